What follows belongs to an exercise in optimizing a design on an open flow for small area; a production flow would make more cautious choices. Where RTL was checked, it was by simulation tests only, not by an equivalence proof against the original. Runs are listed by start time; runs that overlapped did not see each other's results, and the first one shown may already differ from the original design. Not every run is shown, and edits may drop behaviour that the tests do not exercise. The RTL of runs 3 and 4 was laid out without a check of its function.

===== flow/config.mk =====
export PLATFORM = sky130hd
export DESIGN_NAME = orionkeyboard
export DESIGN_NICKNAME = orionkeyboard
export VERILOG_FILES = /design/flow/design.v
export SDC_FILE = /design/flow/constraint.sdc
export NUM_CORES = 4
export LEC_CHECK = 0
export CAP_MARGIN = 20
export CORE_MARGIN = 2
export CORE_UTILIZATION = 40
export SLEW_MARGIN = 20

===== flow/constraint.sdc =====
create_clock -name core_clock -period 10.0 [get_ports {clk}]
set_input_delay 2.0000 -clock core_clock [delete_from_list [all_inputs] [get_ports {clk}]]
set_output_delay 2.0000 -clock core_clock [all_outputs]
set_load 0.01 [all_outputs]

===== flow/design.v =====
module ps2_keyboard (
input clk,
input reset,
output ps2_clk_en_o_,
output ps2_data_en_o_,
input  ps2_clk_i,
input  ps2_data_i,
output reg rx_extended,
output reg rx_released,
output rx_shift_key_on,
output reg [7:0] rx_scan_code,
output reg [7:0] rx_ascii,
output reg rx_data_ready,
input rx_read,
input [7:0] tx_data,
input tx_write,
output tx_write_ack_o,
output reg tx_error_no_keyboard_ack,
input  translate
  );
parameter TIMER_60USEC_VALUE_PP = 2950;   
parameter TIMER_60USEC_BITS_PP  = 12;    
parameter TIMER_5USEC_VALUE_PP = 185;    
parameter TIMER_5USEC_BITS_PP  = 8;      
parameter TRAP_SHIFT_KEYS_PP = 0;        
parameter m1_rx_clk_h = 1;
parameter m1_rx_clk_l = 0;
parameter m1_rx_falling_edge_marker = 13;
parameter m1_rx_rising_edge_marker = 14;
parameter m1_tx_force_clk_l = 3;
parameter m1_tx_first_wait_clk_h = 10;
parameter m1_tx_first_wait_clk_l = 11;
parameter m1_tx_reset_timer = 12;
parameter m1_tx_wait_clk_h = 2;
parameter m1_tx_clk_h = 4;
parameter m1_tx_clk_l = 5;
parameter m1_tx_wait_keyboard_ack = 6;
parameter m1_tx_done_recovery = 7;
parameter m1_tx_error_no_keyboard_ack = 8;
parameter m1_tx_rising_edge_marker = 9;
parameter m2_rx_data_ready = 1;
parameter m2_rx_data_ready_ack = 0;
wire timer_60usec_done;
wire timer_5usec_done;
wire extended;
wire released;
wire shift_key_on;
wire rx_output_event;     
wire rx_output_strobe;    
wire tx_parity_bit;
wire rx_shifting_done;
wire tx_shifting_done;
wire [11:0] shift_key_plus_code;
reg [11-1:0] q;
reg [3:0] m1_state;
reg [3:0] m1_next_state;
reg m2_state;
reg m2_next_state;
reg [3:0] bit_count;
reg enable_timer_60usec;
reg enable_timer_5usec;
reg [TIMER_60USEC_BITS_PP-1:0] timer_60usec_count;
reg [TIMER_5USEC_BITS_PP-1:0] timer_5usec_count;
reg [7:0] ascii;       
reg left_shift_key;
reg right_shift_key;
reg hold_extended;     
reg hold_released;     
reg ps2_clk_s;         
reg ps2_data_s;        
reg ps2_clk_hi_z;      
reg ps2_data_hi_z;     
assign ps2_clk_en_o_  = ps2_clk_hi_z  ;
assign ps2_data_en_o_ = ps2_data_hi_z ;
always @(posedge clk)
begin
  if (reset)
  begin
    ps2_clk_s <= 0;
    ps2_data_s <= 0;
  end
  else
  begin
    ps2_clk_s <= ps2_clk_i;
    ps2_data_s <= ps2_data_i;
  end
end
always @(posedge clk)
begin : m1_state_register
  if (reset) m1_state <= m1_rx_clk_h;
  else m1_state <= m1_next_state;
end
always @(m1_state
         or q
         or tx_shifting_done
         or tx_write
         or ps2_clk_s
         or ps2_data_s
         or timer_60usec_done
         or timer_5usec_done
         )
begin : m1_state_logic
  ps2_clk_hi_z <= 1;
  ps2_data_hi_z <= 1;
  tx_error_no_keyboard_ack <= 0;
  enable_timer_60usec <= 0;
  enable_timer_5usec <= 0;
  case (m1_state)
    m1_rx_clk_h :
      begin
        enable_timer_60usec <= 1;
        if (tx_write) m1_next_state <= m1_tx_reset_timer;
        else if (~ps2_clk_s) m1_next_state <= m1_rx_falling_edge_marker;
        else m1_next_state <= m1_rx_clk_h;
      end
    m1_rx_falling_edge_marker :
      begin
        enable_timer_60usec <= 0;
        m1_next_state <= m1_rx_clk_l;
      end
    m1_rx_rising_edge_marker :
      begin
        enable_timer_60usec <= 0;
        m1_next_state <= m1_rx_clk_h;
      end
    m1_rx_clk_l :
      begin
        enable_timer_60usec <= 1;
        if (tx_write) m1_next_state <= m1_tx_reset_timer;
        else if (ps2_clk_s) m1_next_state <= m1_rx_rising_edge_marker;
        else m1_next_state <= m1_rx_clk_l;
      end
    m1_tx_reset_timer:
      begin
        enable_timer_60usec <= 0;
        m1_next_state <= m1_tx_force_clk_l;
      end
    m1_tx_force_clk_l :
      begin
        enable_timer_60usec <= 1;
        ps2_clk_hi_z <= 0;   
        if (timer_60usec_done) m1_next_state <= m1_tx_first_wait_clk_h;
        else m1_next_state <= m1_tx_force_clk_l;
      end
    m1_tx_first_wait_clk_h :
      begin
        enable_timer_5usec <= 1;
        ps2_data_hi_z <= 0;         
        if (~ps2_clk_s && timer_5usec_done)
          m1_next_state <= m1_tx_clk_l;
        else
          m1_next_state <= m1_tx_first_wait_clk_h;
      end
    m1_tx_first_wait_clk_l :
      begin
        ps2_data_hi_z <= 0;
        if (~ps2_clk_s) m1_next_state <= m1_tx_clk_l;
        else m1_next_state <= m1_tx_first_wait_clk_l;
      end
    m1_tx_wait_clk_h :
      begin
        enable_timer_5usec <= 1;
        ps2_data_hi_z <= q[0];
        if (ps2_clk_s && timer_5usec_done)
          m1_next_state <= m1_tx_rising_edge_marker;
        else
          m1_next_state <= m1_tx_wait_clk_h;
      end
    m1_tx_rising_edge_marker :
      begin
        ps2_data_hi_z <= q[0];
        m1_next_state <= m1_tx_clk_h;
      end
    m1_tx_clk_h :
      begin
        ps2_data_hi_z <= q[0];
        if (tx_shifting_done) m1_next_state <= m1_tx_wait_keyboard_ack;
        else if (~ps2_clk_s) m1_next_state <= m1_tx_clk_l;
        else m1_next_state <= m1_tx_clk_h;
      end
    m1_tx_clk_l :
      begin
        ps2_data_hi_z <= q[0];
        if (ps2_clk_s) m1_next_state <= m1_tx_wait_clk_h;
        else m1_next_state <= m1_tx_clk_l;
      end
    m1_tx_wait_keyboard_ack :
      begin
        if (~ps2_clk_s && ps2_data_s)
          m1_next_state <= m1_tx_error_no_keyboard_ack;
        else if (~ps2_clk_s && ~ps2_data_s)
          m1_next_state <= m1_tx_done_recovery;
        else m1_next_state <= m1_tx_wait_keyboard_ack;
      end
    m1_tx_done_recovery :
      begin
        if (ps2_clk_s && ps2_data_s) m1_next_state <= m1_rx_clk_h;
        else m1_next_state <= m1_tx_done_recovery;
      end
    m1_tx_error_no_keyboard_ack :
      begin
        tx_error_no_keyboard_ack <= 1;
        if (ps2_clk_s && ps2_data_s) m1_next_state <= m1_rx_clk_h;
        else m1_next_state <= m1_tx_error_no_keyboard_ack;
      end
    default : m1_next_state <= m1_rx_clk_h;
  endcase
end
always @(posedge clk)
begin : m2_state_register
  if (reset) m2_state <= m2_rx_data_ready_ack;
  else m2_state <= m2_next_state;
end
always @(m2_state or rx_output_strobe or rx_read)
begin : m2_state_logic
  rx_data_ready <= 1'b0;
  case (m2_state)
    m2_rx_data_ready_ack:
          begin
            rx_data_ready <= 1'b0;
            if (rx_output_strobe) m2_next_state <= m2_rx_data_ready;
            else m2_next_state <= m2_rx_data_ready_ack;
          end
    m2_rx_data_ready:
          begin
            rx_data_ready <= 1'b1;
            if (rx_read) m2_next_state <= m2_rx_data_ready_ack;
            else m2_next_state <= m2_rx_data_ready;
          end
    default : m2_next_state <= m2_rx_data_ready_ack;
  endcase
end
always @(posedge clk)
begin
  if (   reset
      || rx_shifting_done
      || (m1_state == m1_tx_wait_keyboard_ack)         
      ) bit_count <= 0;   
  else if (timer_60usec_done
           && (m1_state == m1_rx_clk_h)
           && (ps2_clk_s)
      ) bit_count <= 0;   
  else if ( (m1_state == m1_rx_falling_edge_marker)    
           ||(m1_state == m1_tx_rising_edge_marker)    
           )
    bit_count <= bit_count + 1;
end
assign rx_shifting_done = (bit_count == 11);
assign tx_shifting_done = (bit_count == 11-1);
assign tx_write_ack_o = (  (tx_write && (m1_state == m1_rx_clk_h))
                         ||(tx_write && (m1_state == m1_rx_clk_l))
                         );
assign tx_parity_bit = ~^tx_data;
always @(posedge clk)
begin
  if (reset) q <= 0;
  else if (tx_write_ack_o) q <= {1'b1,tx_parity_bit,tx_data,1'b0};
  else if ( (m1_state == m1_rx_falling_edge_marker)
           ||(m1_state == m1_tx_rising_edge_marker) )
    q <= {ps2_data_s,q[11-1:1]};
end
always @(posedge clk)
begin
  if (reset || ~enable_timer_60usec) timer_60usec_count <= 0;
  else if (~timer_60usec_done) timer_60usec_count <= timer_60usec_count + 1;
end
assign timer_60usec_done = (timer_60usec_count == (TIMER_60USEC_VALUE_PP - 1));
always @(posedge clk)
begin
  if (reset || ~enable_timer_5usec) timer_5usec_count <= 0;
  else if (~timer_5usec_done) timer_5usec_count <= timer_5usec_count + 1;
end
assign timer_5usec_done = (timer_5usec_count == TIMER_5USEC_VALUE_PP - 1);
assign extended = 1'b0 ;
assign released = (q[8:1] == 16'hF0) && rx_shifting_done && translate ;
always @(posedge clk)
begin
  if (reset || rx_output_event)
  begin
    hold_extended <= 0;
    hold_released <= 0;
  end
  else
  begin
    if (rx_shifting_done && extended) hold_extended <= 1;
    if (rx_shifting_done && released) hold_released <= 1;
  end
end
always @(posedge clk)
begin
  if (reset) left_shift_key <= 0;
  else if ((q[8:1] == 16'h12) && rx_shifting_done && ~hold_released)
    left_shift_key <= 1;
  else if ((q[8:1] == 16'h12) && rx_shifting_done && hold_released)
    left_shift_key <= 0;
end
always @(posedge clk)
begin
  if (reset) right_shift_key <= 0;
  else if ((q[8:1] == 16'h59) && rx_shifting_done && ~hold_released)
    right_shift_key <= 1;
  else if ((q[8:1] == 16'h59) && rx_shifting_done && hold_released)
    right_shift_key <= 0;
end
assign rx_shift_key_on = left_shift_key || right_shift_key;
always @(posedge clk)
begin
  if (reset)
  begin
    rx_extended <= 0;
    rx_released <= 0;
    rx_scan_code <= 0;
    rx_ascii <= 0;
  end
  else if (rx_output_strobe)
  begin
    rx_extended <= hold_extended;
    rx_released <= hold_released;
    rx_scan_code <= q[8:1];
    rx_ascii <= ascii;
  end
end
assign rx_output_event  = (rx_shifting_done
                          && ~extended 
                          && ~released
                          );
assign rx_output_strobe = (rx_shifting_done
                          && ~extended 
                          && ~released
                          && ( (TRAP_SHIFT_KEYS_PP == 0) 
                               || ( (q[8:1] != 16'h59)
                                    &&(q[8:1] != 16'h12)
                                  )
                             )
                          );
assign shift_key_plus_code = {3'b0,rx_shift_key_on,q[8:1]};
always @(shift_key_plus_code)
begin
  casez (shift_key_plus_code)
    12'h?66 : ascii <= 8'h08;   
    12'h?0d : ascii <= 8'h09;   
    12'h?5a : ascii <= 8'h0d;   
    12'h?76 : ascii <= 8'h1b;   
    12'h?29 : ascii <= 8'h20;   
    12'h116 : ascii <= 8'h21;   
    12'h152 : ascii <= 8'h22;   
    12'h126 : ascii <= 8'h23;   
    12'h125 : ascii <= 8'h24;   
    12'h12e : ascii <= 8'h25;   
    12'h13d : ascii <= 8'h26;   
    12'h052 : ascii <= 8'h27;   
    12'h146 : ascii <= 8'h28;   
    12'h145 : ascii <= 8'h29;   
    12'h13e : ascii <= 8'h2a;   
    12'h155 : ascii <= 8'h2b;   
    12'h041 : ascii <= 8'h2c;   
    12'h04e : ascii <= 8'h2d;   
    12'h049 : ascii <= 8'h2e;   
    12'h04a : ascii <= 8'h2f;   
    12'h045 : ascii <= 8'h30;   
    12'h016 : ascii <= 8'h31;   
    12'h01e : ascii <= 8'h32;   
    12'h026 : ascii <= 8'h33;   
    12'h025 : ascii <= 8'h34;   
    12'h02e : ascii <= 8'h35;   
    12'h036 : ascii <= 8'h36;   
    12'h03d : ascii <= 8'h37;   
    12'h03e : ascii <= 8'h38;   
    12'h046 : ascii <= 8'h39;   
    12'h14c : ascii <= 8'h3a;   
    12'h04c : ascii <= 8'h3b;   
    12'h141 : ascii <= 8'h3c;   
    12'h055 : ascii <= 8'h3d;   
    12'h149 : ascii <= 8'h3e;   
    12'h14a : ascii <= 8'h3f;   
    12'h11e : ascii <= 8'h40;   
    12'h11c : ascii <= 8'h41;   
    12'h132 : ascii <= 8'h42;   
    12'h121 : ascii <= 8'h43;   
    12'h123 : ascii <= 8'h44;   
    12'h124 : ascii <= 8'h45;   
    12'h12b : ascii <= 8'h46;   
    12'h134 : ascii <= 8'h47;   
    12'h133 : ascii <= 8'h48;   
    12'h143 : ascii <= 8'h49;   
    12'h13b : ascii <= 8'h4a;   
    12'h142 : ascii <= 8'h4b;   
    12'h14b : ascii <= 8'h4c;   
    12'h13a : ascii <= 8'h4d;   
    12'h131 : ascii <= 8'h4e;   
    12'h144 : ascii <= 8'h4f;   
    12'h14d : ascii <= 8'h50;   
    12'h115 : ascii <= 8'h51;   
    12'h12d : ascii <= 8'h52;   
    12'h11b : ascii <= 8'h53;   
    12'h12c : ascii <= 8'h54;   
    12'h13c : ascii <= 8'h55;   
    12'h12a : ascii <= 8'h56;   
    12'h11d : ascii <= 8'h57;   
    12'h122 : ascii <= 8'h58;   
    12'h135 : ascii <= 8'h59;   
    12'h11a : ascii <= 8'h5a;   
    12'h054 : ascii <= 8'h5b;   
    12'h05d : ascii <= 8'h5c;   
    12'h05b : ascii <= 8'h5d;   
    12'h136 : ascii <= 8'h5e;   
    12'h14e : ascii <= 8'h5f;   
    12'h00e : ascii <= 8'h60;   
    12'h01c : ascii <= 8'h61;   
    12'h032 : ascii <= 8'h62;   
    12'h021 : ascii <= 8'h63;   
    12'h023 : ascii <= 8'h64;   
    12'h024 : ascii <= 8'h65;   
    12'h02b : ascii <= 8'h66;   
    12'h034 : ascii <= 8'h67;   
    12'h033 : ascii <= 8'h68;   
    12'h043 : ascii <= 8'h69;   
    12'h03b : ascii <= 8'h6a;   
    12'h042 : ascii <= 8'h6b;   
    12'h04b : ascii <= 8'h6c;   
    12'h03a : ascii <= 8'h6d;   
    12'h031 : ascii <= 8'h6e;   
    12'h044 : ascii <= 8'h6f;   
    12'h04d : ascii <= 8'h70;   
    12'h015 : ascii <= 8'h71;   
    12'h02d : ascii <= 8'h72;   
    12'h01b : ascii <= 8'h73;   
    12'h02c : ascii <= 8'h74;   
    12'h03c : ascii <= 8'h75;   
    12'h02a : ascii <= 8'h76;   
    12'h01d : ascii <= 8'h77;   
    12'h022 : ascii <= 8'h78;   
    12'h035 : ascii <= 8'h79;   
    12'h01a : ascii <= 8'h7a;   
    12'h154 : ascii <= 8'h7b;   
    12'h15d : ascii <= 8'h7c;   
    12'h15b : ascii <= 8'h7d;   
    12'h10e : ascii <= 8'h7e;   
    12'h?71 : ascii <= 8'h7f;   
    default : ascii <= 8'h2e;   
  endcase
end
endmodule
`default_nettype none
module orionkeyboard
(
input				clk,
input				reset,
output              res_k,
output              turb_10,
output              turb_5,
output              turb_2,
output              rom_s,
output              cpm_s,
input				ps2_clk,
input				ps2_data,
input		[7:0]	rk_kb_scan,
output		[7:0]	rk_kb_out,
output      [1:0]   pref,
output				key_rus_lat,
output				key_us,
output				key_ss,
input				ind_rus_lat,
output		[7:0]	rk_kbo,
output              key_int
);
assign			key_rus_lat	=	caps;
assign			key_us		=	ctrl;
assign			key_ss		=	shift;
assign          res_k       =   res_key;
assign          turb_10     =   turbo10;
assign          turb_5      =   turbo5;
assign          turb_2      =   turbo2;
assign          rom_s       =   rom;
assign          cpm_s       =   cpm;
assign	rk_kbo	=	rk_kb;
assign  key_int =   keyb_int;
assign  pref    =   prefix;
reg		[7:0]	rk_kb;
reg				shift;
reg				ctrl;
reg				caps;
reg             res_key;
reg             turbo10;
reg             turbo5;
reg             turbo2;
reg             rom;
reg             cpm;
reg				ex_code;
reg		[3:0]	state;
reg				press_release;
reg				strobe;
reg             keyb_int;
reg     [1:0]   prefix;
reg				ps2rden;
wire	[7:0]	ps2q;
wire			ps2dsr;
reg		[7:0]	keymatrix[0:7];
always @(posedge clk) begin
	if (reset) begin
		shift			<= 1;
		ctrl			<= 1;
		caps			<= 1;
		state			<= 0;
		res_key         <= 0;
		cpm             <= 0;
		turbo10         <= 0;
		turbo5          <= 0;
		turbo2          <= 0;
		rom             <= 0;
		ex_code         <= 0;
		keyb_int        <= 0;
		prefix          <= 2'b00;
		rk_kb           <= 8'h00;
		press_release   <= 0;
		strobe          <= 0;
		ps2rden         <= 0;
	end 
	else begin
		case (state)
		0: begin
			if (ps2dsr) begin
					ps2rden <= 1;
					state <= 1;
					end
			end
		1:	begin
				state <= 2;
				ps2rden <= 0;
			end
		2:	begin
				ps2rden <= 0;
				if (ps2q == 8'hF0) begin
					state <= 6;
				end
				else if (ps2q == 8'hE0) begin
						ex_code	<= 1;
						state <= 0;
					end
							else	begin
									state <= 4;
									end
			end		
		4:	begin
			if ((ps2q == 8'h12) && ex_code) begin
				ex_code <= 0;
				state <= 0;
			end
				else
					rk_kb <= ps2q;
					prefix<=ex_code? 1 : 0;
					keyb_int<=1'b1;					
					case(ps2q)
						8'h12, 8'h59:	shift		<= 1'b0;		
						8'h14:			ctrl		<= 1'b0;		
						8'h58:			caps		<= 1'b0;		 
						8'h7e:          res_key     <= 1'b1;         
						8'h07:          turbo10     <= 1'b1;         
						8'h78:          turbo5      <= 1'b1;         
						8'h09:          turbo2      <= 1'b1;         
						8'h01:          rom         <= 1'b1;         
						8'h0a:          cpm         <= 1'b1;         
						default: begin
									press_release	<= 1'b1; 
									strobe	<=	1'b1;
						end
					endcase
			state <= 5;
			end
		5:	begin
			strobe	<=	1'b0;
			keyb_int<=  0;
			state	<=	0;
			ex_code <=  0;
			end
		6:	begin
				if (ps2dsr) begin
					ps2rden <= 1;
					state <= 7;
				end
			end
		7:	begin
				ps2rden <= 0;
				state <= 8;
			end
		8:	begin
			if (ps2q == 8'hE0) begin
				ex_code <= 1'b1;
				state <=  6;
				end
			else	begin	
					state <= 9;
					end
			end
		9:	begin
				if ((ps2q == 8'h12) && ex_code) begin
					ex_code <= 0;
					state <= 6;
				end
			else
			    rk_kb <= ps2q;
			    prefix<=2;
				case(ps2q)
					8'h12, 8'h59:	shift			<= 1'b1;  
					8'h14:			ctrl			<= 1'b1;
					8'h58:			caps		 	<= 1'b1;
					8'h7e:          res_key         <= 1'b0;         
					8'h07:          turbo10         <= 1'b0;         
					8'h78:          turbo5          <= 1'b0;         
					8'h09:          turbo2          <= 1'b0;         
					8'h01:          rom             <= 1'b0;         
					8'h0a:          cpm             <= 1'b0;         
					default: 
						begin
						press_release	<= 1'b0;
						strobe	<=	1'b1;
						keyb_int<=  1'b1;
						end
				endcase
				state <= 10;
			end
		10:	begin
			ex_code <=  0;
			strobe	<=	1'b0;
			keyb_int<=  0;
			state	<=	0;
			end
		endcase
	end
end
assign	rk_kb_out = ~(8'h00 |   ((rk_kb_scan[0]==1'b0)? keymatrix[0]: 8'h0) |
								((rk_kb_scan[1]==1'b0)? keymatrix[7]: 8'h0) |
								((rk_kb_scan[2]==1'b0)? keymatrix[6]: 8'h0) |
								((rk_kb_scan[3]==1'b0)? keymatrix[5]: 8'h0) |
								((rk_kb_scan[4]==1'b0)? keymatrix[4]: 8'h0) |
								((rk_kb_scan[5]==1'b0)? keymatrix[3]: 8'h0) |
								((rk_kb_scan[6]==1'b0)? keymatrix[2]: 8'h0) |
								((rk_kb_scan[7]==1'b0)? keymatrix[1]: 8'h0) );
always	@(posedge	clk)
begin
	if (reset) begin
		keymatrix[0]	<= 8'h0;
		keymatrix[1]	<= 8'h0;
		keymatrix[2]	<= 8'h0;
		keymatrix[3]	<= 8'h0;
		keymatrix[4]	<= 8'h0;
		keymatrix[5]	<= 8'h0;
		keymatrix[6]	<= 8'h0;
		keymatrix[7]	<= 8'h0;
	end
	else	begin
				if (strobe) begin
					case ({ex_code, rk_kb[7:0]})
					9'h16c:	keymatrix[0][0]	<= press_release;  
					9'h171:	keymatrix[0][1]	<= press_release;  
					9'h076:	keymatrix[0][2]	<= press_release;  
					9'h005:	keymatrix[0][3]	<= press_release;  
					9'h006:	keymatrix[0][4]	<= press_release;  
					9'h004:	keymatrix[0][5]	<= press_release;  
					9'h00c:	keymatrix[0][6]	<= press_release;  
					9'h003:	keymatrix[0][7]	<= press_release;  
					9'h022:	keymatrix[1][0]	<= press_release;  
					9'h035:	keymatrix[1][1]	<= press_release;  
					9'h01a:	keymatrix[1][2]	<= press_release;  
					9'h054:	keymatrix[1][3]	<= press_release;  
					9'h05d:	keymatrix[1][4]	<= press_release;  
					9'h05b:	keymatrix[1][5]	<= press_release;  
					9'h00e:	keymatrix[1][6]	<= press_release;  
					9'h029:	keymatrix[1][7]	<= press_release;  
					9'h04d:	keymatrix[2][0]	<= press_release;  
					9'h015:	keymatrix[2][1]	<= press_release;  
					9'h02d:	keymatrix[2][2]	<= press_release;  
					9'h01b:	keymatrix[2][3]	<= press_release;  
					9'h02c:	keymatrix[2][4]	<= press_release;  
					9'h03c:	keymatrix[2][5]	<= press_release;  
					9'h02a:	keymatrix[2][6]	<= press_release;  
					9'h01d:	keymatrix[2][7]	<= press_release;  
					9'h033:	keymatrix[3][0]	<= press_release;  
					9'h043:	keymatrix[3][1]	<= press_release;  
					9'h03b:	keymatrix[3][2]	<= press_release;  
					9'h042:	keymatrix[3][3]	<= press_release;  
					9'h04b:	keymatrix[3][4]	<= press_release;  
					9'h03a:	keymatrix[3][5]	<= press_release;  
					9'h031:	keymatrix[3][6]	<= press_release;  
					9'h044:	keymatrix[3][7]	<= press_release;  
					9'h052:	keymatrix[4][0]	<= press_release;  
					9'h01c:	keymatrix[4][1]	<= press_release;  
					9'h032:	keymatrix[4][2]	<= press_release;  
					9'h021:	keymatrix[4][3]	<= press_release;  
					9'h023:	keymatrix[4][4]	<= press_release;  
					9'h024:	keymatrix[4][5]	<= press_release;  
					9'h02b:	keymatrix[4][6]	<= press_release;  
					9'h034:	keymatrix[4][7]	<= press_release;  
					9'h04c:	keymatrix[5][2]	<= press_release;  
					9'h07c:	keymatrix[5][2]	<= press_release;  
					9'h04e:	keymatrix[5][3]	<= press_release;  
					9'h079:	keymatrix[5][3]	<= press_release;  
					9'h041:	keymatrix[5][4]	<= press_release;  
					9'h055:	keymatrix[5][5]	<= press_release;  
					9'h07b:	keymatrix[5][5]	<= press_release;  
					9'h049:	keymatrix[5][6]	<= press_release;  
					9'h071:	keymatrix[5][6]	<= press_release;  
					9'h04a:	keymatrix[5][7]	<= press_release;  
					9'h14a:	keymatrix[5][7]	<= press_release;  
					9'h045:	keymatrix[6][0]	<= press_release;  
		            9'h070:	keymatrix[6][0]	<= press_release;  
			        9'h016:	keymatrix[6][1]	<= press_release;  
			        9'h069:	keymatrix[6][1]	<= press_release;  
			        9'h01e:	keymatrix[6][2]	<= press_release;  
			        9'h072:	keymatrix[6][2]	<= press_release;  
			        9'h026:	keymatrix[6][3]	<= press_release;  
			        9'h07a:	keymatrix[6][3]	<= press_release;  
			        9'h025:	keymatrix[6][4]	<= press_release;  
			        9'h06b:	keymatrix[6][4]	<= press_release;  
			        9'h02e:	keymatrix[6][5]	<= press_release;  
			        9'h073:	keymatrix[6][5]	<= press_release;  
			        9'h036:	keymatrix[6][6]	<= press_release;  
			        9'h074:	keymatrix[6][6]	<= press_release;  
			        9'h03d:	keymatrix[6][7]	<= press_release;  
			        9'h06c:	keymatrix[6][7]	<= press_release;  
			        9'h03e:	keymatrix[5][0]	<= press_release;  
			        9'h075:	keymatrix[5][0]	<= press_release;  
			        9'h046:	keymatrix[5][1]	<= press_release;  
			        9'h07d:	keymatrix[5][1]	<= press_release;  
					9'h00d:	keymatrix[7][0]	<= press_release;  
					9'h170:	keymatrix[7][1]	<= press_release;  
		            9'h05a:	keymatrix[7][2]	<= press_release;  
		            9'h15a:	keymatrix[7][2]	<= press_release;  
					9'h066:	keymatrix[7][3]	<= press_release;  
					9'h16b:	keymatrix[7][4]	<= press_release;  
					9'h175:	keymatrix[7][5]	<= press_release;  
					9'h174:	keymatrix[7][6]	<= press_release;  
					9'h172:	keymatrix[7][7]	<= press_release;  
					endcase
				end
		end
end
ps2_keyboard ps2_keyboard_ins(
	.clk(clk),
	.reset(reset),
	.ps2_clk_en_o_(),
	.ps2_data_en_o_(),
	.ps2_clk_i(ps2_clk),
	.ps2_data_i(ps2_data),
	.rx_extended(),
	.rx_released(),
	.rx_shift_key_on(),
	.rx_scan_code(ps2q),
	.rx_ascii(),
	.rx_data_ready(ps2dsr),
	.rx_read(ps2rden),
	.tx_data(8'h00),
	.tx_write(1'b0),
	.tx_write_ack_o(),
	.tx_error_no_keyboard_ack(),
	.translate(1'b0)
  );
endmodule

===== flow/run.sh =====
#!/bin/bash
# synth_recipe.tcl (not shown) runs the flow's synth.tcl, then flattens the netlist and writes it again
# the make line also repeats each setting of config.mk as NAME=value (left out here)
make -C /OpenROAD-flow-scripts/flow DESIGN_CONFIG=/design/flow/config.mk WORK_HOME=/design/flow/orfs CLKGATE_MAP_FILE= SYNTH_SCRIPT=/design/flow/synth_recipe.tcl finish

==> results.json, run 1 <==
{
  "drive_gt1_share_pct": 6.06,
  "critPathRequiredTime_ps": 8000,
  "antenna_left": 0,
  "grt_setup_unrepaired": "false",
  "die_h_um": 139,
  "netlist.area_leader.share_pct": 39.0,
  "clock_path_buffers": 2,
  "clk_latency_ps": 420,
  "dp_hpwl_mm": 12.7,
  "arrival_ps": 4210,
  "regArea_um2": 2820,
  "root_buffer": "clkbuf_16",
  "wl_mm": 18.9,
  "yosysTopAreaCell": "dfxtp_1",
  "grt_max_degree": 82,
  "ctsResizeCount": 0,
  "synth_common_cells": "141 x dfxtp_1, 110 x nor2_1, 104 x nand2_1",
  "syn_inst": 933,
  "clk_pin_slew_ps": 60,
  "hold_viol": 0,
  "dpl-instance-area_um2": 7700,
  "synth-edff-count": 0,
  "setup_viol_count_final": 0,
  "core_area_um2": 17800,
  "nFillCells": 1727,
  "start_kind": "input pin",
  "tritoncts": "built",
  "ys_top_cells_by_area": "dfxtp_1 39%, mux2i_1 6.6%, nor2_1 5.7%, nand2_1 5.4%, a21oi_1 4.7%",
  "slew_viol_final": 0,
  "post-cts-setup-buffers": 0,
  "drt_iter0_drc": 639,
  "post-route-period-util_pct": 62.1,
  "firstDrtPassIters": 5,
  "outcome": "no timing/DRC/antenna violations",
  "ctsHoldBuffers": 0,
  "multi_input_area_um2": 3870,
  "gr-usage-all-layers_pct": 19.6,
  "initial_core_util_pct": 40.6,
  "place.gp.congestion": 0.911,
  "finalClockSkew_ps": 7.15,
  "max_cap_violations": 0,
  "routed_via_density": 5.56,
  "grt_pass1_wl_mm": 30.8,
  "antenna_found_initial": 0,
  "wl_per_cell_um": 16.2,
  "cts.sinks": 141,
  "post-route-min-period_ps": 6210,
  "endpoint_kind": "primary output",
  "fmax_ghz": 0.161,
  "chipWidth_um": 139,
  "worst-setup-path-type": "input pin to primary output",
  "tightest_slew_ps": 1010,
  "yosysWarnings": 3,
  "via_count": 6494,
  "ys_seq_area_share_pct": 39.0,
  "synth_top_flop_cell": "dfxtp_1",
  "ys_types": 65,
  "globalRoute.totalOverflow": 0,
  "antennaDiodeCount": 0,
  "cts_made_buffers": 17,
  "cts_max_level": 4,
  "rows": 49,
  "final_core_util_pct": 46.7,
  "synth_most_common_cell": "dfxtp_1",
  "ios": 41,
  "tns_ps": 0,
  "dieArea_um2": 19200,
  "portBuffers": 39,
  "cp_max_fo": 8,
  "syn-cell-area_um2": 7240,
  "finalNetCount": 946,
  "route.detailed.drc": 0,
  "maxSlewHeadroom_pct": 31.7,
  "syn_nets": 952,
  "grt_pass1_vias": 5715,
  "ys_ff_latch": 141,
  "async_flop_share_pct": 0,
  "worstHoldPathType": "flip-flop to flip-flop",
  "area_growth_pct": 15.0,
  "synth.avg_cell_area_um2": 7.76,
  "final_design_area_no_fill_um2": 8330
}
[stage by stage]
| stage | worst slack (ps) | hold slack [ps] | instances |
|---|---|---|---|
| after floorplan | 5210 | 432 | 933 |
| after global placement | 3880 | 438 | 1137 |
| after detailed placement | 3860 | 441 | 1137 |
| after CTS | 3830 | 450 | 1169 |
| after global routing | 3700 | 459 | 1169 |
| final | 3790 | 445 | 1169 |
[worst paths after layout]
| check | slack (ps) | depth (start not counted) | from | end |
|---|---|---|---|---|
| max | 3790 | 4 | rk_kb_scan[5] | rk_kb_out[2] |
| min | 450 | 2 | keyb_int | keyb_int |
| max reg2reg | 7420 | 5 | strobe | keymatrix[6][7] |
| min reg2reg | 450 | 2 | keyb_int | keyb_int |
[layout make-up]
cell class / instances / area share, %
multi-input cells: 643 / 46.5
flip-flops and latches: 141 / 33.9
clock buffers: 21 / 5.41
repair buffers: 44 / 5.11
inverters: 80 / 3.61
well taps: 229 / 3.44
clock inverters: 11 / 2.00
[critical path, cell delays in order]
cell and delay [ps]:
clkdlybuf4s50_1 720, o22ai_1 180, nor4_1 630, clkdlybuf4s50_1 670
[registers in the layout (all words and copies together), names as in the netlist, 2 cells and up]
signal                               flops
ps2_keyboard_ins.timer_60usec_count     12
ps2_keyboard_ins.bit_count               4
keymatrix                               64
ps2_keyboard_ins.m1_state                4
rk_kb                                    8
ps2_keyboard_ins.rx_scan_code            8
ps2_keyboard_ins.q                      10
prefix                                   2
state                                    4
ps2_keyboard_ins.timer_5usec_count       8
[layout by cell type, fill, tap and decap left out, types with 4 or more instances in the layout]
master	Yosys	layout
nand3_1	47	47
nor4b_1	6	5
nor2_1	110	110
nor3_1	25	24
a31oi_1	8	8
nand2b_1	11	11
nand2_1	104	104
nand4_1	8	8
clkdlybuf4s50_1	0	38
dfxtp_1	141	140
a22oi_1	4	4
nor4_1	18	17
or3_1	7	7
mux2i_1	48	48
nor4b_2	3	4
xor2_1	13	13
bufinv_16	0	4
xnor2_1	8	8
a211oi_1	12	12
a221o_1	4	4
o21ai_0	14	14
o22ai_1	39	39
buf_4	0	6
ha_1	6	6
clkbuf_16	0	17
or4b_1	4	4
nor2b_1	12	12
nand4bb_1	6	6
a21oi_1	68	68
inv_1	80	80
nand3b_1	5	5
[per-layer routing]
layer / up-vias / GRT usage, % / wire [um]
met5: - / 0 / 0
met2: 184 / 28.6 / 8290
met4: 0 / 7.25 / 373
met3: 30 / 5.11 / 1130
met1: 3053 / 28.0 / 9100
li1: 3227 / - / -
[cells by family (layout without fill, tap and decap cells)]
group,count (synthesis),in the layout,share of synthesized area [%]
buf+inv,149,156,7.90
fa+ha+maj,6,6,1.04
mux,50,50,6.95
xor+xnor,21,21,2.54
flops,141,141,39.0
simple gates,394,394,27.9
compound gates,172,172,14.7
Power of run 1 is not shown: the default activity estimate is doubtful for this run.
==> inputs of run 2 (changes only) <==
==> flow/design.v (replaced) <==
module ps2_keyboard (
  input            clk,
  input            reset,
  input            ps2_clk_i,
  input            ps2_data_i,
  output           rx_done,
  output reg [7:0] rx_data
);
reg        ps2_clk_s;
reg  [1:0] m;
reg  [3:0] bit_count;
reg [11:0] timer;
wire in_clk_h   = ~m[1] & ~m[0];
wire fall       =  m[1] &  m[0];
wire rise       =  m[1] & ~m[0];
wire timer_done = (timer == 12'h020);
assign rx_done = (bit_count == 4'd11);
always @(posedge clk) begin
  if (reset) begin
    ps2_clk_s <= 1'b0;
    m         <= 2'b00;
  end else begin
    ps2_clk_s <= ps2_clk_i;
    m[0]      <= m[1] ? m[0] : ~ps2_clk_s;
    m[1]      <= ~m[1] & (m[0] == ps2_clk_s);
  end
end
always @(posedge clk) begin
  if (reset || rx_done || (timer_done && in_clk_h && ps2_clk_s))
    bit_count <= 4'd0;
  else if (fall)
    bit_count <= bit_count + 4'd1;
end
always @(posedge clk) begin
  if (reset || rise)
    timer <= 12'd0;
  else
    timer <= {timer[10:0], ~(timer[11] ^ timer[10])};
end
always @(posedge clk) begin
  if (in_clk_h && ~ps2_clk_s && (bit_count != 4'd0) && (bit_count <= 4'd8))
    rx_data <= {ps2_data_i, rx_data[7:1]};
end
endmodule
`default_nettype none
module orionkeyboard
(
input				clk,
input				reset,
output              res_k,
output              turb_10,
output              turb_5,
output              turb_2,
output              rom_s,
output              cpm_s,
input				ps2_clk,
input				ps2_data,
input		[7:0]	rk_kb_scan,
output		[7:0]	rk_kb_out,
output      [1:0]   pref,
output				key_rus_lat,
output				key_us,
output				key_ss,
input				ind_rus_lat,
output		[7:0]	rk_kbo,
output              key_int
);
wire       rx_done;
wire [7:0] code;
ps2_keyboard ps2_keyboard_ins (
  .clk        (clk),
  .reset      (reset),
  .ps2_clk_i  (ps2_clk),
  .ps2_data_i (ps2_data),
  .rx_done    (rx_done),
  .rx_data    (code)
);
reg [7:0] rk_kb;
reg       shift, ctrl, caps;
reg       res_key, turbo10, turbo5, turbo2, rom, cpm;
reg       ex_code;
reg       brk;           
reg [1:0] prefix;
reg [2:0] ph;            
reg [7:0] keymatrix [0:7];
assign key_rus_lat = caps;
assign key_us      = ctrl;
assign key_ss      = shift;
assign res_k       = res_key;
assign turb_10     = turbo10;
assign turb_5      = turbo5;
assign turb_2      = turbo2;
assign rom_s       = rom;
assign cpm_s       = cpm;
assign rk_kbo      = rk_kb;
assign pref        = prefix;
wire ph4 =  ph[2] &  ph[1] & ~ph[0];
wire ph5 =  ph[2] & ~ph[1];
wire is_f0  = (code == 8'hF0);
wire is_e0  = (code == 8'hE0);
wire is_12  = (code == 8'h12);
reg  is_mod;
always @* begin
  case (code)
    8'h12, 8'h59, 8'h14, 8'h58, 8'h7e, 8'h07, 8'h78, 8'h09, 8'h01, 8'h0a: is_mod = 1'b1;
    default: is_mod = 1'b0;
  endcase
end
wire apply = ~is_e0 & (brk | ~is_f0);
wire strobe = ph5 & apply & ~is_mod;
assign key_int = ph5 & apply & (~brk | ~is_mod);
always @(posedge clk) begin
  if (reset)
    ph <= 3'b000;
  else
    ph <= {ph[1], ph[0], ~ph[2] & (ph[0] | rx_done)};
end
always @(posedge clk) begin
  if (reset) begin
    shift   <= 1'b1;
    ctrl    <= 1'b1;
    caps    <= 1'b1;
    res_key <= 1'b0;
    cpm     <= 1'b0;
    turbo10 <= 1'b0;
    turbo5  <= 1'b0;
    turbo2  <= 1'b0;
    rom     <= 1'b0;
    rk_kb   <= 8'h00;
    prefix  <= 2'b00;
  end else if (ph4 && apply) begin
    if (!(is_12 && ex_code))
      rk_kb <= code;
    prefix <= brk ? 2'd2 : {1'b0, ex_code};
    case (code)
      8'h12, 8'h59: shift   <= brk;
      8'h14:        ctrl    <= brk;
      8'h58:        caps    <= brk;
      8'h7e:        res_key <= ~brk;
      8'h07:        turbo10 <= ~brk;
      8'h78:        turbo5  <= ~brk;
      8'h09:        turbo2  <= ~brk;
      8'h01:        rom     <= ~brk;
      8'h0a:        cpm     <= ~brk;
      default: ;
    endcase
  end
end
always @(posedge clk) begin
  if (reset) begin
    ex_code <= 1'b0;
    brk     <= 1'b0;
  end else if (ph5) begin
    ex_code <= is_e0 | (ex_code & ~brk & is_f0);
    brk     <= (~brk & is_f0) | (brk & is_e0);
  end
end
assign	rk_kb_out = ~(8'h00 |   ((rk_kb_scan[0]==1'b0)? keymatrix[0]: 8'h0) |
								((rk_kb_scan[1]==1'b0)? keymatrix[7]: 8'h0) |
								((rk_kb_scan[2]==1'b0)? keymatrix[6]: 8'h0) |
								((rk_kb_scan[3]==1'b0)? keymatrix[5]: 8'h0) |
								((rk_kb_scan[4]==1'b0)? keymatrix[4]: 8'h0) |
								((rk_kb_scan[5]==1'b0)? keymatrix[3]: 8'h0) |
								((rk_kb_scan[6]==1'b0)? keymatrix[2]: 8'h0) |
								((rk_kb_scan[7]==1'b0)? keymatrix[1]: 8'h0) );
wire press_release = ~brk;
always	@(posedge	clk)
begin
	if (reset) begin
		keymatrix[0]	<= 8'h0;
		keymatrix[1]	<= 8'h0;
		keymatrix[2]	<= 8'h0;
		keymatrix[3]	<= 8'h0;
		keymatrix[4]	<= 8'h0;
		keymatrix[5]	<= 8'h0;
		keymatrix[6]	<= 8'h0;
		keymatrix[7]	<= 8'h0;
	end
	else	begin
				if (strobe) begin
					case ({ex_code, code[7:0]})
					9'h16c:	keymatrix[0][0]	<= press_release;  
					9'h171:	keymatrix[0][1]	<= press_release;  
					9'h076:	keymatrix[0][2]	<= press_release;  
					9'h005:	keymatrix[0][3]	<= press_release;  
					9'h006:	keymatrix[0][4]	<= press_release;  
					9'h004:	keymatrix[0][5]	<= press_release;  
					9'h00c:	keymatrix[0][6]	<= press_release;  
					9'h003:	keymatrix[0][7]	<= press_release;  
					9'h022:	keymatrix[1][0]	<= press_release;  
					9'h035:	keymatrix[1][1]	<= press_release;  
					9'h01a:	keymatrix[1][2]	<= press_release;  
					9'h054:	keymatrix[1][3]	<= press_release;  
					9'h05d:	keymatrix[1][4]	<= press_release;  
					9'h05b:	keymatrix[1][5]	<= press_release;  
					9'h00e:	keymatrix[1][6]	<= press_release;  
					9'h029:	keymatrix[1][7]	<= press_release;  
					9'h04d:	keymatrix[2][0]	<= press_release;  
					9'h015:	keymatrix[2][1]	<= press_release;  
					9'h02d:	keymatrix[2][2]	<= press_release;  
					9'h01b:	keymatrix[2][3]	<= press_release;  
					9'h02c:	keymatrix[2][4]	<= press_release;  
					9'h03c:	keymatrix[2][5]	<= press_release;  
					9'h02a:	keymatrix[2][6]	<= press_release;  
					9'h01d:	keymatrix[2][7]	<= press_release;  
					9'h033:	keymatrix[3][0]	<= press_release;  
					9'h043:	keymatrix[3][1]	<= press_release;  
					9'h03b:	keymatrix[3][2]	<= press_release;  
					9'h042:	keymatrix[3][3]	<= press_release;  
					9'h04b:	keymatrix[3][4]	<= press_release;  
					9'h03a:	keymatrix[3][5]	<= press_release;  
					9'h031:	keymatrix[3][6]	<= press_release;  
					9'h044:	keymatrix[3][7]	<= press_release;  
					9'h052:	keymatrix[4][0]	<= press_release;  
					9'h01c:	keymatrix[4][1]	<= press_release;  
					9'h032:	keymatrix[4][2]	<= press_release;  
					9'h021:	keymatrix[4][3]	<= press_release;  
					9'h023:	keymatrix[4][4]	<= press_release;  
					9'h024:	keymatrix[4][5]	<= press_release;  
					9'h02b:	keymatrix[4][6]	<= press_release;  
					9'h034:	keymatrix[4][7]	<= press_release;  
					9'h04c:	keymatrix[5][2]	<= press_release;  
					9'h07c:	keymatrix[5][2]	<= press_release;  
					9'h04e:	keymatrix[5][3]	<= press_release;  
					9'h079:	keymatrix[5][3]	<= press_release;  
					9'h041:	keymatrix[5][4]	<= press_release;  
					9'h055:	keymatrix[5][5]	<= press_release;  
					9'h07b:	keymatrix[5][5]	<= press_release;  
					9'h049:	keymatrix[5][6]	<= press_release;  
					9'h071:	keymatrix[5][6]	<= press_release;  
					9'h04a:	keymatrix[5][7]	<= press_release;  
					9'h14a:	keymatrix[5][7]	<= press_release;  
					9'h045:	keymatrix[6][0]	<= press_release;  
					9'h070:	keymatrix[6][0]	<= press_release;  
					9'h016:	keymatrix[6][1]	<= press_release;  
					9'h069:	keymatrix[6][1]	<= press_release;  
					9'h01e:	keymatrix[6][2]	<= press_release;  
					9'h072:	keymatrix[6][2]	<= press_release;  
					9'h026:	keymatrix[6][3]	<= press_release;  
					9'h07a:	keymatrix[6][3]	<= press_release;  
					9'h025:	keymatrix[6][4]	<= press_release;  
					9'h06b:	keymatrix[6][4]	<= press_release;  
					9'h02e:	keymatrix[6][5]	<= press_release;  
					9'h073:	keymatrix[6][5]	<= press_release;  
					9'h036:	keymatrix[6][6]	<= press_release;  
					9'h074:	keymatrix[6][6]	<= press_release;  
					9'h03d:	keymatrix[6][7]	<= press_release;  
					9'h06c:	keymatrix[6][7]	<= press_release;  
					9'h03e:	keymatrix[5][0]	<= press_release;  
					9'h075:	keymatrix[5][0]	<= press_release;  
					9'h046:	keymatrix[5][1]	<= press_release;  
					9'h07d:	keymatrix[5][1]	<= press_release;  
					9'h00d:	keymatrix[7][0]	<= press_release;  
					9'h170:	keymatrix[7][1]	<= press_release;  
					9'h05a:	keymatrix[7][2]	<= press_release;  
					9'h15a:	keymatrix[7][2]	<= press_release;  
					9'h066:	keymatrix[7][3]	<= press_release;  
					9'h16b:	keymatrix[7][4]	<= press_release;  
					9'h175:	keymatrix[7][5]	<= press_release;  
					9'h174:	keymatrix[7][6]	<= press_release;  
					9'h172:	keymatrix[7][7]	<= press_release;  
					default: ;
					endcase
				end
		end
end
endmodule
==> run 2 against run 1 <==
Net effect:
- still clean on timing, DRC and antenna
- synthesized cell count fell by 27%
- via count fell by 26%
- register-to-register slack worse by 420 ps
- count of clock-buffer cells in the layout increased by 4
- fmax up 3.2%
- utilization rose by 0.86 points
- largest cell class unchanged
- final cell count fell by 24%
- die area decreased by 18%
- critical path depth unchanged
- worst hold slack improved by 5.9 ps
- synthesized area shrank 19%
- design area decreased by 18%
==> results.json, run 2 <==
{
  "outcome": "no timing/DRC/antenna violations",
  "ios": 41,
  "post-route-period-util_pct": 60.2,
  "grt_max_degree": 94,
  "multi_input_area_um2": 3000,
  "final_common_cell": "dfxtp_1",
  "path_cells": "clkdlybuf4s50_1 > o22ai_1 > nor4_1 > clkdlybuf4s50_1",
  "antennaDiodeCount": 0,
  "yosysWarnings": 3,
  "die_h_um": 125,
  "cts.sinks": 115,
  "ys_ff_latch": 115,
  "root_buffer": "clkbuf_16",
  "chipWidth_um": 125,
  "area_growth_pct": 16.7,
  "ys_top_cells_by_area": "dfxtp_1 36%, mux2i_1 11%, nand2b_1 7.7%, o22ai_1 4.6%, inv_1 4.5%",
  "synth_compound_area_share_pct": 9.22,
  "synth_adder_area_share_pct": 0.639,
  "fmax_ghz": 0.166,
  "yosysTopAreaCell": "dfxtp_1",
  "clk_pin_slew_ps": 50,
  "syn-cell-area_um2": 5880,
  "grt_pass1_vias": 4681,
  "finalNetCount": 712,
  "globalRoute.totalOverflow": 0,
  "core_area_um2": 14400,
  "slowest_delay_ps": 720,
  "synth_top_family_by_area": "simple AND/OR/NAND/NOR gates",
  "ys_seq_area_share_pct": 40.5,
  "initial_core_util_pct": 40.7,
  "slowest_stage": "clkdlybuf4s50_1",
  "post-route-min-period_ps": 6020,
  "dp_hpwl_mm": 10.4,
  "synth_most_common_cell": "dfxtp_1",
  "synth-edff-count": 8,
  "async_flop_share_pct": 0,
  "synthMuxAreaShare_pct": 11.1,
  "clock_path_buffers": 2,
  "syn_inst": 679,
  "drt_iter0_drc": 396,
  "route.detailed.drc": 0,
  "dpl-instance-area_um2": 6310,
  "gr-usage-all-layers_pct": 20.4,
  "via_count": 4785,
  "post-cts-setup-buffers": 0,
  "critPathRequiredTime_ps": 8000,
  "cts_max_level": 4,
  "tns_ps": 0,
  "final_cell_mix": "107 x dfxtp_1, 72 x nand2b_1, 70 x inv_1",
  "largest_reg_flops": 64,
  "regMostFlops": "keymatrix",
  "syn_nets": 695,
  "synth_simple_gate_area_share_pct": 29.0,
  "wl_mm": 15.5,
  "netlist.area_leader.share_pct": 36.5,
  "tritoncts": "built",
  "antenna_left": 0,
  "synth.avg_cell_area_um2": 8.65,
  "maxSlewHeadroom_pct": 33.1,
  "portBuffers": 39,
  "slew_viol_final": 0,
  "arrival_ps": 4020,
  "place.gp.congestion": 0.841,
  "routed_via_density": 5.36,
  "drive_gt1_share_pct": 8.33,
  "dieArea_um2": 15700,
  "worst-setup-path-type": "input pin to primary output",
  "critical_path.most_common_cell": "clkdlybuf4s50_1",
  "rows": 44,
  "finalClockSkew_ps": 8.09,
  "setup_viol_count_final": 0,
  "wl_per_cell_um": 17.4,
  "synth_common_cells": "107 x dfxtp_1, 72 x nand2b_1, 70 x inv_1",
  "max_cap_violations": 0,
  "final_design_area_no_fill_um2": 6860,
  "ctsResizeCount": 0,
  "grt_pass1_wl_mm": 24.9,
  "clk_latency_ps": 430,
  "nFillCells": 1432,
  "reg_top3": "keymatrix x64, ps2_keyboard_ins.timer x12",
  "ctsHoldBuffers": 0,
  "endpoint_kind": "primary output",
  "synth_top_flop_cell": "dfxtp_1",
  "hold_viol": 0,
  "cts_made_buffers": 17,
  "tightest_slew_ps": 996,
  "firstDrtPassIters": 5,
  "regArea_um2": 2380,
  "cp_max_fo": 8,
  "synthXorXnorAreaFrac_pct": 0.894,
  "start_kind": "input pin",
  "antenna_found_initial": 0,
  "worstHoldPathType": "flip-flop to flip-flop",
  "ys_types": 60,
  "grt_setup_unrepaired": "false"
}
-- run 2: changes by cell type after synthesis, sizes merged, moves of 11 or more --
cell	previous run	this run
buf	6	20
xor2	13	2
nand2b	11	72
nand3	47	33
dfxtp	141	107
nor3	27	9
nor2	110	29
clkbuf	63	29
nand2	104	67
a21oi	68	21
mux2i	48	65
-- run 2: cells by family (layout without fill, tap and decap cells) --
| group | count (synthesis) | count (layout) |
|---|---|---|
| AND/OR/NAND/NOR | 285 | 285 |
| XOR/XNOR | 6 | 6 |
| AO/OA/AOI/OAI | 86 | 86 |
| adder cells (fa/ha/maj) | 3 | 3 |
| multiplexers | 65 | 65 |
| flip-flops | 115 | 115 |
| buffers and inverters | 119 | 148 |
-- run 2: path summary, 6_finish.rpt --
check | start | end | slack (ps) | depth (start not counted)
hold / removal | ps2_keyboard_ins.timer[5] | ps2_keyboard_ins.timer[6] | 450 | 1
setup / recovery | rk_kb_scan[3] | rk_kb_out[1] | 3980 | 4
setup reg to reg | ps2_keyboard_ins.rx_data[1] | keymatrix[5][2] | 7000 | 5
hold reg to reg | ps2_keyboard_ins.timer[5] | ps2_keyboard_ins.timer[6] | 450 | 1
-- run 2: area by class of cell --
| type | count | share of cell area, % |
|---|---|---|
| inverter | 70 | 3.83 |
| tap | 184 | 3.36 |
| multi-input combinational | 445 | 43.8 |
| clock inverter | 6 | 0.803 |
| sequential | 115 | 34.8 |
| timing repair buffer | 47 | 6.55 |
| clock buffer | 25 | 6.94 |
-- run 2: critical path, delay by kind of cell --
| family | cells | cell delay, ps |
|---|---|---|
| AO/OA/AOI/OAI | 1 | 170 |
| buffers and inverters | 2 | 1360 |
| AND/OR/NAND/NOR | 1 | 480 |
-- run 2: routing by layer --
layer | wire, um | vias to the layer above | GRT usage [%]
met5 | 0 | - | 0
met4 | 409 | 0 | 9.93
met3 | 794 | 28 | 4.49
met2 | 7100 | 144 | 31.7
met1 | 7210 | 2278 | 27.1
li1 | - | 2335 | -
-- run 2: stage by stage --
step           hold slack [ps]  utilization, %  instances  setup slack [ps]
5_1_grt                    474            47.5        892              3890
4_1_cts                    453            47.4        891              4000
2_1_floorplan              421               -        679              5210
3_5_place_dp               441            43.8        860              4030
3_3_place_gp               437            43.7        860              3940
6_report                   451            47.5        892              3980
Power of run 2 is not shown: the default activity estimate is doubtful for this run.
==> inputs of run 3 (changes only) <==
==> flow/design.v (replaced) <==
module ps2_keyboard (
  input            clk,
  input            reset,
  input            ps2_clk_i,
  input            ps2_data_i,
  output           rx_done,
  output reg [7:0] rx_data
);
reg        ps2_clk_s;
reg  [1:0] m;
reg  [3:0] bit_count;
reg [11:0] timer;
wire in_clk_h   = ~m[1] & ~m[0];
wire fall       =  m[1] &  m[0];
wire rise       =  m[1] & ~m[0];
wire timer_done = (timer == 12'h020);
assign rx_done = (bit_count == 4'd11);
always @(posedge clk) begin
  if (reset) begin
    ps2_clk_s <= 1'b0;
    m         <= 2'b00;
  end else begin
    ps2_clk_s <= ps2_clk_i;
    m[0]      <= m[1] ? m[0] : ~ps2_clk_s;
    m[1]      <= ~m[1] & (m[0] == ps2_clk_s);
  end
end
always @(posedge clk) begin
  if (reset || rx_done || (timer_done && in_clk_h && ps2_clk_s))
    bit_count <= 4'd0;
  else if (fall)
    bit_count <= bit_count + 4'd1;
end
always @(posedge clk) begin
  if (reset || rise)
    timer <= 12'd0;
  else
    timer <= {timer[10:0], ~(timer[11] ^ timer[10])};
end
always @(posedge clk) begin
  if (in_clk_h && ~ps2_clk_s && (bit_count != 4'd0) && (bit_count <= 4'd8))
    rx_data <= {ps2_data_i, rx_data[7:1]};
end
endmodule
`default_nettype none
module orionkeyboard
(
input				clk,
input				reset,
output              res_k,
output              turb_10,
output              turb_5,
output              turb_2,
output              rom_s,
output              cpm_s,
input				ps2_clk,
input				ps2_data,
input		[7:0]	rk_kb_scan,
output		[7:0]	rk_kb_out,
output      [1:0]   pref,
output				key_rus_lat,
output				key_us,
output				key_ss,
input				ind_rus_lat,
output		[7:0]	rk_kbo,
output              key_int
);
wire       rx_done;
wire [7:0] code;
ps2_keyboard ps2_keyboard_ins (
  .clk        (clk),
  .reset      (reset),
  .ps2_clk_i  (ps2_clk),
  .ps2_data_i (ps2_data),
  .rx_done    (rx_done),
  .rx_data    (code)
);
reg [7:0] rk_kb;
reg       shift, ctrl, caps;
reg       res_key, turbo10, turbo5, turbo2, rom, cpm;
reg       ex_code;
reg       brk;           
reg [1:0] prefix;
reg [2:0] ph;            
reg [63:0] km;
assign key_rus_lat = caps;
assign key_us      = ctrl;
assign key_ss      = shift;
assign res_k       = res_key;
assign turb_10     = turbo10;
assign turb_5      = turbo5;
assign turb_2      = turbo2;
assign rom_s       = rom;
assign cpm_s       = cpm;
assign rk_kbo      = rk_kb;
assign pref        = prefix;
wire ph4 =  ph[2] &  ph[1] & ~ph[0];
wire ph5 =  ph[2] & ~ph[1];
wire is_f0  = (code == 8'hF0);
wire is_e0  = (code == 8'hE0);
wire is_12  = (code == 8'h12);
reg  is_mod;
always @* begin
  case (code)
    8'h12, 8'h59, 8'h14, 8'h58, 8'h7e, 8'h07, 8'h78, 8'h09, 8'h01, 8'h0a: is_mod = 1'b1;
    default: is_mod = 1'b0;
  endcase
end
wire apply = ~is_e0 & (brk | ~is_f0);
wire strobe = ph5 & apply & ~is_mod;
assign key_int = ph5 & apply & (~brk | ~is_mod);
always @(posedge clk) begin
  if (reset)
    ph <= 3'b000;
  else
    ph <= {ph[1], ph[0], ~ph[2] & (ph[0] | rx_done)};
end
always @(posedge clk) begin
  if (reset) begin
    shift   <= 1'b1;
    ctrl    <= 1'b1;
    caps    <= 1'b1;
    res_key <= 1'b0;
    cpm     <= 1'b0;
    turbo10 <= 1'b0;
    turbo5  <= 1'b0;
    turbo2  <= 1'b0;
    rom     <= 1'b0;
    rk_kb   <= 8'h00;
    prefix  <= 2'b00;
  end else if (ph4 && apply) begin
    if (!(is_12 && ex_code))
      rk_kb <= code;
    prefix <= brk ? 2'd2 : {1'b0, ex_code};
    case (code)
      8'h12, 8'h59: shift   <= brk;
      8'h14:        ctrl    <= brk;
      8'h58:        caps    <= brk;
      8'h7e:        res_key <= ~brk;
      8'h07:        turbo10 <= ~brk;
      8'h78:        turbo5  <= ~brk;
      8'h09:        turbo2  <= ~brk;
      8'h01:        rom     <= ~brk;
      8'h0a:        cpm     <= ~brk;
      default: ;
    endcase
  end
end
always @(posedge clk) begin
  if (reset) begin
    ex_code <= 1'b0;
    brk     <= 1'b0;
  end else if (ph5) begin
    ex_code <= is_e0 | (ex_code & ~brk & is_f0);
    brk     <= (~brk & is_f0) | (brk & is_e0);
  end
end
assign	rk_kb_out = ~(8'h00 |   ((rk_kb_scan[0]==1'b0)? km[8*0 +: 8]: 8'h0) |
								((rk_kb_scan[1]==1'b0)? km[8*7 +: 8]: 8'h0) |
								((rk_kb_scan[2]==1'b0)? km[8*6 +: 8]: 8'h0) |
								((rk_kb_scan[3]==1'b0)? km[8*5 +: 8]: 8'h0) |
								((rk_kb_scan[4]==1'b0)? km[8*4 +: 8]: 8'h0) |
								((rk_kb_scan[5]==1'b0)? km[8*3 +: 8]: 8'h0) |
								((rk_kb_scan[6]==1'b0)? km[8*2 +: 8]: 8'h0) |
								((rk_kb_scan[7]==1'b0)? km[8*1 +: 8]: 8'h0) );
wire km_d = ~brk & ~reset;
reg [63:0] km_sel;
always @* begin
  km_sel = 64'd0;
  case ({ex_code, code})
    9'h16c: km_sel[0] = 1'b1;
    9'h171: km_sel[1] = 1'b1;
    9'h076: km_sel[2] = 1'b1;
    9'h005: km_sel[3] = 1'b1;
    9'h006: km_sel[4] = 1'b1;
    9'h004: km_sel[5] = 1'b1;
    9'h00c: km_sel[6] = 1'b1;
    9'h003: km_sel[7] = 1'b1;
    9'h022: km_sel[8] = 1'b1;
    9'h035: km_sel[9] = 1'b1;
    9'h01a: km_sel[10] = 1'b1;
    9'h054: km_sel[11] = 1'b1;
    9'h05d: km_sel[12] = 1'b1;
    9'h05b: km_sel[13] = 1'b1;
    9'h00e: km_sel[14] = 1'b1;
    9'h029: km_sel[15] = 1'b1;
    9'h04d: km_sel[16] = 1'b1;
    9'h015: km_sel[17] = 1'b1;
    9'h02d: km_sel[18] = 1'b1;
    9'h01b: km_sel[19] = 1'b1;
    9'h02c: km_sel[20] = 1'b1;
    9'h03c: km_sel[21] = 1'b1;
    9'h02a: km_sel[22] = 1'b1;
    9'h01d: km_sel[23] = 1'b1;
    9'h033: km_sel[24] = 1'b1;
    9'h043: km_sel[25] = 1'b1;
    9'h03b: km_sel[26] = 1'b1;
    9'h042: km_sel[27] = 1'b1;
    9'h04b: km_sel[28] = 1'b1;
    9'h03a: km_sel[29] = 1'b1;
    9'h031: km_sel[30] = 1'b1;
    9'h044: km_sel[31] = 1'b1;
    9'h052: km_sel[32] = 1'b1;
    9'h01c: km_sel[33] = 1'b1;
    9'h032: km_sel[34] = 1'b1;
    9'h021: km_sel[35] = 1'b1;
    9'h023: km_sel[36] = 1'b1;
    9'h024: km_sel[37] = 1'b1;
    9'h02b: km_sel[38] = 1'b1;
    9'h034: km_sel[39] = 1'b1;
    9'h04c: km_sel[42] = 1'b1;
    9'h07c: km_sel[42] = 1'b1;
    9'h04e: km_sel[43] = 1'b1;
    9'h079: km_sel[43] = 1'b1;
    9'h041: km_sel[44] = 1'b1;
    9'h055: km_sel[45] = 1'b1;
    9'h07b: km_sel[45] = 1'b1;
    9'h049: km_sel[46] = 1'b1;
    9'h071: km_sel[46] = 1'b1;
    9'h04a: km_sel[47] = 1'b1;
    9'h14a: km_sel[47] = 1'b1;
    9'h045: km_sel[48] = 1'b1;
    9'h070: km_sel[48] = 1'b1;
    9'h016: km_sel[49] = 1'b1;
    9'h069: km_sel[49] = 1'b1;
    9'h01e: km_sel[50] = 1'b1;
    9'h072: km_sel[50] = 1'b1;
    9'h026: km_sel[51] = 1'b1;
    9'h07a: km_sel[51] = 1'b1;
    9'h025: km_sel[52] = 1'b1;
    9'h06b: km_sel[52] = 1'b1;
    9'h02e: km_sel[53] = 1'b1;
    9'h073: km_sel[53] = 1'b1;
    9'h036: km_sel[54] = 1'b1;
    9'h074: km_sel[54] = 1'b1;
    9'h03d: km_sel[55] = 1'b1;
    9'h06c: km_sel[55] = 1'b1;
    9'h03e: km_sel[40] = 1'b1;
    9'h075: km_sel[40] = 1'b1;
    9'h046: km_sel[41] = 1'b1;
    9'h07d: km_sel[41] = 1'b1;
    9'h00d: km_sel[56] = 1'b1;
    9'h170: km_sel[57] = 1'b1;
    9'h05a: km_sel[58] = 1'b1;
    9'h15a: km_sel[58] = 1'b1;
    9'h066: km_sel[59] = 1'b1;
    9'h16b: km_sel[60] = 1'b1;
    9'h175: km_sel[61] = 1'b1;
    9'h174: km_sel[62] = 1'b1;
    9'h172: km_sel[63] = 1'b1;
    default: ;
  endcase
end
genvar gi;
generate for (gi = 0; gi < 64; gi = gi + 1) begin : g_km
  always @(posedge clk)
    if (reset || (strobe && km_sel[gi]))
      km[gi] <= km_d;
end endgenerate
endmodule
--- a/flow/config.mk
+++ b/flow/config.mk
@@ -10,2 +10,5 @@
 export CORE_UTILIZATION = 40
+export CTS_BUF_LIST = sky130_fd_sc_hd__clkbuf_4
+export CTS_CLUSTER_DIAMETER = 100
+export CTS_CLUSTER_SIZE = 30
 export SLEW_MARGIN = 20
==> run 3 against run 2 <==
Net effect:
- still clean on timing, DRC and antenna
- via count shrank 12%
- register-to-register slack better by 60 ps
- clock skew increased by 12 ps
- synthesized cell count is 22% lower
- fmax grew 0.34%
- sequential share of layout area is 12 points higher
- flip-flop and latch count is the same
- utilization fell by 0.75 points
- global-route usage is 0.33 points lower
- setup slack better by 20 ps
- count of clock-buffer cells in the layout is 5 lower
- largest cell class is now sequential cells
- highest routed layer unchanged
==> results.json, run 3 <==
{
  "slew_viol_final": 0,
  "route.detailed.drc": 0,
  "place.gp.congestion": 0.770,
  "nFillCells": 1293,
  "antenna_found_initial": 1,
  "dp_hpwl_mm": 8.66,
  "start_kind": "input pin",
  "initial_core_util_pct": 41.2,
  "synth-edff-count": 72,
  "regArea_um2": 3020,
  "slowest_stage": "clkdlybuf4s50_1",
  "gr-usage-all-layers_pct": 20.1,
  "die_h_um": 124,
  "cts_max_level": 4,
  "met1_usage_pct": 28.1,
  "netlist.area_leader.share_pct": 37.7,
  "regMostFlops": "km",
  "chipWidth_um": 124,
  "syn_inst": 533,
  "hold_path_end": "ps2_keyboard_ins.timer[6]",
  "drt_iter0_drc": 411,
  "setup_viol_count_final": 0,
  "ys_ff_latch": 115,
  "core_area_um2": 13900,
  "tightest_slew_ps": 1030,
  "tns_ps": 0,
  "globalRoute.totalOverflow": 0,
  "portBuffers": 39,
  "cp_num_buf_inv": 2,
  "ff2ff_setup_slack_ps": 7060,
  "firstDrtPassIters": 7,
  "synth_most_common_cell": "edfxtp_1",
  "synth_common_cells": "72 x edfxtp_1, 71 x inv_1, 43 x dfxtp_1",
  "outcome": "no timing/DRC/antenna violations",
  "clk_latency_ps": 540,
  "wl_mm": 14.4,
  "finalNetCount": 561,
  "grt.met2_usage_pct": 30.4,
  "ys_seq_area_share_pct": 52.7,
  "syn-cell-area_um2": 5740,
  "finalClockSkew_ps": 19.6,
  "min_from": "ps2_keyboard_ins.timer[5]",
  "path_cells": "clkdlybuf4s50_1 > o22ai_1 > nor4_1 > clkdlybuf4s50_1",
  "antenna_left": 0,
  "via_count": 4206,
  "cp_max_fo": 8,
  "multi_input_area_um2": 2190,
  "r2r_cells": 5,
  "arrival_ps": 4000,
  "synth_top_flop_cell": "edfxtp_1",
  "worst-setup-path-type": "input pin to primary output",
  "area_growth_pct": 13.6,
  "ctsResizeCount": 0,
  "critical_path.most_common_cell": "clkdlybuf4s50_1",
  "post-cts-setup-buffers": 0,
  "path_delay_family": "buffers and inverters",
  "hold_viol": 0,
  "post-route-min-period_ps": 6000,
  "endpoint_kind": "primary output",
  "async_flop_share_pct": 0,
  "clock_path_buffers": 2,
  "max_cap_violations": 0,
  "top_usage_layer": "met2",
  "slowest_delay_ps": 750,
  "wl_per_cell_um": 19.5,
  "tritoncts": "built",
  "rows": 43,
  "grt_pass1_vias": 4108,
  "post-route-period-util_pct": 60.0,
  "ctsHoldBuffers": 0,
  "cts.sinks": 115,
  "yosysTopAreaCell": "edfxtp_1",
  "ys_types": 60,
  "ys_top_cells_by_area": "edfxtp_1 38%, dfxtp_1 15%, a31o_1 5.8%, inv_1 4.6%, o22ai_1 3.5%",
  "drive_gt1_share_pct": 11.8,
  "r2r_end": "km[63]",
  "cts_made_buffers": 17,
  "synth.avg_cell_area_um2": 10.8,
  "routed_via_density": 5.69,
  "largest_reg_flops": 64,
  "grt_max_degree": 94,
  "grt_setup_unrepaired": "false",
  "met3_usage_pct": 4.85,
  "dieArea_um2": 15300,
  "root_buffer": "clkbuf_4",
  "hold_depth": 1,
  "clk_pin_slew_ps": 100,
  "critPathRequiredTime_ps": 8000,
  "maxSlewHeadroom_pct": 31.1,
  "reg_top3": "km x64, ps2_keyboard_ins.timer x12",
  "final_common_cell": "edfxtp_1",
  "worstHoldPathType": "flip-flop to flip-flop",
  "fmax_ghz": 0.167,
  "yosysWarnings": 2,
  "grt_pass1_wl_mm": 22.7,
  "final_cell_mix": "72 x edfxtp_1, 71 x inv_1, 43 x dfxtp_1",
  "critical_path.reg2reg.startpoint": "ps2_keyboard_ins.rx_data[4]",
  "syn_nets": 549,
  "ios": 41
}
[run 3: changes by cell type after synthesis, sizes merged, moves of 12 or more]
cell,delta
a21o,+12
a31o,+41
a41o,+12
dfxtp,-64
edfxtp,+64
mux2i,-56
nand2,-58
nand2b,-62
nand3,-14
nor2,-14
o22ai,-12
[run 3: worst register-to-register path: cells and delay by family (launching register included)]
family	cells	cell delay [ps]
buffers and inverters	1	330
AO/OA/AOI/OAI	2	730
flip-flops	1	630
AND/OR/NAND/NOR	2	1020
[run 3: logic make-up after synthesis]
kind of cell	count (synthesis)	synth area share [%]
AO/OA/AOI/OAI	144	19.7
AND/OR/NAND/NOR	129	14.8
buffers and inverters	128	9.90
flip-flops	115	52.7
multiplexers	9	1.57
XOR/XNOR	5	0.763
adder cells (fa/ha/maj)	3	0.654
[run 3: worst max path at each step]
stage | from | end | slack (ps) | cells after the start
final | rk_kb_scan[4] | rk_kb_out[1] | 4000 | 4
after global routing | rk_kb_scan[1] | rk_kb_out[3] | 3930 | 4
after floorplan | rk_kb_scan[6] | rk_kb_out[4] | 5210 | 3
after detailed placement | rk_kb_scan[4] | rk_kb_out[1] | 4000 | 4
after CTS | rk_kb_scan[3] | rk_kb_out[3] | 3990 | 4
after global placement | rk_kb_scan[4] | rk_kb_out[1] | 3980 | 4
[run 3: area by class of cell]
cell class / count / share of cell area, %
repair buffers: 50 / 7.24
clock inverters: 12 / 2.86
inverters: 71 / 4.09
well taps: 180 / 3.45
flip-flops and latches: 115 / 46.4
clock buffers: 20 / 2.30
multi-input cells: 290 / 33.6
diodes: 1 / 0.0384
[run 3: metal layers]
layer	routed length (um)	up-vias
li1	-	1994
met1	6880	2071
met2	6660	124
met3	674	17
met4	208	0
met5	0	-
[run 3: per-stage QoR]
| step | hold WS [ps] | worst slack (ps) | std cells | instance area (um2) | util, % |
|---|---|---|---|---|---|
| 2_1_floorplan | 421 | 5210 | 533 | 5740 | - |
| 3_3_place_gp | 434 | 3980 | 705 | 6170 | 44.3 |
| 3_5_place_dp | 435 | 4000 | 705 | 6170 | 44.3 |
| 4_1_cts | 460 | 3990 | 737 | 6500 | 46.7 |
| 5_1_grt | 487 | 3930 | 739 | 6520 | 46.8 |
| 6_report | 463 | 4000 | 739 | 6520 | 46.8 |
Power of run 3 is not shown: the default activity estimate is doubtful for this run.
==> inputs of run 4 (changes only) <==
--- a/flow/config.mk
+++ b/flow/config.mk
@@ -10,5 +10,5 @@
 export CORE_UTILIZATION = 40
-export CTS_BUF_LIST = sky130_fd_sc_hd__clkbuf_4
-export CTS_CLUSTER_DIAMETER = 100
-export CTS_CLUSTER_SIZE = 30
+export CTS_BUF_LIST = sky130_fd_sc_hd__clkbuf_2 sky130_fd_sc_hd__clkbuf_4
+export CTS_CLUSTER_DIAMETER = 200
+export CTS_CLUSTER_SIZE = 50
 export SLEW_MARGIN = 20
==> run 4 against run 3 <==
Net effect:
- flip-flop and latch count stayed put
- count of clock-buffer cells in the layout stayed put
- global-route usage stayed put
- synthesized area stayed put
- largest cell class unchanged
- highest routed layer unchanged
==> results.json, run 4 <==
{
  "synth.avg_cell_area_um2": 10.8,
  "grt_pass1_wl_mm": 22.7,
  "cts_made_buffers": 17,
  "finalNetCount": 561,
  "root_buffer": "clkbuf_4",
  "worst-setup-path-type": "input pin to primary output",
  "globalRoute.totalOverflow": 0,
  "critical_path.most_common_cell": "clkdlybuf4s50_1",
  "portBuffers": 39,
  "antenna_left": 0,
  "syn_nets": 549,
  "ys_seq_area_share_pct": 52.7,
  "yosysTopAreaCell": "edfxtp_1",
  "hold_viol": 0,
  "ys_types": 60,
  "synth_common_cells": "72 x edfxtp_1, 71 x inv_1, 43 x dfxtp_1",
  "firstDrtPassIters": 7,
  "final_common_cell": "edfxtp_1",
  "yosysWarnings": 2,
  "nFillCells": 1293,
  "tritoncts": "built",
  "slew_viol_final": 0,
  "ys_ff_latch": 115,
  "chipWidth_um": 124,
  "largest_reg_flops": 64,
  "setup_viol_count_final": 0,
  "routed_via_density": 5.69,
  "endpoint_kind": "primary output",
  "cts_max_level": 4,
  "drive_gt1_share_pct": 11.8,
  "via_count": 4206,
  "syn-cell-area_um2": 5740,
  "place.gp.congestion": 0.770,
  "tightest_slew_ps": 1030,
  "dieArea_um2": 15300,
  "post-route-period-util_pct": 60.0,
  "clock_path_buffers": 2,
  "slowest_stage": "clkdlybuf4s50_1",
  "drt_iter0_drc": 411,
  "gr-usage-all-layers_pct": 20.1,
  "post-route-min-period_ps": 6000,
  "finalClockSkew_ps": 19.6,
  "dp_hpwl_mm": 8.66,
  "netlist.area_leader.share_pct": 37.7,
  "regMostFlops": "km",
  "ys_top_cells_by_area": "edfxtp_1 38%, dfxtp_1 15%, a31o_1 5.8%, inv_1 4.6%, o22ai_1 3.5%",
  "maxSlewHeadroom_pct": 31.1,
  "tns_ps": 0,
  "worstHoldPathType": "flip-flop to flip-flop",
  "synth_top_flop_cell": "edfxtp_1",
  "reg_top3": "km x64, ps2_keyboard_ins.timer x12",
  "outcome": "no timing/DRC/antenna violations",
  "ctsResizeCount": 0,
  "clk_pin_slew_ps": 100,
  "path_delay_family": "buffers and inverters",
  "cts.sinks": 115,
  "wl_per_cell_um": 19.5,
  "ios": 41,
  "max_cap_violations": 0,
  "arrival_ps": 4000,
  "path_cells": "clkdlybuf4s50_1 > o22ai_1 > nor4_1 > clkdlybuf4s50_1",
  "area_growth_pct": 13.6,
  "post-cts-setup-buffers": 0,
  "final_cell_mix": "72 x edfxtp_1, 71 x inv_1, 43 x dfxtp_1",
  "grt_setup_unrepaired": "false",
  "wl_mm": 14.4,
  "route.detailed.drc": 0,
  "slowest_delay_ps": 750,
  "start_kind": "input pin",
  "clk_latency_ps": 540,
  "cp_num_buf_inv": 2,
  "cp_max_fo": 8,
  "die_h_um": 124,
  "syn_inst": 533,
  "ctsHoldBuffers": 0,
  "synth_most_common_cell": "edfxtp_1",
  "antenna_found_initial": 1,
  "async_flop_share_pct": 0,
  "rows": 43,
  "fmax_ghz": 0.167,
  "critPathRequiredTime_ps": 8000,
  "synth-edff-count": 72,
  "core_area_um2": 13900,
  "grt_max_degree": 94,
  "grt_pass1_vias": 4108,
  "initial_core_util_pct": 41.2
}
run 4: cell counts after synthesis:
Identical to the previous run, type by type.
run 4: path summary, 6_finish.rpt:
path	startpoint	to	slack, ps	cells after the start
worst max register to register	ps2_keyboard_ins.rx_data[4]	km[63]	7060	5
worst min-delay path	ps2_keyboard_ins.timer[5]	ps2_keyboard_ins.timer[6]	460	1
worst min register to register	ps2_keyboard_ins.timer[5]	ps2_keyboard_ins.timer[6]	460	1
worst max-delay path	rk_kb_scan[4]	rk_kb_out[1]	4000	4
run 4: final cells by class:
cell class / instances / area (um2) / area share (%)
repair buffers: 50 / 472 / 7.24
well taps: 180 / 225 / 3.45
inverters: 71 / 267 / 4.09
clock inverters: 12 / 186 / 2.86
multi-input cells: 290 / 2190 / 33.6
clock buffers: 20 / 150 / 2.30
flip-flops and latches: 115 / 3020 / 46.4
diodes: 1 / 2.50 / 0.0384
run 4: worst reg2reg max path, stage by stage (launching register included):
cell	delay, ps
edfxtp_1	630
nor4_4	970
a221o_1	350
nor3_4	50
buf_4	330
a41o_1	380
run 4: cell families after synthesis:
| logic type | after synthesis | synth area share (%) |
|---|---|---|
| multiplexers | 9 | 1.57 |
| flip-flops | 115 | 52.7 |
| adder cells (fa/ha/maj) | 3 | 0.654 |
| buffers and inverters | 128 | 9.90 |
| AO/OA/AOI/OAI | 144 | 19.7 |
| XOR/XNOR | 5 | 0.763 |
| AND/OR/NAND/NOR | 129 | 14.8 |
run 4: through the flow:
step                      util (%)  worst slack (ps)  hold slack [ps]  instance area, um2  cells
after global placement        44.3              3980              434                6170    705
after CTS                     46.7              3990              460                6500    737
after detailed placement      44.3              4000              435                6170    705
final                         46.8              4000              463                6520    739
after global routing          46.8              3930              487                6520    739
after floorplan                  -              5210              421                5740    533
run 4: metal layers:
layer / track usage [%] / vias to the layer above / routed length, um
met1: 28.1 / 2071 / 6880
met4: 7.24 / 0 / 208
li1: - / 1994 / -
met2: 30.4 / 124 / 6660
met3: 4.85 / 17 / 674
met5: 0 / - / 0
Power of run 4 is not shown: the default activity estimate is doubtful for this run.
==> inputs of run 5 (changes only) <==
==> flow/design.v (replaced) <==
module ps2_keyboard (
  input            clk,
  input            reset,
  input            ps2_clk_i,
  input            ps2_data_i,
  output           rx_done,
  output reg [7:0] rx_data
);
reg        ps2_clk_s;
reg  [1:0] m;
reg  [3:0] bit_count;
reg [11:0] timer_s;
wire [11:0] timer = timer_s ^ 12'hAAA;
wire in_clk_h   = ~m[1] & ~m[0];
wire fall       =  m[1] &  m[0];
wire rise       =  m[1] & ~m[0];
wire timer_done = (timer == 12'h020);
wire timer_clr  = reset | rise;
assign rx_done = (bit_count == 4'd11);
always @(posedge clk) begin
  if (reset) begin
    ps2_clk_s <= 1'b0;
    m         <= 2'b00;
  end else begin
    ps2_clk_s <= ps2_clk_i;
    m[0]      <= m[1] ? m[0] : ~ps2_clk_s;
    m[1]      <= ~m[1] & (m[0] == ps2_clk_s);
  end
end
always @(posedge clk) begin
  if (reset || rx_done || (timer_done && in_clk_h && ps2_clk_s))
    bit_count <= 4'd0;
  else if (fall)
    bit_count <= bit_count + 4'd1;
end
always @(posedge clk)
  timer_s <= ({12{~timer_clr}} & {timer[10:0], ~(timer[11] ^ timer[10])}) ^ 12'hAAA;
always @(posedge clk) begin
  if (in_clk_h && ~ps2_clk_s && (bit_count != 4'd0) && (bit_count <= 4'd8))
    rx_data <= {ps2_data_i, rx_data[7:1]};
end
endmodule
`default_nettype none
module orionkeyboard
(
input				clk,
input				reset,
output              res_k,
output              turb_10,
output              turb_5,
output              turb_2,
output              rom_s,
output              cpm_s,
input				ps2_clk,
input				ps2_data,
input		[7:0]	rk_kb_scan,
output		[7:0]	rk_kb_out,
output      [1:0]   pref,
output				key_rus_lat,
output				key_us,
output				key_ss,
input				ind_rus_lat,
output		[7:0]	rk_kbo,
output              key_int
);
wire       rx_done;
wire [7:0] code;
ps2_keyboard ps2_keyboard_ins (
  .clk        (clk),
  .reset      (reset),
  .ps2_clk_i  (ps2_clk),
  .ps2_data_i (ps2_data),
  .rx_done    (rx_done),
  .rx_data    (code)
);
reg [7:0]  rk_kb;
reg        shift, ctrl, caps;
reg        res_key, turbo10, turbo5, turbo2, rom, cpm;
reg        ex_code;
reg        brk;           
reg [1:0]  prefix;
reg [2:0]  ph;            
reg [63:0] kmn;           
assign key_rus_lat = caps;
assign key_us      = ctrl;
assign key_ss      = shift;
assign res_k       = res_key;
assign turb_10     = turbo10;
assign turb_5      = turbo5;
assign turb_2      = turbo2;
assign rom_s       = rom;
assign cpm_s       = cpm;
assign rk_kbo      = rk_kb;
assign pref        = prefix;
wire ph4 =  ph[2] &  ph[1] & ~ph[0];
wire ph5 =  ph[2] & ~ph[1];
wire is_f0  = (code == 8'hF0);
wire is_e0  = (code == 8'hE0);
wire is_12  = (code == 8'h12);
reg  is_mod;
always @* begin
  case (code)
    8'h12, 8'h59, 8'h14, 8'h58, 8'h7e, 8'h07, 8'h78, 8'h09, 8'h01, 8'h0a: is_mod = 1'b1;
    default: is_mod = 1'b0;
  endcase
end
wire apply = ~is_e0 & (brk | ~is_f0);
assign key_int = ph5 & apply & (~brk | ~is_mod);
always @(posedge clk) begin
  if (reset)
    ph <= 3'b000;
  else
    ph <= {ph[1], ph[0], ~ph[2] & (ph[0] | rx_done)};
end
always @(posedge clk) begin
  if (reset) begin
    shift   <= 1'b1;
    ctrl    <= 1'b1;
    caps    <= 1'b1;
    res_key <= 1'b0;
    cpm     <= 1'b0;
    turbo10 <= 1'b0;
    turbo5  <= 1'b0;
    turbo2  <= 1'b0;
    rom     <= 1'b0;
    rk_kb   <= 8'h00;
    prefix  <= 2'b00;
  end else if (ph4 && apply) begin
    if (!(is_12 && ex_code))
      rk_kb <= code;
    prefix <= brk ? 2'd2 : {1'b0, ex_code};
    case (code)
      8'h12, 8'h59: shift   <= brk;
      8'h14:        ctrl    <= brk;
      8'h58:        caps    <= brk;
      8'h7e:        res_key <= ~brk;
      8'h07:        turbo10 <= ~brk;
      8'h78:        turbo5  <= ~brk;
      8'h09:        turbo2  <= ~brk;
      8'h01:        rom     <= ~brk;
      8'h0a:        cpm     <= ~brk;
      default: ;
    endcase
  end
end
always @(posedge clk) begin
  if (reset) begin
    ex_code <= 1'b0;
    brk     <= 1'b0;
  end else if (ph5) begin
    ex_code <= is_e0 | (ex_code & ~brk & is_f0);
    brk     <= (~brk & is_f0) | (brk & is_e0);
  end
end
wire lo_0 = (code[3:0] == 4'h0) | reset;
wire lo_1 = (code[3:0] == 4'h1) | reset;
wire lo_2 = (code[3:0] == 4'h2) | reset;
wire lo_3 = (code[3:0] == 4'h3) | reset;
wire lo_4 = (code[3:0] == 4'h4) | reset;
wire lo_5 = (code[3:0] == 4'h5) | reset;
wire lo_6 = (code[3:0] == 4'h6) | reset;
wire lo_9 = (code[3:0] == 4'h9) | reset;
wire lo_a = (code[3:0] == 4'ha) | reset;
wire lo_b = (code[3:0] == 4'hb) | reset;
wire lo_c = (code[3:0] == 4'hc) | reset;
wire lo_d = (code[3:0] == 4'hd) | reset;
wire lo_e = (code[3:0] == 4'he) | reset;
wire hi_00 = (ph5 & ({ex_code, code[7:4]} == 5'h00)) | reset;
wire hi_01 = (ph5 & ({ex_code, code[7:4]} == 5'h01)) | reset;
wire hi_02 = (ph5 & ({ex_code, code[7:4]} == 5'h02)) | reset;
wire hi_03 = (ph5 & ({ex_code, code[7:4]} == 5'h03)) | reset;
wire hi_04 = (ph5 & ({ex_code, code[7:4]} == 5'h04)) | reset;
wire hi_05 = (ph5 & ({ex_code, code[7:4]} == 5'h05)) | reset;
wire hi_06 = (ph5 & ({ex_code, code[7:4]} == 5'h06)) | reset;
wire hi_07 = (ph5 & ({ex_code, code[7:4]} == 5'h07)) | reset;
wire hi_14 = (ph5 & ({ex_code, code[7:4]} == 5'h14)) | reset;
wire hi_15 = (ph5 & ({ex_code, code[7:4]} == 5'h15)) | reset;
wire hi_16 = (ph5 & ({ex_code, code[7:4]} == 5'h16)) | reset;
wire hi_17 = (ph5 & ({ex_code, code[7:4]} == 5'h17)) | reset;
wire [63:0] km_en;
assign km_en[0] = (lo_c & hi_16);
assign km_en[1] = (lo_1 & hi_17);
assign km_en[2] = (lo_6 & hi_07);
assign km_en[3] = (lo_5 & hi_00);
assign km_en[4] = (lo_6 & hi_00);
assign km_en[5] = (lo_4 & hi_00);
assign km_en[6] = (lo_c & hi_00);
assign km_en[7] = (lo_3 & hi_00);
assign km_en[8] = (lo_2 & hi_02);
assign km_en[9] = (lo_5 & hi_03);
assign km_en[10] = (lo_a & hi_01);
assign km_en[11] = (lo_4 & hi_05);
assign km_en[12] = (lo_d & hi_05);
assign km_en[13] = (lo_b & hi_05);
assign km_en[14] = (lo_e & hi_00);
assign km_en[15] = (lo_9 & hi_02);
assign km_en[16] = (lo_d & hi_04);
assign km_en[17] = (lo_5 & hi_01);
assign km_en[18] = (lo_d & hi_02);
assign km_en[19] = (lo_b & hi_01);
assign km_en[20] = (lo_c & hi_02);
assign km_en[21] = (lo_c & hi_03);
assign km_en[22] = (lo_a & hi_02);
assign km_en[23] = (lo_d & hi_01);
assign km_en[24] = (lo_3 & hi_03);
assign km_en[25] = (lo_3 & hi_04);
assign km_en[26] = (lo_b & hi_03);
assign km_en[27] = (lo_2 & hi_04);
assign km_en[28] = (lo_b & hi_04);
assign km_en[29] = (lo_a & hi_03);
assign km_en[30] = (lo_1 & hi_03);
assign km_en[31] = (lo_4 & hi_04);
assign km_en[32] = (lo_2 & hi_05);
assign km_en[33] = (lo_c & hi_01);
assign km_en[34] = (lo_2 & hi_03);
assign km_en[35] = (lo_1 & hi_02);
assign km_en[36] = (lo_3 & hi_02);
assign km_en[37] = (lo_4 & hi_02);
assign km_en[38] = (lo_b & hi_02);
assign km_en[39] = (lo_4 & hi_03);
assign km_en[40] = (lo_e & hi_03) | (lo_5 & hi_07);
assign km_en[41] = (lo_6 & hi_04) | (lo_d & hi_07);
assign km_en[42] = (lo_c & hi_04) | (lo_c & hi_07);
assign km_en[43] = (lo_e & hi_04) | (lo_9 & hi_07);
assign km_en[44] = (lo_1 & hi_04);
assign km_en[45] = (lo_5 & hi_05) | (lo_b & hi_07);
assign km_en[46] = (lo_9 & hi_04) | (lo_1 & hi_07);
assign km_en[47] = (lo_a & hi_04) | (lo_a & hi_14);
assign km_en[48] = (lo_5 & hi_04) | (lo_0 & hi_07);
assign km_en[49] = (lo_6 & hi_01) | (lo_9 & hi_06);
assign km_en[50] = (lo_e & hi_01) | (lo_2 & hi_07);
assign km_en[51] = (lo_6 & hi_02) | (lo_a & hi_07);
assign km_en[52] = (lo_5 & hi_02) | (lo_b & hi_06);
assign km_en[53] = (lo_e & hi_02) | (lo_3 & hi_07);
assign km_en[54] = (lo_6 & hi_03) | (lo_4 & hi_07);
assign km_en[55] = (lo_d & hi_03) | (lo_c & hi_06);
assign km_en[56] = (lo_d & hi_00);
assign km_en[57] = (lo_0 & hi_17);
assign km_en[58] = (lo_a & hi_05) | (lo_a & hi_15);
assign km_en[59] = (lo_6 & hi_06);
assign km_en[60] = (lo_b & hi_16);
assign km_en[61] = (lo_5 & hi_17);
assign km_en[62] = (lo_4 & hi_17);
assign km_en[63] = (lo_2 & hi_17);
wire km_d = brk | reset;
genvar gi;
generate for (gi = 0; gi < 64; gi = gi + 1) begin : g_km
  always @(posedge clk)
    if (km_en[gi])
      kmn[gi] <= km_d;
end endgenerate
assign rk_kb_out = (kmn[8*0 +: 8] | {8{rk_kb_scan[0]}}) &
                   (kmn[8*7 +: 8] | {8{rk_kb_scan[1]}}) &
                   (kmn[8*6 +: 8] | {8{rk_kb_scan[2]}}) &
                   (kmn[8*5 +: 8] | {8{rk_kb_scan[3]}}) &
                   (kmn[8*4 +: 8] | {8{rk_kb_scan[4]}}) &
                   (kmn[8*3 +: 8] | {8{rk_kb_scan[5]}}) &
                   (kmn[8*2 +: 8] | {8{rk_kb_scan[6]}}) &
                   (kmn[8*1 +: 8] | {8{rk_kb_scan[7]}});
endmodule
--- a/flow/config.mk
+++ b/flow/config.mk
@@ -10,5 +10,2 @@
 export CORE_UTILIZATION = 40
-export CTS_BUF_LIST = sky130_fd_sc_hd__clkbuf_2 sky130_fd_sc_hd__clkbuf_4
-export CTS_CLUSTER_DIAMETER = 200
-export CTS_CLUSTER_SIZE = 50
 export SLEW_MARGIN = 20
==> run 5 against run 4 <==
Net effect:
- count of clock-buffer cells in the layout did not move
- design area fell by 8.5%
- utilization rose by 2.7 points
- synthesized cell count fell by 16%
- setup slack got worse by 26 ps
- synthesized area fell by 14%
- worst hold slack got worse by 83 ps
==> results.json, run 5 <==
{
  "outcome": "no timing/DRC/antenna violations",
  "tightest_slew_ps": 1100,
  "yosysTopAreaCell": "edfxtp_1",
  "drive_gt1_share_pct": 10.4,
  "max_cap_violations": 0,
  "nFillCells": 1133,
  "tritoncts": "built",
  "maxSlewHeadroom_pct": 26.7,
  "initial_core_util_pct": 41.0,
  "dp.cells": 626,
  "cp-endpoint": "rk_kb_out[7]",
  "area_growth_pct": 20.5,
  "post-route-period-util_pct": 60.3,
  "multi_input_area_um2": 1710,
  "grt_pass1_wl_mm": 19.5,
  "start_kind": "input pin",
  "r2r_end": "kmn[52]",
  "syn-cell-area_um2": 4950,
  "dp_hpwl_mm": 7.75,
  "tns_ps": 0,
  "critPathRequiredTime_ps": 8000,
  "crit_start": "rk_kb_scan[5]",
  "cp_max_fo": 8,
  "final_common_cell": "nor2_1",
  "ys_types": 53,
  "synth_top_flop_cell": "edfxtp_1",
  "firstDrtPassIters": 5,
  "globalRoute.totalOverflow": 0,
  "grt_max_degree": 66,
  "ios": 41,
  "chipWidth_um": 115,
  "endpoint_kind": "primary output",
  "root_buffer": "clkbuf_16",
  "synth-edff-count": 72,
  "grt_pass1_vias": 3576,
  "ctsHoldBuffers": 0,
  "regMostFlops": "kmn",
  "min_from": "ps2_keyboard_ins.timer_s[10]",
  "antenna_found_initial": 0,
  "grt_setup_unrepaired": "false",
  "ys_ff_latch": 115,
  "largest_reg_flops": 64,
  "finalClockSkew_ps": 7.28,
  "post-cts-setup-buffers": 0,
  "yosysWarnings": 2,
  "cts.sinks": 115,
  "routed_via_density": 5.56,
  "place.gp.congestion": 0.810,
  "syn_nets": 463,
  "netlist.area_leader.share_pct": 43.7,
  "cts_made_buffers": 17,
  "wl_mm": 12.5,
  "fmax_ghz": 0.166,
  "slew_viol_final": 0,
  "critical_path.reg2reg.startpoint": "ps2_keyboard_ins.rx_data[3]",
  "arrival_ps": 4030,
  "core_area_um2": 12100,
  "finalNetCount": 494,
  "ff2ff_setup_slack_ps": 7690,
  "clk_pin_slew_ps": 60,
  "setup_viol_count_final": 0,
  "dieArea_um2": 13300,
  "worst-setup-path-type": "input pin to primary output",
  "clk_latency_ps": 410,
  "ys_seq_area_share_pct": 61.1,
  "worstHoldPathType": "flip-flop to flip-flop",
  "cts_max_level": 4,
  "synth_most_common_cell": "nor2_1",
  "final_cell_count_no_fill": 659,
  "r2r_cells": 3,
  "via_count": 3662,
  "final_cell_mix": "82 x nor2_1, 72 x edfxtp_1, 45 x o22ai_1",
  "rows": 40,
  "syn_inst": 447,
  "hold_viol": 0,
  "wl_per_cell_um": 18.9,
  "portBuffers": 39,
  "gr-usage-all-layers_pct": 19.6,
  "clock_path_buffers": 2,
  "post-route-min-period_ps": 6030,
  "antenna_left": 0,
  "antennaDiodeCount": 0,
  "synth_common_cells": "82 x nor2_1, 72 x edfxtp_1, 45 x o22ai_1",
  "synth.avg_cell_area_um2": 11.1,
  "reg_top3": "kmn x64, ps2_keyboard_ins.timer_s x12",
  "die_h_um": 115,
  "ctsResizeCount": 0,
  "async_flop_share_pct": 0,
  "ys_top_cells_by_area": "edfxtp_1 44%, dfxtp_1 17%, nor2_1 6.2%, o22ai_1 5.7%, a21oi_1 2.6%",
  "regArea_um2": 3020,
  "drt_iter0_drc": 388,
  "route.detailed.drc": 0
}
[run 5: cell count changes in the layout (fill, tap and decap cells not counted), moves of 12 or more]
cell       delta
and2_1       -15
a31o_1       -38
a41o_1       -12
o22ai_1      +13
clkbuf_16    +19
nor2_1       +67
nand2_1      +23
clkbuf_4     -20
inv_1        -65
[run 5: area by class of cell]
class | count | area share (%)
clock buffers | 20 | 8.20
clock inverters | 12 | 1.49
inverters | 7 | 0.441
multi-input cells | 294 | 28.7
flip-flops and latches | 115 | 50.7
well taps | 168 | 3.52
repair buffers | 43 | 6.97
[run 5: how the worst min path moves through the flow]
| stage | endpoint | slack, ps | cells after the start |
|---|---|---|---|
| after detailed placement | ps2_keyboard_ins.timer_s[11] | 370 | 1 |
| after global routing | ps2_keyboard_ins.timer_s[5] | 390 | 1 |
| after global placement | ps2_keyboard_ins.timer_s[11] | 360 | 1 |
| after floorplan | ps2_keyboard_ins.timer_s[3] | 360 | 1 |
| final | ps2_keyboard_ins.timer_s[11] | 380 | 1 |
| after CTS | ps2_keyboard_ins.timer_s[11] | 380 | 1 |
[run 5: worst max-delay path, stage by stage]
cell and delay (ps):
clkdlybuf4s50_1 780, o22ai_1 170, nor4_1 450, clkdlybuf4s50_1 620
[run 5: per-layer routing]
metal  routed length [um]  global-route usage, %  share of wire [%]
met4                  172                   6.10                1.4
met3                  728                   5.06                5.8
met2                 5880                   30.7                 47
met5                    0                      0                  0
met1                 5670                   27.0                 46
[run 5: kinds of logic after synthesis]
| group | count (synthesis) | synth area share (%) |
|---|---|---|
| AO/OA/AOI/OAI | 94 | 11.9 |
| flip-flops | 115 | 61.1 |
| buffers and inverters | 38 | 4.45 |
| AND/OR/NAND/NOR | 185 | 19.5 |
| adder cells (fa/ha/maj) | 3 | 0.758 |
| multiplexers | 7 | 1.42 |
| XOR/XNOR | 5 | 0.885 |
[run 5: stage by stage]
stage	hold WS (ps)	setup slack (ps)	cell area [um2]	utilization [%]
after floorplan	358	5210	4950	-
after CTS	383	4020	5960	49.4
after detailed placement	370	4020	5380	44.6
after global placement	360	4040	5370	44.6
after global routing	389	3920	5960	49.4
final	379	3970	5960	49.4
Power of run 5 is not shown: the default activity estimate is doubtful for this run.
==> inputs of run 6 (changes only) <==
==> flow/flow/run.sh (new file) <==
#!/bin/bash
# Own layout flow: the standard ORFS flow (standard synthesis unchanged),
# with the input/output port buffers made of sky130_fd_sc_hd__buf_1 and
# clock-tree synthesis without dummy loads. Each tool's output is in
# orfs/logs/; what each call of standard.sh prints is in synth.log and
# layout.log.
set -euo pipefail
export BUFFER_PORTS_ARGS="-buffer_cell sky130_fd_sc_hd__buf_1"
export CTS_ARGS="-sink_clustering_enable -repair_clock_nets -dont_use_dummy_load -buf_list sky130_fd_sc_hd__clkbuf_4"
bash standard.sh synth > synth.log 2>&1
bash standard.sh > layout.log 2>&1
==> flow/standard.sh (new file) <==
#!/bin/bash
# synth_recipe.tcl (not shown) runs the flow's synth.tcl, then flattens the netlist and writes it again
# the make line also repeats each setting of config.mk as NAME=value (left out here)
make -C /OpenROAD-flow-scripts/flow DESIGN_CONFIG=/design/flow/config.mk WORK_HOME=/design/flow/orfs CLKGATE_MAP_FILE= SYNTH_SCRIPT=/design/flow/synth_recipe.tcl "${@:-finish}"
removed: flow/run.sh
==> run 6 against run 5 <==
Net effect:
- die area unchanged
- setup slack improved by 810 ps
- critical path depth is the same
- sequential share of layout area is 6.7 points higher
- global-route usage fell by 1.2 points
- clock skew rose by 37 ps
- flip-flop and latch count unchanged
- register-to-register slack worse by 110 ps
- largest cell class unchanged
==> results.json, run 6 <==
{
  "synth_top_family_by_area": "simple AND/OR/NAND/NOR gates",
  "wl_mm": 11.8,
  "dieArea_um2": 13300,
  "regMostFlops": "kmn",
  "fmax_ghz": 0.192,
  "clk_latency_ps": 520,
  "max_cap_violations": 0,
  "hold_viol": 0,
  "start_kind": "input pin",
  "synth_common_cells": "82 x nor2_1, 72 x edfxtp_1, 45 x o22ai_1",
  "slew_viol_final": 0,
  "core_area_um2": 12100,
  "drt_iter0_drc": 387,
  "rows": 40,
  "setup_viol_count_final": 0,
  "grt_max_degree": 66,
  "ctsResizeCount": 0,
  "endpoint_kind": "primary output",
  "ios": 41,
  "worst-setup-path-type": "input pin to primary output",
  "synth_compound_area_share_pct": 11.9,
  "reg_top3": "kmn x64, ps2_keyboard_ins.timer_s x12",
  "wl_per_cell_um": 18.4,
  "arrival_ps": 3210,
  "route.detailed.drc": 0,
  "cts_max_level": 4,
  "synthXorXnorAreaFrac_pct": 0.885,
  "ff2ff_setup_slack_ps": 7580,
  "synth_adder_area_share_pct": 0.758,
  "routed_via_density": 5.58,
  "cp_max_fo": 8,
  "tritoncts": "built",
  "firstDrtPassIters": 5,
  "ctsHoldBuffers": 0,
  "cts_made_buffers": 17,
  "async_flop_share_pct": 0,
  "final_common_cell": "nor2_1",
  "nFillCells": 1201,
  "worstHoldPathType": "flip-flop to flip-flop",
  "chipWidth_um": 115,
  "antenna_left": 0,
  "r2r_cells": 4,
  "finalNetCount": 493,
  "r2r_end": "kmn[41]",
  "netlist.area_leader.share_pct": 43.7,
  "crit_start": "rk_kb_scan[2]",
  "critPathRequiredTime_ps": 8000,
  "grt_setup_unrepaired": "false",
  "clock_path_buffers": 2,
  "ys_ff_latch": 115,
  "final_cell_mix": "82 x nor2_1, 72 x edfxtp_1, 45 x o22ai_1",
  "finalClockSkew_ps": 44.3,
  "area_growth_pct": 6.42,
  "drive_gt1_share_pct": 7.37,
  "root_buffer": "clkbuf_4",
  "dp.cells": 626,
  "syn_inst": 447,
  "synth_top_flop_cell": "edfxtp_1",
  "die_h_um": 115,
  "ys_seq_area_share_pct": 61.1,
  "syn-cell-area_um2": 4950,
  "grt_pass1_wl_mm": 18.4,
  "post-cts-setup-buffers": 0,
  "yosysWarnings": 2,
  "antennaDiodeCount": 0,
  "grt_pass1_vias": 3553,
  "synth_most_common_cell": "nor2_1",
  "via_count": 3591,
  "cp-endpoint": "rk_kb_out[7]",
  "yosysTopAreaCell": "edfxtp_1",
  "synth_simple_gate_area_share_pct": 19.5,
  "tightest_slew_ps": 1130,
  "ys_types": 53,
  "post-route-period-util_pct": 52.1,
  "globalRoute.totalOverflow": 0,
  "outcome": "no timing/DRC/antenna violations",
  "final_cell_count_no_fill": 643,
  "critical_path.reg2reg.startpoint": "ps2_keyboard_ins.rx_data[7]",
  "synth-edff-count": 72,
  "synth.avg_cell_area_um2": 11.1,
  "regArea_um2": 3020,
  "clk_pin_slew_ps": 100,
  "cts.sinks": 115,
  "antenna_found_initial": 0,
  "maxSlewHeadroom_pct": 24.5,
  "place.gp.congestion": 0.857,
  "gr-usage-all-layers_pct": 18.5,
  "post-route-min-period_ps": 5210,
  "initial_core_util_pct": 41.0,
  "multi_input_area_um2": 1710,
  "ys_top_cells_by_area": "edfxtp_1 44%, dfxtp_1 17%, nor2_1 6.2%, o22ai_1 5.7%, a21oi_1 2.6%",
  "syn_nets": 463,
  "dp_hpwl_mm": 7.63,
  "synthMuxAreaShare_pct": 1.42,
  "portBuffers": 39,
  "largest_reg_flops": 64,
  "tns_ps": 0
}
[run 6: metal layers]
layer  global-route usage (%)  wire length (um)  vias up
met5                        0                 0        -
met4                     6.18               127        0
met3                     5.22               738       15
met2                     30.0              5570      121
met1                     23.9              5380     1758
li1                         -                 -     1697
[run 6: area by class of cell]
class	instances	share of cell area [%]
Timing Repair Buffer	42	3.23
Sequential cell	115	57.4
Tap cell	168	3.99
Clock buffer	17	2.42
Inverter	7	0.499
Multi-Input combinational cell	294	32.5
[run 6: metrics by stage]
stage,cell area [um2],hold WS [ps],utilization (%),setup slack (ps)
after CTS,5270,375,43.7,4800
after global placement,5140,361,42.6,4800
final,5270,371,43.7,4790
after global routing,5270,389,43.7,4740
after detailed placement,5140,367,42.6,4800
after floorplan,4950,358,-,5210
[run 6: cell families after synthesis]
logic type | count (synthesis)
simple gates | 185
fa+ha+maj | 3
flops | 115
buf+inv | 38
xor+xnor | 5
compound gates | 94
mux | 7
[run 6: critical path, stage by stage]
cell and delay, ps:
buf_1 410, o22ai_1 180, nor4_1 420, buf_1 200
[run 6: worst min-delay path by stage]
stage	startpoint	cells past startpoint	to	slack (ps)
2_1_floorplan	ps2_keyboard_ins.timer_s[2]	1	ps2_keyboard_ins.timer_s[3]	360
3_3_place_gp	ps2_keyboard_ins.timer_s[2]	1	ps2_keyboard_ins.timer_s[3]	360
3_5_place_dp	ps2_keyboard_ins.timer_s[10]	1	ps2_keyboard_ins.timer_s[11]	370
4_1_cts	ps2_keyboard_ins.timer_s[0]	1	ps2_keyboard_ins.timer_s[1]	370
5_1_grt	ps2_keyboard_ins.timer_s[0]	1	ps2_keyboard_ins.timer_s[1]	390
6_report	ps2_keyboard_ins.timer_s[0]	1	ps2_keyboard_ins.timer_s[1]	370
Power of run 6 is not shown: the default activity estimate is doubtful for this run.
==> inputs of run 7 (changes only) <==
--- a/flow/config.mk
+++ b/flow/config.mk
@@ -7,2 +7,3 @@
 export LEC_CHECK = 0
+export ABC_AREA = 1
 export CAP_MARGIN = 20
==> run 7 against run 6 <==
Net effect:
- still clean on timing, DRC and antenna
- largest cell class unchanged
- sequential share of layout area down 0.39 points
- non-clock buffer count increased by 1
- synthesized area decreased by 1.0%
- wire length shrank 0.75%
- final cell count increased by 9.8%
- count of clock-buffer cells in the layout stayed put
- critical path type unchanged
- critical path depth is 1 higher
- clock skew decreased by 8.6 ps
==> results.json, run 7 <==
{
  "outcome": "no timing/DRC/antenna violations",
  "dp_hpwl_mm": 7.82,
  "root_buffer": "clkbuf_4",
  "max_cap_violations": 0,
  "post-cts-setup-buffers": 0,
  "drive_gt1_share_pct": 6.08,
  "grt_setup_unrepaired": "false",
  "initial_core_util_pct": 41.0,
  "chipWidth_um": 115,
  "post-route-min-period_ps": 5240,
  "finalClockSkew_ps": 35.7,
  "synth_common_cells": "133 x nor2_1, 78 x nand2_1, 72 x edfxtp_1",
  "fmax_ghz": 0.191,
  "reg_top3": "kmn x64, ps2_keyboard_ins.timer_s x12",
  "multi_input_area_um2": 1610,
  "nFillCells": 1162,
  "regArea_um2": 3020,
  "syn_inst": 515,
  "synth_most_common_cell": "nor2_1",
  "min_from": "ps2_keyboard_ins.timer_s[2]",
  "grt_max_degree": 65,
  "maxSlewHeadroom_pct": 28.8,
  "critical_path.reg2reg.startpoint": "ps2_keyboard_ins.rx_data[6]",
  "endpoint_kind": "primary output",
  "setup_viol_count_final": 0,
  "start_kind": "input pin",
  "top_usage_layer": "met2",
  "routed_via_density": 5.28,
  "ctsResizeCount": 0,
  "slew_viol_final": 0,
  "worst-setup-path-type": "input pin to primary output",
  "grt.met2_usage_pct": 29.5,
  "route.detailed.drc": 0,
  "hold_depth": 1,
  "cts_max_level": 4,
  "clock_path_buffers": 2,
  "hold_viol": 0,
  "synth-edff-count": 72,
  "globalRoute.totalOverflow": 0,
  "clk_pin_slew_ps": 90,
  "ys_ff_latch": 115,
  "grt_pass1_wl_mm": 18.7,
  "firstDrtPassIters": 5,
  "rows": 40,
  "die_h_um": 115,
  "ys_top_cells_by_area": "edfxtp_1 44%, dfxtp_1 18%, nor2_1 10%, nand2_1 6.0%, o22ai_1 4.0%",
  "worstHoldPathType": "flip-flop to flip-flop",
  "cts_made_buffers": 17,
  "yosysTopAreaCell": "edfxtp_1",
  "arrival_ps": 3240,
  "post-route-period-util_pct": 52.4,
  "final_common_cell": "nor2_1",
  "cp_max_fo": 8,
  "tns_ps": 0,
  "tritoncts": "built",
  "place.gp.congestion": 0.907,
  "critPathRequiredTime_ps": 8000,
  "r2r_end": "kmn[54]",
  "antenna_left": 0,
  "finalNetCount": 577,
  "portBuffers": 39,
  "synth.avg_cell_area_um2": 9.51,
  "ios": 41,
  "regMostFlops": "kmn",
  "netlist.area_leader.share_pct": 44.1,
  "met1_usage_pct": 24.7,
  "gr-usage-all-layers_pct": 19.1,
  "dieArea_um2": 13200,
  "cts.sinks": 115,
  "via_count": 3731,
  "synth_top_flop_cell": "edfxtp_1",
  "drt_iter0_drc": 267,
  "syn-cell-area_um2": 4900,
  "clk_latency_ps": 530,
  "async_flop_share_pct": 0,
  "r2r_cells": 4,
  "final_cell_mix": "133 x nor2_1, 78 x nand2_1, 72 x edfxtp_1",
  "syn_nets": 531,
  "antennaDiodeCount": 0,
  "hold_path_end": "ps2_keyboard_ins.timer_s[3]",
  "core_area_um2": 12000,
  "grt_pass1_vias": 3660,
  "ff2ff_setup_slack_ps": 7840,
  "largest_reg_flops": 64,
  "met3_usage_pct": 5.51,
  "ys_types": 33,
  "tightest_slew_ps": 1070,
  "yosysWarnings": 2,
  "ys_seq_area_share_pct": 61.7,
  "wl_per_cell_um": 16.6,
  "antenna_found_initial": 0,
  "ctsHoldBuffers": 0,
  "area_growth_pct": 8.25,
  "wl_mm": 11.7
}
==> run 7: final cells by class <==
class                           count  share of cell area [%]
Tap cell                          147                    3.47
Clock buffer                       17                    2.41
Multi-Input combinational cell    335                    30.3
Inverter                           49                    3.49
Sequential cell                   115                    57.0
Timing Repair Buffer               43                    3.33
==> run 7: how the worst max path moves through the flow <==
stage	to	cells past startpoint	slack, ps	startpoint
5_1_grt	rk_kb_out[7]	5	4650	rk_kb_scan[4]
6_report	rk_kb_out[7]	5	4760	rk_kb_scan[4]
2_1_floorplan	rk_kb_out[3]	4	5130	rk_kb_scan[2]
3_5_place_dp	rk_kb_out[7]	5	4760	rk_kb_scan[4]
4_1_cts	rk_kb_out[7]	5	4760	rk_kb_scan[4]
3_3_place_gp	rk_kb_out[7]	5	4770	rk_kb_scan[4]
==> run 7: metrics by stage <==
stage	area (um2)	hold slack, ps	utilization (%)	setup WS, ps	instances
4_1_cts	5300	401	44.3	4760	706
3_5_place_dp	5180	378	43.3	4760	689
3_3_place_gp	5180	371	43.3	4770	689
5_1_grt	5300	407	44.3	4650	706
2_1_floorplan	4900	366	-	5130	515
6_report	5300	396	44.3	4760	706
==> run 7: per-layer routing <==
layer,share of wire [%],vias up
li1,-,1826
met1,45,1747
met2,46,132
met3,6.2,26
met4,2.5,0
met5,0,-
==> run 7: logic make-up (layout without fill, tap and decap cells) <==
kind of cell / after synthesis / in the layout / share of synthesized area [%]
xor+xnor: 4 / 4 / 0.715
compound gates: 72 / 72 / 9.14
flops: 115 / 115 / 61.7
simple gates: 255 / 255 / 22.0
mux: 1 / 1 / 0.230
buf+inv: 65 / 109 / 5.49
fa+ha+maj: 3 / 3 / 0.766
==> run 7: worst max-delay path, stage by stage <==
cell and delay (ps):
buf_1 420, or2_2 200, o221ai_1 100, nor4_1 330, buf_1 200
Power of run 7 is not shown: the default activity estimate is doubtful for this run.
==> inputs of run 8 (changes only) <==
--- a/flow/config.mk
+++ b/flow/config.mk
@@ -7,6 +7,5 @@
 export LEC_CHECK = 0
-export ABC_AREA = 1
-export CAP_MARGIN = 20
+export CAP_MARGIN = 0
 export CORE_MARGIN = 2
 export CORE_UTILIZATION = 40
-export SLEW_MARGIN = 20
+export SLEW_MARGIN = 0
==> run 8 against run 7 <==
Net effect:
- design area down 0.71%
- non-clock buffer count down 1
- fmax up 0.20%
- utilization down 0.68 points
- count of clock-buffer cells in the layout unchanged
- synthesized cell count down 13%
- global-route usage down 0.55 points
- flip-flop and latch count unchanged
- via count down 5.0%
- sequential share of layout area up 0.41 points
- synthesized area up 1.0%
==> results.json, run 8 <==
{
  "antenna_left": 0,
  "area_growth_pct": 6.40,
  "ys_top_cells_by_area": "edfxtp_1 44%, dfxtp_1 17%, nor2_1 6.2%, o22ai_1 5.7%, a21oi_1 2.6%",
  "clk_latency_ps": 510,
  "ios": 41,
  "max_cap_violations": 0,
  "final_common_cell": "nor2_1",
  "syn-cell-area_um2": 4950,
  "antenna_found_initial": 0,
  "regMostFlops": "kmn",
  "rows": 40,
  "maxSlewHeadroom_pct": 19.9,
  "synth_most_common_cell": "nor2_1",
  "tns_ps": 0,
  "ys_types": 53,
  "clock_path_buffers": 2,
  "core_area_um2": 12100,
  "grt_pass1_wl_mm": 18.5,
  "async_flop_share_pct": 0,
  "route.detailed.drc": 0,
  "grt_pass1_vias": 3546,
  "drt_iter0_drc": 357,
  "tightest_slew_ps": 1200,
  "root_buffer": "clkbuf_4",
  "synth-edff-count": 72,
  "multi_input_area_um2": 1710,
  "tritoncts": "built",
  "dp_hpwl_mm": 7.57,
  "slew_viol_final": 0,
  "synth.avg_cell_area_um2": 11.1,
  "worst-setup-path-type": "input pin to primary output",
  "cts_max_level": 4,
  "ctsResizeCount": 0,
  "grt_max_degree": 66,
  "ys_seq_area_share_pct": 61.1,
  "endpoint_kind": "primary output",
  "crit_start": "rk_kb_scan[2]",
  "yosysWarnings": 2,
  "gr-usage-all-layers_pct": 18.5,
  "clk_pin_slew_ps": 120,
  "final_cell_mix": "82 x nor2_1, 72 x edfxtp_1, 45 x o22ai_1",
  "yosysTopAreaCell": "edfxtp_1",
  "final_core_util_pct": 43.7,
  "finalNetCount": 493,
  "cp-endpoint": "rk_kb_out[7]",
  "post-route-min-period_ps": 5230,
  "die_h_um": 115,
  "r2r_end": "kmn[41]",
  "cts_made_buffers": 17,
  "nFillCells": 1205,
  "cp_max_fo": 8,
  "synth_common_cells": "82 x nor2_1, 72 x edfxtp_1, 45 x o22ai_1",
  "routed_via_density": 5.50,
  "reg_top3": "kmn x64, ps2_keyboard_ins.timer_s x12",
  "start_kind": "input pin",
  "grt_setup_unrepaired": "false",
  "critical_path.reg2reg.startpoint": "ps2_keyboard_ins.rx_data[7]",
  "wl_per_cell_um": 18.2,
  "regArea_um2": 3020,
  "wl_mm": 11.7,
  "r2r_cells": 4,
  "syn_nets": 463,
  "synth_top_flop_cell": "edfxtp_1",
  "netlist.area_leader.share_pct": 43.7,
  "place.gp.congestion": 0.857,
  "cts.sinks": 115,
  "largest_reg_flops": 64,
  "portBuffers": 39,
  "syn_inst": 447,
  "finalClockSkew_ps": 54.6,
  "critPathRequiredTime_ps": 8000,
  "post-cts-setup-buffers": 0,
  "ff2ff_setup_slack_ps": 7580,
  "via_count": 3545,
  "fmax_ghz": 0.191,
  "dieArea_um2": 13300,
  "chipWidth_um": 115,
  "firstDrtPassIters": 4,
  "worstHoldPathType": "flip-flop to flip-flop",
  "initial_core_util_pct": 41.0,
  "arrival_ps": 3230,
  "setup_viol_count_final": 0,
  "hold_viol": 0,
  "globalRoute.totalOverflow": 0,
  "ys_ff_latch": 115,
  "ctsHoldBuffers": 0,
  "post-route-period-util_pct": 52.3,
  "drive_gt1_share_pct": 7.16,
  "outcome": "no timing/DRC/antenna violations"
}
-- run 8: cells by family (layout without fill, tap and decap cells) --
kind of cell / count (synthesis) / count (layout) / share of synthesized area, %
multiplexers: 7 / 7 / 1.42
AND/OR/NAND/NOR: 185 / 185 / 19.5
adder cells (fa/ha/maj): 3 / 3 / 0.758
other: 0 / 1 / 0
XOR/XNOR: 5 / 5 / 0.885
buffers and inverters: 38 / 66 / 4.45
AO/OA/AOI/OAI: 94 / 94 / 11.9
flip-flops: 115 / 115 / 61.1
-- run 8: worst min-delay path by stage --
stage / start / end / slack, ps / cells after the start
2_1_floorplan: ps2_keyboard_ins.timer_s[2] / ps2_keyboard_ins.timer_s[3] / 360 / 1
3_3_place_gp: ps2_keyboard_ins.timer_s[2] / ps2_keyboard_ins.timer_s[3] / 360 / 1
3_5_place_dp: ps2_keyboard_ins.timer_s[0] / ps2_keyboard_ins.timer_s[1] / 370 / 1
4_1_cts: ps2_keyboard_ins.timer_s[0] / ps2_keyboard_ins.timer_s[1] / 400 / 1
5_1_grt: ps2_keyboard_ins.timer_s[0] / ps2_keyboard_ins.timer_s[1] / 410 / 1
6_report: ps2_keyboard_ins.timer_s[10] / ps2_keyboard_ins.timer_s[11] / 400 / 1
-- run 8: final cells by class --
class | instances | area share, %
diodes | 1 | 0.0475
flip-flops and latches | 115 | 57.4
multi-input cells | 294 | 32.4
repair buffers | 42 | 3.23
well taps | 168 | 3.99
inverters | 7 | 0.499
clock buffers | 17 | 2.42
-- run 8: worst max-delay path, cell delays in order --
cell     delay (ps)
buf_1           430
o22ai_1         180
nor4_1          420
buf_1           200
-- run 8: stage by stage --
stage,instances,setup WS [ps],instance area [um2],hold slack (ps)
global route,643,4740,5260,412
finish,644,4770,5270,397
global placement,626,4800,5140,361
detailed placement,626,4800,5140,371
floorplan,447,5210,4950,358
CTS,643,4790,5260,399
-- run 8: layer usage --
layer,share of wire [%],wire length [um],global-route usage [%]
met4,1.6,191,5.78
met3,5.7,675,4.96
met5,0,0,0
met2,47,5540,29.9
met1,45,5340,24.5
Power of run 8 is not shown: the default activity estimate is doubtful for this run.
==> inputs of run 9 (changes only) <==
--- a/flow/flow/run.sh
+++ b/flow/flow/run.sh
@@ -3,3 +3,4 @@
 # with the input/output port buffers made of sky130_fd_sc_hd__buf_1 and
-# clock-tree synthesis without dummy loads. Each tool's output is in
+# clock-tree synthesis without dummy loads, and power recovery (downsizing
+# gates off the critical paths) after global routing. Each tool's output is in
 # orfs/logs/; what each call of standard.sh prints is in synth.log and
@@ -8,2 +9,3 @@
 export BUFFER_PORTS_ARGS="-buffer_cell sky130_fd_sc_hd__buf_1"
+export RECOVER_POWER=100
 export CTS_ARGS="-sink_clustering_enable -repair_clock_nets -dont_use_dummy_load -buf_list sky130_fd_sc_hd__clkbuf_4"
--- a/flow/config.mk
+++ b/flow/config.mk
@@ -7,5 +7,5 @@
 export LEC_CHECK = 0
-export CAP_MARGIN = 0
+export CAP_MARGIN = 20
 export CORE_MARGIN = 2
 export CORE_UTILIZATION = 40
-export SLEW_MARGIN = 0
+export SLEW_MARGIN = 20
==> run 9 against run 8 <==
Net effect:
- now fails the layout checks on capacitance limit, slew limit
- count of clock-buffer cells in the layout unchanged
- first-iteration DRC count is 1.1% higher
- synthesized cell count unchanged
- worst hold slack worse by 25 ps
- utilization decreased by 0.12 points
- global-route usage barely moved
- register-to-register slack worse by 800 ps
- synthesized area is the same
- clock skew is 10 ps lower
- via count up 1.8%
- non-clock buffer count is the same
- final cell count is 0.16% lower
==> results.json, run 9 <==
{
  "synth_adder_area_share_pct": 0.758,
  "ys_types": 53,
  "drive_gt1_share_pct": 6.32,
  "ctsHoldBuffers": 0,
  "die_h_um": 115,
  "largest_reg_flops": 64,
  "post-cts-setup-buffers": 0,
  "setup_viol_count_final": 0,
  "pre_cts_slack_ps": 4800,
  "final_common_cell": "nor2_1",
  "root_buffer": "clkbuf_4",
  "rows": 40,
  "initial_core_util_pct": 41.0,
  "wl_per_cell_um": 18.3,
  "synth.avg_cell_area_um2": 11.1,
  "netlist.area_leader.share_pct": 43.7,
  "arrival_ps": 5870,
  "worst-setup-path-type": "input pin to flip-flop",
  "tightest_slew_ps": 2360,
  "async_flop_share_pct": 0,
  "ios": 41,
  "synth_top_family_by_area": "simple AND/OR/NAND/NOR gates",
  "routed_via_density": 5.61,
  "grt_setup_unrepaired": "false",
  "route.detailed.drc": 0,
  "gr-usage-all-layers_pct": 18.5,
  "worstHoldPathType": "flip-flop to flip-flop",
  "syn_nets": 463,
  "firstDrtPassIters": 4,
  "wl_mm": 11.8,
  "antenna_left": 0,
  "ctsResizeCount": 0,
  "cp_max_fo": 65,
  "endpoint_kind": "flip-flop",
  "grt_max_degree": 66,
  "synth-edff-count": 72,
  "finalWorstSetupSlack_ps": 4090,
  "finalClockSkew_ps": 44.3,
  "reg_top3": "kmn x64, ps2_keyboard_ins.timer_s x12",
  "tritoncts": "built",
  "regMostFlops": "kmn",
  "start_kind": "input pin",
  "cts_max_level": 4,
  "final_cell_mix": "82 x nor2_1, 72 x edfxtp_1, 45 x o22ai_1",
  "synth_most_common_cell": "nor2_1",
  "tns_ps": 0,
  "yosysWarnings": 2,
  "fmax_ghz": 0.169,
  "syn_inst": 447,
  "nFillCells": 1205,
  "cts.sinks": 115,
  "cts_made_buffers": 17,
  "synth_compound_area_share_pct": 11.9,
  "finalNetCount": 493,
  "ys_top_cells_by_area": "edfxtp_1 44%, dfxtp_1 17%, nor2_1 6.2%, o22ai_1 5.7%, a21oi_1 2.6%",
  "drt_iter0_drc": 361,
  "clk_latency_ps": 520,
  "synthMuxAreaShare_pct": 1.42,
  "antennaDiodeCount": 0,
  "maxSlewHeadroom_pct": -57.5,
  "place.gp.congestion": 0.857,
  "globalRoute.totalOverflow": 0,
  "portBuffers": 39,
  "max_cap_violations": 2,
  "synthXorXnorAreaFrac_pct": 0.885,
  "syn-cell-area_um2": 4950,
  "grt_pass1_wl_mm": 18.4,
  "area_growth_pct": 6.09,
  "core_area_um2": 12100,
  "chipWidth_um": 115,
  "ys_seq_area_share_pct": 61.1,
  "synth_common_cells": "82 x nor2_1, 72 x edfxtp_1, 45 x o22ai_1",
  "ys_ff_latch": 115,
  "slew_viol_final": 119,
  "critPathRequiredTime_ps": 9950,
  "dp_hpwl_mm": 7.63,
  "hold_viol": 0,
  "via_count": 3610,
  "antenna_found_initial": 0,
  "synth_simple_gate_area_share_pct": 19.5,
  "outcome": "finished with violations",
  "synth_top_flop_cell": "edfxtp_1",
  "grt_pass1_vias": 3553,
  "clk_pin_slew_ps": 100,
  "post-route-min-period_ps": 5910,
  "post-route-period-util_pct": 59.1,
  "clock_path_buffers": 2,
  "violations": "capacitance limit, slew limit",
  "yosysTopAreaCell": "edfxtp_1",
  "dieArea_um2": 13300
}
run 9: final cells by class:
type,instances,area (um2),area share (%)
clock buffer,17,128,2.43
sequential,115,3020,57.6
tap,168,210,4.00
timing repair buffer,42,161,3.07
multi-input combinational,294,1700,32.4
inverter,7,26.3,0.500
run 9: per-stage QoR:
stage | utilization, % | area [um2] | cells | hold slack, ps
finish | 43.5 | 5250 | 643 | 371
global route | 43.5 | 5250 | 643 | 389
CTS | 43.7 | 5270 | 643 | 375
detailed placement | 42.6 | 5140 | 626 | 367
global placement | 42.6 | 5140 | 626 | 361
floorplan | - | 4950 | 447 | 358
run 9: logic make-up after synthesis:
group | count (synthesis)
DFF | 115
and+or+nand+nor | 185
xor gates and xnor gates | 5
adders and majority gates | 3
buffers and inverters | 38
AOI/OAI and AO/OA | 94
muxes | 7
run 9: layer usage:
layer	routed length (um)	GRT usage (%)
met5	0	0
met4	114	6.18
met3	778	5.22
met2	5600	30.0
met1	5280	23.9
run 9: final timing paths:
kind         slack, ps  cells past startpoint                          end                   startpoint
min reg2reg        370                      1  ps2_keyboard_ins.timer_s[1]  ps2_keyboard_ins.timer_s[0]
min                370                      1  ps2_keyboard_ins.timer_s[1]  ps2_keyboard_ins.timer_s[0]
max               4090                      4                      kmn[57]                        reset
max reg2reg       6780                      3                      kmn[57]                          brk
run 9: worst max-delay path: stages:
cell and delay (ps):
clkbuf_1 1460, inv_1 500, nand2_1 190, clkbuf_1 1700
Power of run 9 is not shown: the default activity estimate is doubtful for this run.
==> inputs of run 10 (changes only) <==
==> flow/flow/run.sh (replaced) <==
#!/bin/bash
# Own layout flow: the standard ORFS flow (standard synthesis unchanged),
# with the input/output port buffers made of sky130_fd_sc_hd__buf_1 and
# clock-tree synthesis without dummy loads. Each tool's output is in
# orfs/logs/; what each call of standard.sh prints is in synth.log and
# layout.log.
set -euo pipefail
export BUFFER_PORTS_ARGS="-buffer_cell sky130_fd_sc_hd__buf_1"
export CTS_ARGS="-sink_clustering_enable -repair_clock_nets -dont_use_dummy_load -buf_list sky130_fd_sc_hd__clkbuf_4"
bash standard.sh synth > synth.log 2>&1
bash standard.sh > layout.log 2>&1
--- a/flow/config.mk
+++ b/flow/config.mk
@@ -9,3 +9,3 @@
 export CORE_MARGIN = 2
-export CORE_UTILIZATION = 40
+export CORE_UTILIZATION = 70
 export SLEW_MARGIN = 20
==> run 10 against run 9 <==
Net effect:
- synthesized cell count stayed put
- count of clock-buffer cells in the layout stayed put
- clock skew hardly changed
- critical path type is now input pin to primary output
- critical path depth stayed put
- first-iteration DRC count is 14% lower
- flip-flop and latch count stayed put
- wire length is 5.3% lower
- fmax is 14% higher
- worst hold slack worse by 15 ps
- now clean on timing, DRC and antenna
==> results.json, run 10 <==
{
  "ys_types": 53,
  "grt_max_degree": 66,
  "async_flop_share_pct": 0,
  "die_h_um": 88.1,
  "via_count": 3662,
  "post-cts-setup-buffers": 0,
  "synth_top_flop_cell": "edfxtp_1",
  "chipWidth_um": 88.1,
  "worst-setup-path-type": "input pin to primary output",
  "syn-cell-area_um2": 4950,
  "maxSlewHeadroom_pct": 22.5,
  "antennaDiodeCount": 0,
  "endpoint_kind": "primary output",
  "wl_per_cell_um": 19.5,
  "critical_path.reg2reg.startpoint": "ps2_keyboard_ins.rx_data[6]",
  "ctsHoldBuffers": 0,
  "nFillCells": 524,
  "worstHoldPathType": "flip-flop to flip-flop",
  "firstDrtPassIters": 5,
  "route.detailed.drc": 0,
  "regMostFlops": "kmn",
  "path_cells": "buf_1 > o22ai_1 > nor4_1 > buf_1",
  "synth.avg_cell_area_um2": 11.1,
  "hold_viol": 0,
  "max_cap_violations": 0,
  "globalRoute.totalOverflow": 0,
  "drive_gt1_share_pct": 7.16,
  "dp_hpwl_mm": 7.19,
  "dieArea_um2": 7760,
  "synth_common_cells": "82 x nor2_1, 72 x edfxtp_1, 45 x o22ai_1",
  "crit_start": "rk_kb_scan[2]",
  "tritoncts": "built",
  "ys_top_cells_by_area": "edfxtp_1 44%, dfxtp_1 17%, nor2_1 6.2%, o22ai_1 5.7%, a21oi_1 2.6%",
  "clk_latency_ps": 510,
  "synth_most_common_cell": "nor2_1",
  "tns_ps": 0,
  "cts.sinks": 115,
  "finalNetCount": 493,
  "cts_max_level": 4,
  "syn_nets": 463,
  "rows": 30,
  "grt_setup_unrepaired": "false",
  "slew_viol_final": 0,
  "netlist.area_leader.share_pct": 43.7,
  "critical_path.most_common_cell": "buf_1",
  "cts_made_buffers": 17,
  "ys_seq_area_share_pct": 61.1,
  "core_area_um2": 6830,
  "cp_max_fo": 8,
  "syn_inst": 447,
  "grt_pass1_vias": 3443,
  "clock_path_buffers": 2,
  "outcome": "no timing/DRC/antenna violations",
  "critPathRequiredTime_ps": 8000,
  "path_delay_family": "buffers and inverters",
  "antenna_found_initial": 0,
  "wl_mm": 11.1,
  "synth-edff-count": 72,
  "ctsResizeCount": 0,
  "slowest_delay_ps": 430,
  "initial_core_util_pct": 72.5,
  "slowest_stage": "nor4_1",
  "final_common_cell": "nor2_1",
  "setup_viol_count_final": 0,
  "yosysTopAreaCell": "edfxtp_1",
  "reg_top3": "kmn x64, ps2_keyboard_ins.timer_s x12",
  "fmax_ghz": 0.193,
  "area_growth_pct": 4.47,
  "tightest_slew_ps": 1160,
  "gr-usage-all-layers_pct": 30.2,
  "min_from": "ps2_keyboard_ins.timer_s[4]",
  "finalClockSkew_ps": 44.6,
  "arrival_ps": 3190,
  "final_cell_mix": "82 x nor2_1, 72 x edfxtp_1, 45 x o22ai_1",
  "antenna_left": 0,
  "start_kind": "input pin",
  "root_buffer": "clkbuf_4",
  "post-route-min-period_ps": 5190,
  "drt_iter0_drc": 311,
  "post-route-period-util_pct": 51.9,
  "ys_ff_latch": 115,
  "largest_reg_flops": 64,
  "place.gp.congestion": 0.935,
  "yosysWarnings": 2,
  "portBuffers": 39,
  "ios": 41,
  "routed_via_density": 6.41,
  "grt_pass1_wl_mm": 17.0,
  "clk_pin_slew_ps": 90,
  "cp_num_buf_inv": 2
}
[run 10: cell counts after synthesis]
No cell type changed its count.
[run 10: kinds of logic after synthesis]
logic type | after synthesis | synth area share (%)
AND/OR/NAND/NOR | 185 | 19.5
flip-flops | 115 | 61.1
multiplexers | 7 | 1.42
XOR/XNOR | 5 | 0.885
AO/OA/AOI/OAI | 94 | 11.9
adder cells (fa/ha/maj) | 3 | 0.758
buffers and inverters | 38 | 4.45
[run 10: per-layer routing]
metal  global-route usage (%)  routed length, um
met1                     36.6               4270
met5                        0                  0
met2                     49.9               5490
met4                     13.9                360
met3                     9.24               1020
[run 10: path summary, 6_finish.rpt]
| check | depth (start not counted) | end | slack (ps) |
|---|---|---|---|
| min | 1 | ps2_keyboard_ins.timer_s[5] | 360 |
| max reg2reg | 3 | kmn[53] | 7710 |
| min reg2reg | 1 | ps2_keyboard_ins.timer_s[5] | 360 |
| max | 4 | rk_kb_out[7] | 4810 |
[run 10: worst register-to-register path: stages, from the launching register on]
cell and delay [ps]:
edfxtp_1 700, nor4_2 150, a21oi_1 940, o22ai_1 230
[run 10: cell type report]
type | count | area [um2] | area share (%)
timing repair buffer | 42 | 168 | 3.24
clock buffer | 17 | 128 | 2.47
multi-input combinational | 294 | 1710 | 33.0
tap | 96 | 120 | 2.32
inverter | 7 | 26.3 | 0.508
sequential | 115 | 3020 | 58.5
[run 10: stage by stage]
stage | hold slack, ps | area, um2 | instances | setup WS, ps | util, %
finish | 356 | 5170 | 571 | 4810 | 75.7
global route | 372 | 5170 | 571 | 4820 | 75.7
CTS | 360 | 5170 | 571 | 4860 | 75.7
detailed placement | 371 | 5040 | 554 | 4880 | 73.8
global placement | 360 | 5040 | 553 | 4880 | 73.8
floorplan | 358 | 4950 | 447 | 5210 | -
Power of run 10 is not shown: the default activity estimate is doubtful for this run.

## afterwards: timing with drivers on the ports
Ports are ideal in the flow. The routed layouts listed here were re-timed in OpenROAD. Step 1: set_driving_cell puts a clkbuf_16 on clk and a buf_2 on each other input, an assumption about the parent block. Step 2 times the ports against the registers' clock, not the clock port: input delays grow and output delays shrink by t, the midpoint of the rising clock arrivals with the driver on. Slacks: no drivers / after step 1 / after step 2; pairs: no drivers / after step 1.
run	t, ns	setup WS [ns]	hold slack, ns	worst slew at a driven data input, ns
run 1	0.460	3.788 / 3.764 / 3.764	0.445 / 0.445 / 0.445	0.05
run 2	0.463	3.978 / 3.952 / 3.952	0.451 / 0.451 / 0.451	0.03
run 3	0.564	3.998 / 3.973 / 3.973	0.463 / 0.463 / 0.463	0.03
run 4	0.564	3.998 / 3.973 / 3.973	0.463 / 0.463 / 0.463	0.03
run 5	0.448	3.972 / 3.945 / 3.945	0.379 / 0.379 / 0.379	0.04
run 6	0.527	4.787 / 4.763 / 4.763	0.371 / 0.371 / 0.371	0.03
run 7	0.542	4.756 / 4.727 / 4.727	0.396 / 0.396 / 0.396	0.03
run 8	0.512	4.767 / 4.742 / 4.742	0.397 / 0.397 / 0.397	0.04
run 9	0.528	4.085 / 4.067 / 3.538	0.371 / 0.371 / 0.371	0.03
run 10	0.518	4.812 / 4.788 / 4.788	0.356 / 0.356 / 0.356	0.03
For run 9, which loses most, drivers alone change the setup slack by -0.018 ns; drivers and shift together by -0.547 ns.
